From an optimization exercise on the open Yosys and OpenROAD flow, aimed at small area; shortcuts taken in it are not production practice.
RTL that was checked went through simulation tests only; none was proved equivalent to the original.
The runs stand in the order in which they began. Some may have run side by side, so a run need not build on the results above it, and the first need not be the original design.
Not every run is shown, and edits may drop behaviour that the tests do not exercise.
No functional check of the RTL was part of runs 3 to 5.
No activity file was given, so power comes from the tool's default toggle rates. The clock port is modelled as an ideal driver; clocking choices that lean on that would not hold on a real chip.

## design/flow/design.v

```verilog
module dMemBase(addr, clk, enable, dataIn, readwrite, reset, dataOut);
input [31:0] addr;
input clk, enable, readwrite, reset;
input [31:0] dataIn;
output reg [31:0] dataOut;
wire [1023:0] storage;
wire [6:0] a0 = addr[6:0];
wire [6:0] a1 = addr[6:0] + 7'd1;
wire [6:0] a2 = addr[6:0] + 7'd2;
wire [6:0] a3 = addr[6:0] + 7'd3;
wire rd = enable && !readwrite;
wire wr = enable && readwrite;
genvar g;
generate
	for (g = 0; g < 128; g = g + 1) begin : loc
		reg [7:0] q;
		always @(posedge clk) begin
			if (reset) q <= 8'd0;
			else if (wr && a0 == g) q <= dataIn[7:0];
			else if (wr && a1 == g) q <= dataIn[15:8];
			else if (wr && a2 == g) q <= dataIn[23:16];
			else if (wr && a3 == g) q <= dataIn[31:24];
		end
		assign storage[8*g +: 8] = q;
	end
endgenerate
always @(posedge clk) begin
	if (!reset && rd) begin
		dataOut <= {storage[8*a3 +: 8], storage[8*a2 +: 8], storage[8*a1 +: 8], storage[8*a0 +: 8]};
	end
end 
endmodule
```

## design/flow/constraint.sdc

```tcl
create_clock -name core_clock -period 10.0 [get_ports {clk}]
set_input_delay 2.0000 -clock core_clock [delete_from_list [all_inputs] [get_ports {clk}]]
set_output_delay 2.0000 -clock core_clock [all_outputs]
set_load 0.01 [all_outputs]
```

## design/flow/run.sh

```bash
#!/bin/bash
# synth_recipe.tcl (not shown) runs the flow's synth.tcl, then flattens the netlist and writes it again
# the make line also repeats each setting of config.mk as NAME=value (left out here)
make -C /OpenROAD-flow-scripts/flow DESIGN_CONFIG=/design/flow/config.mk WORK_HOME=/design/flow/orfs CLKGATE_MAP_FILE= SYNTH_SCRIPT=/design/flow/synth_recipe.tcl finish
```

## design/flow/config.mk

```make
export PLATFORM = sky130hd
export DESIGN_NAME = dMemBase
export DESIGN_NICKNAME = dMemBase
export VERILOG_FILES = /design/flow/design.v
export SDC_FILE = /design/flow/constraint.sdc
export NUM_CORES = 8
export LEC_CHECK = 0
export CAP_MARGIN = 40
export CORE_MARGIN = 2
export CORE_UTILIZATION = 40
export SLEW_MARGIN = 40
```

==> implementation parameters, run 1 <==
Parameter                              Value

Outcome
  Status  timing/DRC/antenna clean

Finish
  Core Util, Final    0.449
  Area growth from synthesis to layout    11.8%
  Fraction of layout instances using a drive strength above 1    0.209
  Final design area excluding fillers    115,000 sq um
  Most common cell after layout, fill and taps aside    sky130_fd_sc_hd__nor2_1
  Filler cells    24,652
  Area used by multi-input combinational logic    between 70,000 and 80,000 sq um
  Final nets    11,373
  Post-layout instance count excluding filler cells    14,919
  Commonest cells after routing, fill and taps aside    1,226 x sky130_fd_sc_hd__nor2_1, 1,088 x sky130_fd_sc_hd__nand2_1, 1,024 x sky130_fd_sc_hd__dfxtp_1, 1,015 x sky130_fd_sc_hd__mux4_2, 760 x sky130_fd_sc_hd__a211oi_1
  Sequential cell area    21,500 sq um

Placement
  Placed wire-length estimate    547,000 microns
  Last weighted congestion value of the routability-driven placer    1.17
  Port Buf Inserts    between 70 and 80
  Total cell area at the placement stage    109,000 sq um
  Placement-stage worst setup slack    between 2000 and 2500 ps
  DP Cell Count    14,512

STA
  Total setup violations reported at the end of the flow    0
  Final Worst Setup Slack    2750 ps
  Setup repair after global routing missed its margin    no
  Slew Limit Fails    0
  Highest achievable clock rate    0.138 GHz
  Worst Hold Margin    ~510 ps
  Worst Clk Skew    33.5 ps
  Worst relative slew slack    0.251
  Final worst-path cycle share    0.725
  Minimum period implied by the final worst setup slack    ~7200 ps
  Slew @ Worst Pin    approximately 1100 ps
  Setup total negative slack    0 ps
  Number of endpoints with negative hold slack in the final report    0

Die
  Count of standard-cell rows    186
  CORE AREA    256,000 sq um
  DIE HEIGHT    512 microns
  Effective utilization at floorplan    0.402
  Total die area    262,000 sq um
  Ports    100
  Horiz. Die Dim    between 500 and 600 microns

Detailed routing
  Routed vias/inst    8.61
  Routed via count    128,489
  Met1 Routed Length    262,000 microns
  Detail Route Antenna Nets    0
  Met2 wirelength from detailed routing    289,000 microns
  Highest metal layer with signal wires    met5
  Final WL    between 700,000 and 800,000 microns
  Number of DRC violations after detailed routing    0
  Number of violations reported at the end of detailed-routing iteration 0    29,517
  Post-detailed-route wirelength per cell    53.3 microns
  Total met3 wirelength after detailed routing    about 150,000 microns
  Total iterations of the first detailed-routing run    14

Critical path
  Maximum fanout count along the critical path    92
  Biggest cell delay along the critical path    around 940 ps
  Slowest-stage cell, CP    sky130_fd_sc_hd__o211ai_1
  CP arrival    7950 ps
  Required time of the critical path    10,700 ps
  Nature of the critical path startpoint    input pin
  Crit-path cells    buf_16 -> clkinv_2 -> ha_1 -> nand3b_1 -> o21a_1 -> nor2_2 -> buf_4 -> nand2_1 -> o211ai_1 -> and2_0 -> a2111oi_0
  Critical Path End Type    flip-flop
  Startpoint-to-endpoint class of the critical path    input pin to flip-flop

Global routing
  Wire length of the first global-routing pass    1,040,000 microns
  Total global-route track usage    0.581
  Vias in the first global route    about 110k
  Remaining global-route overflow    0
  Maximum number of pins on one net before global-route repair    154
  Initial antenna violation count    128

Yosys
  Number of synthesized register bits    1,056
  Post-Synthesis Cell Area    approximately 100,000 sq um
  Cells after synthesis    12,006
  Post-synthesis async set-or-reset flop share    0
  Ys flop type    sky130_fd_sc_hd__dfxtp_1
  Register area share after synthesis    0.208
  Net Count, Synth    between 10,000 and 15,000
  Number of library cell types mapped by synthesis    slightly below 100
  Number of synthesized flops with an enable pin    32
  Avg Inst Size Synth    around 8.6 sq um
  YS warnings    1

Clocking
  Buffers inserted by post-CTS timing repair    0
  Cts repair resizes    0
  Number of buffers on the longest clock path    3
  Number of buffers created by CTS    145
  Clock transition at the registers of the reported paths    approximately 60 ps
  CTS H-Tree Depth    4
  Number of hold-repair buffers added at the cts stage    0
  Clock Latency Late Sink    just under 900 ps
  TritonCTS clock tree    done
  Buffer cell driving the clock tree root    sky130_fd_sc_hd__clkbuf_16
  Sinks on Clock Net    ~1,100

Worst hold path
  Worst min-delay path category    flip-flop to flip-flop

Job
  Max Cap Viol    0

Power
  Total power divided by cell area    117 nW/um^2
  Leakage    around 34 nW
  Power after layout    13.5 mW
  Max VDD drop    0.199 mV
==> state kept, by name, indices dropped and copies added (netlist names) <==
register	flops
dataOut	32
loc.q	1024
==> layer usage <==
metal,up-vias,global-route usage
li1,46564,-
met1,62771,0.667
met2,14820,0.740
met3,4215,0.359
met4,119,0.484
met5,-,0.0842
==> cell type report <==
cell class,count,area share
diodes,121,0.00263
clock buffers,198,0.0364
clock inverters,67,0.00708
inverters,53,0.00181
multi-input cells,9390,0.677
flip-flops and latches,1056,0.186
well taps,3384,0.0367
repair buffers,650,0.0519
==> kinds of logic after synthesis <==
family,synth area share
AOI/OAI and AO/OA,0.277
and+or+nand+nor,0.154
adders and majority gates,0.00109
buffers and inverters,0.0615
DFF,0.208
muxes,0.297
xor gates and xnor gates,0.00172
==> worst max-delay path: cells and delay by family <==
kind | cells | cell delay, ps
AO/OA/AOI/OAI | 3 | 1610
buffers and inverters | 3 | 1810
AND/OR/NAND/NOR | 4 | 1870
adder cells (fa/ha/maj) | 1 | 540
==> cells in the mapped netlist (21+ instances only) <==
cell	n	area share
sky130_fd_sc_hd__nor2_1	1273	0.046
sky130_fd_sc_hd__nand2_1	1105	0.040
sky130_fd_sc_hd__clkbuf_1	1066	0.039
sky130_fd_sc_hd__dfxtp_1	1024	0.20
sky130_fd_sc_hd__mux4_2	1015	0.22
sky130_fd_sc_hd__a211oi_1	783	0.057
sky130_fd_sc_hd__mux2i_1	721	0.070
sky130_fd_sc_hd__o211ai_1	696	0.051
sky130_fd_sc_hd__nor3_1	596	0.029
sky130_fd_sc_hd__o21ai_0	526	0.026
sky130_fd_sc_hd__a21oi_1	486	0.024
sky130_fd_sc_hd__buf_2	306	0.015
sky130_fd_sc_hd__nand3_1	305	0.015
sky130_fd_sc_hd__a22oi_1	229	0.017
sky130_fd_sc_hd__a31oi_1	212	0.013
sky130_fd_sc_hd__a311oi_1	161	0.014
sky130_fd_sc_hd__a221oi_1	138	0.012
sky130_fd_sc_hd__buf_1	109	0.0040
sky130_fd_sc_hd__nand4_1	105	0.0064
sky130_fd_sc_hd__o22ai_1	85	0.0052
sky130_fd_sc_hd__a2111oi_0	83	0.0071
sky130_fd_sc_hd__a211o_1	83	0.0071
sky130_fd_sc_hd__and2_1	77	0.0047
sky130_fd_sc_hd__a221o_1	70	0.0068
sky130_fd_sc_hd__o2111ai_1	69	0.0059
sky130_fd_sc_hd__o311ai_0	56	0.0048
sky130_fd_sc_hd__and3_1	52	0.0032
sky130_fd_sc_hd__inv_1	46	0.0017
sky130_fd_sc_hd__mux2_2	44	0.0048
sky130_fd_sc_hd__edfxtp_1	32	0.0093
sky130_fd_sc_hd__a221oi_2	30	0.0044
sky130_fd_sc_hd__or3_1	30	0.0018
sky130_fd_sc_hd__nor4_1	25	0.0015
sky130_fd_sc_hd__a32o_1	24	0.0023
sky130_fd_sc_hd__a32oi_1	22	0.0019
sky130_fd_sc_hd__buf_4	21	0.0015
==> where the power goes <==
| group | switching [mW] | internal [mW] | leakage (nW) | total, mW |
|---|---|---|---|---|
| Sequential | 0.0692 | 4.27 | 8.55 | 4.34 |
| Clock | 2.48 | 3.30 | 2.44 | 5.78 |
| Combinational | 2.56 | 0.778 | 22.6 | 3.34 |
| Total | 5.11 | 8.35 | 33.6 | 13.5 |
==> path summary, 6_finish.rpt <==
path	start	end	slack, ps	depth (start not counted)
min	loc[123].q[0]	loc[123].q[0]	510	2
min reg2reg	loc[123].q[0]	loc[123].q[0]	510	2
max	addr[0]	loc[12].q[4]	2750	11
max reg2reg	loc[18].q[6]	dataOut[6]	6310	7
==> inputs of run 2 (changes only) <==
==> design/flow/design.v (replaced) <==
module dMemBase(addr, clk, enable, dataIn, readwrite, reset, dataOut);
input [31:0] addr;
input clk, enable, readwrite, reset;
input [31:0] dataIn;
output reg [31:0] dataOut;
wire [4:0] R = addr[6:2];
wire [1:0] k = addr[1:0];
wire rd = enable && !readwrite;
wire wr = enable && readwrite;
wire [31:0] dec;
genvar g, c;
generate
	for (g = 0; g < 32; g = g + 1) begin : rdec
		assign dec[g] = (R == g);
	end
endgenerate
wire [3:0] hi;
assign hi[0] = (k == 2'd0);
assign hi[1] = (k <= 2'd1);
assign hi[2] = (k <= 2'd2);
assign hi[3] = 1'b1;
wire [127:0] hit;
wire [127:0] we;
wire [31:0] decw = ({32{wr}} & dec) | {32{reset}};
wire [3:0] hiw = hi | {4{reset}};
wire [3:0] low = ~hi | {4{reset}};
generate
	for (g = 0; g < 32; g = g + 1) begin : hrow
		for (c = 0; c < 4; c = c + 1) begin : hcol
			assign hit[4*g+c] = (dec[g] & hi[c]) | (dec[(g+31)%32] & ~hi[c]);
			assign we[4*g+c]  = (decw[g] & hiw[c]) | (decw[(g+31)%32] & low[c]);
		end
	end
endgenerate
wire [7:0] lane [0:3];
assign lane[0] = dataIn[7:0];
assign lane[1] = dataIn[15:8];
assign lane[2] = dataIn[23:16];
assign lane[3] = dataIn[31:24];
wire [7:0] wd [0:3];
generate
	for (c = 0; c < 4; c = c + 1) begin : wcol
		assign wd[c] = reset ? 8'd0 : lane[(c - k) & 2'd3];
	end
endgenerate
wire [1023:0] storage;
generate
	for (g = 0; g < 128; g = g + 1) begin : loc
		reg [7:0] q;
		always @(posedge clk) begin
			if (we[g]) q <= wd[g % 4];
		end
		assign storage[8*g +: 8] = q;
	end
endgenerate
reg [7:0] col [0:3];
integer r, cc;
always @(*) begin
	for (cc = 0; cc < 4; cc = cc + 1) begin
		col[cc] = 8'd0;
		for (r = 0; r < 32; r = r + 1)
			col[cc] = col[cc] | (storage[8*(4*r+cc) +: 8] & {8{hit[4*r+cc]}});
	end
end
wire [31:0] rdata = {col[(k+2'd3)&2'd3], col[(k+2'd2)&2'd3], col[(k+2'd1)&2'd3], col[k]};
always @(posedge clk) begin
	if (!reset && rd) dataOut <= rdata;
end
endmodule
--- a/design/flow/config.mk
+++ b/design/flow/config.mk
@@ -5,6 +5,7 @@
 export SDC_FILE = /design/flow/constraint.sdc
 export NUM_CORES = 8
 export LEC_CHECK = 0
+export ABC_AREA = 1
 export CAP_MARGIN = 40
 export CORE_MARGIN = 2
 export CORE_UTILIZATION = 40
==> implementation parameters, run 2 <==
Parameter                              Value

Clocking
  Number of hold-repair buffers added at the cts stage    0
  TritonCTS clock tree    done
  Cts repair resizes    0
  Number of buffers on the longest clock path    3
  Clock Latency Late Sink    700 ps
  Sinks on Clock Net    1,056
  Buffer cell driving the clock tree root    sky130_fd_sc_hd__clkbuf_16
  Clock transition at the registers of the reported paths    60 ps
  Buffers inserted by post-CTS timing repair    0
  CTS H-Tree Depth    3
  Number of buffers created by CTS    108

Finish
  Registers with the highest flip-flop counts    loc.q: 1024 flops, dataOut: 32 flops
  Most common cell after layout, fill and taps aside    sky130_fd_sc_hd__nand2_1
  Fraction of layout instances using a drive strength above 1    0.0807
  Register with the most flip-flops    loc.q
  Flip-flop count of the largest register, all copies and words added    1,024
  Commonest cells after routing, fill and taps aside    1,201 x sky130_fd_sc_hd__nand2_1, 1,056 x sky130_fd_sc_hd__edfxtp_1, 788 x sky130_fd_sc_hd__nand3_1, 334 x sky130_fd_sc_hd__nor2_1, 148 x sky130_fd_sc_hd__inv_1
  Final nets    approximately 4,200
  Area growth from synthesis to layout    15.7%

STA
  Worst relative slew slack    0.392
  Total setup violations reported at the end of the flow    0
  Setup total negative slack    0 ps
  Setup repair after global routing missed its margin    no
  Worst Clk Skew    24.4 ps
  Final worst-path cycle share    0.603
  Number of endpoints with negative hold slack in the final report    0
  Minimum period implied by the final worst setup slack    6030 ps
  Slew @ Worst Pin    909 ps
  Highest achievable clock rate    0.166 GHz
  Slew Limit Fails    0

Yosys
  Register area share after synthesis    0.719
  Number of synthesized flops with an enable pin    between 1,000 and 1,500
  YS warnings    2
  Number of synthesized register bits    1,056
  Number of library cell types mapped by synthesis    24
  Dominant cell type by area after synthesis    sky130_fd_sc_hd__edfxtp_1
  Synth cell count leaders    1,204 x sky130_fd_sc_hd__nand2_1, 1,056 x sky130_fd_sc_hd__edfxtp_1, 799 x sky130_fd_sc_hd__nand3_1
  Cells after synthesis    3,907
  Net Count, Synth    3,975
  Biggest area contributors in the synthesized netlist    sky130_fd_sc_hd__edfxtp_1 72%, sky130_fd_sc_hd__nand2_1 10%, sky130_fd_sc_hd__nand3_1 9.1%
  Ys flop type    sky130_fd_sc_hd__edfxtp_1
  Post-synthesis async set-or-reset flop share    0
  Post-Synthesis Cell Area    44,100 sq um
  Yosys top cell area share    0.719
  Avg Inst Size Synth    11.3 sq um
  Cell with the most instances after synthesis    sky130_fd_sc_hd__nand2_1

Worst hold path
  Worst min-delay path category    flip-flop to flip-flop

Critical path
  Critical Path End Type    flip-flop
  CP arrival    6420 ps
  Maximum fanout count along the critical path    17
  Required time of the critical path    10,390 ps
  Nature of the critical path startpoint    input pin
  Startpoint-to-endpoint class of the critical path    input pin to flip-flop

Detailed routing
  Post-detailed-route wirelength per cell    27.2 microns
  Routed via count    32,730
  Number of DRC violations after detailed routing    0
  Number of violations reported at the end of detailed-routing iteration 0    5,570
  Final WL    between 150,000 and 200,000 microns
  Routed vias/inst    5.78
  Detail Route Antenna Nets    0
  Total iterations of the first detailed-routing run    6

Die
  Effective utilization at floorplan    0.404
  DIE HEIGHT    around 340 microns
  CORE AREA    roughly 110,000 sq um
  Horiz. Die Dim    336 microns
  Total die area    113,000 sq um
  Count of standard-cell rows    121
  Ports    100

Power
  Max VDD drop    between 0.1 and 0.15 mV
  Total power divided by cell area    208 nW/um^2
  Leakage    20.3 nW
  Power after layout    10.6 mW

Global routing
  Vias in the first global route    30,043
  Maximum number of pins on one net before global-route repair    55
  Initial antenna violation count    5
  Total global-route track usage    0.269
  Wire length of the first global-routing pass    215,000 microns
  Remaining global-route overflow    0

Placement
  Placed wire-length estimate    103,000 microns
  Last weighted congestion value of the routability-driven placer    approximately 0.95
  Port Buf Inserts    74

Job
  Max Cap Viol    0

Outcome
  Status  timing/DRC/antenna clean
## run 2: cell types whose count changed in the layout (fill, tap and decap cells not counted), moves of 694 or more
cell                       change
sky130_fd_sc_hd__mux2i_1     -711
sky130_fd_sc_hd__a211oi_1    -760
sky130_fd_sc_hd__edfxtp_1   +1024
sky130_fd_sc_hd__nor2_1      -892
sky130_fd_sc_hd__o211ai_1    -694
sky130_fd_sc_hd__dfxtp_1    -1024
sky130_fd_sc_hd__mux4_2     -1015
## run 2: power by group
group          switching (mW)  internal (mW)
sequential              0.126           5.49
combinational           0.908          0.263
clock                    1.68           2.17
total                    2.71           7.92
## run 2: stage by stage
step	instance area, sq um	instances	util	setup WS (ps)	hold slack, ps
after floorplan	44100	3907	-	4710	760
after global placement	47300	5457	0.433	3520	954
after detailed placement	47600	5465	0.436	3370	970
after CTS	50900	5662	0.467	4080	987
after global routing	51000	5664	0.468	4210	1070
final	51000	5666	0.468	3970	999
## run 2: cell type report
cell class                      count  area (sq um)
Fill cell                        9918         58100
Sequential cell                  1056         31700
Multi-Input combinational cell   2616         12100
Clock buffer                      129          2850
Tap cell                         1476          1850
Timing Repair Buffer              157          1420
Inverter                          162           608
Clock inverter                     68           467
Antenna cell                        2          5.00
## run 2: worst max-delay path: stages
cell,delay [ps]
sky130_fd_sc_hd__clkdlybuf4s50_1,950
sky130_fd_sc_hd__inv_2,300
sky130_fd_sc_hd__nand3_1,620
sky130_fd_sc_hd__clkinv_1,700
sky130_fd_sc_hd__a21oi_2,740
sky130_fd_sc_hd__inv_1,520
sky130_fd_sc_hd__o22ai_1,330
sky130_fd_sc_hd__inv_1,250
## run 2: worst paths after layout
kind	start	endpoint	slack (ps)	cells past startpoint
worst max-delay path	addr[6]	loc[41].q[7]	3970	8
worst min register to register	loc[97].q[0]	dataOut[24]	1000	8
worst min-delay path	loc[97].q[0]	dataOut[24]	1000	8
worst max register to register	loc[20].q[2]	dataOut[18]	7720	8
## run 2: kinds of logic (layout without fill, tap and decap cells)
family,Yosys count,in the layout,synth area share
other,0,2,0
AOI/OAI and AO/OA,189,189,0.0273
and+or+nand+nor,2427,2427,0.233
buffers and inverters,235,516,0.0208
DFF,1056,1056,0.719
## run 2: routing by layer
| layer | wire [microns] | global-route usage | vias up |
|---|---|---|---|
| met2 | 64900 | 0.390 | 2157 |
| met1 | 59400 | 0.370 | 15808 |
| met4 | 8400 | 0.122 | 6 |
| met5 | 35 | 0 | - |
| met3 | 21500 | 0.0851 | 351 |
| li1 | - | - | 14408 |
==> inputs of run 3 (changes only) <==
==> design/flow/design.v (replaced) <==
module dm_aoi222(input a1, a2, b1, b2, c1, c2, output y);
	assign y = ~((a1 & a2) | (b1 & b2) | (c1 & c2));
endmodule
module dm_aoi22(input a1, a2, b1, b2, output y);
	assign y = ~((a1 & a2) | (b1 & b2));
endmodule
module dm_nand4(input a, b, c, d, output y);
	assign y = ~(a & b & c & d);
endmodule
module dm_nand3(input a, b, c, output y);
	assign y = ~(a & b & c);
endmodule
module dm_nand2(input a, b, output y);
	assign y = ~(a & b);
endmodule
module dm_or3(input a, b, c, output y);
	assign y = a | b | c;
endmodule
module dm_nor2(input a, b, output y);
	assign y = ~(a | b);
endmodule
module dm_ctrl(
	input [6:0] addr,
	input enable, readwrite, reset,
	output [63:0] rn,     
	output [63:0] wn,     
	output [15:0] rs,     
	output hold,          
	output [15:0] rw      
);
	wire [1:0] k = addr[1:0];
	wire [4:0] R = addr[6:2];
	wire rd_ok = enable & ~readwrite & ~reset;
	wire wr = enable & readwrite;
	assign hold = ~rd_ok;
	genvar c, i;
	generate
		for (c = 0; c < 4; c = c + 1) begin : col
			wire [4:0] row = R + {4'd0, (c < k)};
			for (i = 0; i < 4; i = i + 1) begin : p2
				wire p = (row[1:0] == i);
				assign rn[16*c + i] = ~p;
				assign wn[16*c + i] = ~((p & wr) | reset);
			end
			for (i = 0; i < 8; i = i + 1) begin : p3
				wire p = (row[4:2] == i);
				assign rn[16*c + 4 + i] = ~p;
				assign wn[16*c + 4 + i] = ~(p | reset);
			end
			for (i = 0; i < 4; i = i + 1) begin : rot
				assign rs[4*i + c] = rd_ok & (((k + i) & 2'd3) == c);
				assign rw[4*c + i] = ~reset & (((c - k) & 2'd3) == i);
			end
		end
	endgenerate
endmodule
module dMemBase(addr, clk, enable, dataIn, readwrite, reset, dataOut);
input [31:0] addr;
input clk, enable, readwrite, reset;
input [31:0] dataIn;
output reg [31:0] dataOut;
wire [63:0] rn, wn;
wire [15:0] rs, rw;
wire hold;
dm_ctrl u_ctrl(.addr(addr[6:0]), .enable(enable), .readwrite(readwrite), .reset(reset),
	.rn(rn), .wn(wn), .rs(rs), .hold(hold), .rw(rw));
wire [1023:0] storage;
wire [127:0] sel, we;
wire [31:0] wd;
wire [31:0] colb;
wire [31:0] dnext;
genvar r, c, b, t;
generate
	for (r = 0; r < 32; r = r + 1) begin : rsel
		for (c = 0; c < 4; c = c + 1) begin : cs
			dm_nor2 u_s(.a(rn[16*c + (r % 4)]), .b(rn[16*c + 4 + (r / 4)]), .y(sel[4*r + c]));
			dm_nor2 u_w(.a(wn[16*c + (r % 4)]), .b(wn[16*c + 4 + (r / 4)]), .y(we[4*r + c]));
		end
	end
	for (c = 0; c < 4; c = c + 1) begin : wdc
		for (b = 0; b < 8; b = b + 1) begin : wdb
			wire x, z;
			dm_aoi222 u_a(.a1(rw[4*c+0]), .a2(dataIn[b]), .b1(rw[4*c+1]), .b2(dataIn[8+b]),
				.c1(rw[4*c+2]), .c2(dataIn[16+b]), .y(x));
			dm_nand2 u_n(.a(rw[4*c+3]), .b(dataIn[24+b]), .y(z));
			dm_nand2 u_o(.a(x), .b(z), .y(wd[8*c+b]));
		end
	end
	for (r = 0; r < 128; r = r + 1) begin : loc
		reg [7:0] q;
		always @(posedge clk) begin
			if (we[r]) q <= wd[8*(r % 4) +: 8];
		end
		assign storage[8*r +: 8] = q;
	end
	for (c = 0; c < 4; c = c + 1) begin : rdc
		for (b = 0; b < 8; b = b + 1) begin : rdb
			wire [10:0] x;
			wire [2:0] y;
			for (t = 0; t < 10; t = t + 1) begin : g3
				dm_aoi222 u_a(
					.a1(sel[4*(3*t+0)+c]), .a2(storage[8*(4*(3*t+0)+c)+b]),
					.b1(sel[4*(3*t+1)+c]), .b2(storage[8*(4*(3*t+1)+c)+b]),
					.c1(sel[4*(3*t+2)+c]), .c2(storage[8*(4*(3*t+2)+c)+b]), .y(x[t]));
			end
			dm_aoi22 u_l(.a1(sel[4*30+c]), .a2(storage[8*(4*30+c)+b]),
				.b1(sel[4*31+c]), .b2(storage[8*(4*31+c)+b]), .y(x[10]));
			dm_nand4 u_y0(.a(x[0]), .b(x[1]), .c(x[2]), .d(x[3]), .y(y[0]));
			dm_nand4 u_y1(.a(x[4]), .b(x[5]), .c(x[6]), .d(x[7]), .y(y[1]));
			dm_nand3 u_y2(.a(x[8]), .b(x[9]), .c(x[10]), .y(y[2]));
			dm_or3 u_c(.a(y[0]), .b(y[1]), .c(y[2]), .y(colb[8*c+b]));
		end
	end
	for (t = 0; t < 4; t = t + 1) begin : lane
		for (b = 0; b < 8; b = b + 1) begin : lb
			wire x, z;
			dm_aoi222 u_a(.a1(rs[4*t+0]), .a2(colb[b]), .b1(rs[4*t+1]), .b2(colb[8+b]),
				.c1(rs[4*t+2]), .c2(colb[16+b]), .y(x));
			dm_aoi22 u_b(.a1(rs[4*t+3]), .a2(colb[24+b]), .b1(hold), .b2(dataOut[8*t+b]), .y(z));
			dm_nand2 u_o(.a(x), .b(z), .y(dnext[8*t+b]));
		end
	end
endgenerate
always @(posedge clk) dataOut <= dnext;
endmodule
==> design/flow/flow/run.sh (new file) <==
#!/bin/bash
# Own layout flow: the standard flow, with
#  - synthesis mapped by abc with an area-oriented script (flow/area.abc),
#  - CTS with small clock buffers and no dummy loads.
set -euo pipefail
W=$(pwd)
export OWN_WORK=$W
export OWN_ABC_SCRIPT=$W/flow/area.abc
CTS="-sink_clustering_enable -repair_clock_nets -dont_use_dummy_load -buf_list {sky130_fd_sc_hd__clkbuf_4 sky130_fd_sc_hd__clkbuf_8}"
bash standard.sh SYNTH_SCRIPT=$W/flow/synth.tcl "CTS_ARGS=$CTS" finish > $W/standard.log 2>&1
==> design/flow/flow/area.abc (new file) <==
strash
dch
amap
topo
stime -c
==> design/flow/flow/synth.tcl (new file) <==
# The standard synthesis (synth_recipe.tcl), with the abc mapping step
# run with an area-oriented script (amap) in place of ORFS's.
proc abc {args} {
  set i [lsearch -exact $args -script]
  if { $i >= 0 } { lset args [expr { $i + 1 }] $::env(OWN_ABC_SCRIPT) }
  yosys abc {*}$args
}
source $::env(OWN_WORK)/synth_recipe.tcl
==> design/flow/standard.sh (new file) <==
#!/bin/bash
# synth_recipe.tcl (not shown) runs the flow's synth.tcl, then flattens the netlist and writes it again
# the make line also repeats each setting of config.mk as NAME=value (left out here)
make -C /OpenROAD-flow-scripts/flow DESIGN_CONFIG=/design/flow/config.mk WORK_HOME=/design/flow/orfs CLKGATE_MAP_FILE= SYNTH_SCRIPT=/design/flow/synth_recipe.tcl "${@:-finish}"
--- a/design/flow/config.mk
+++ b/design/flow/config.mk
@@ -10,3 +10,4 @@
 export CORE_MARGIN = 2
 export CORE_UTILIZATION = 40
 export SLEW_MARGIN = 40
+export SYNTH_HIERARCHICAL = 1
removed: design/flow/run.sh
==> implementation parameters, run 3 <==
Parameter                              Value

Power
  Max VDD drop    0.0862 mV
  Leakage    roughly 13 nW
  Power after layout    9.36 mW
  Total power divided by cell area    214 nW/um^2

Detailed routing
  Routed via count    approximately 24,000
  Post-detailed-route wirelength per cell    26.9 microns
  Number of DRC violations after detailed routing    0
  Total iterations of the first detailed-routing run    10
  Final WL    100,000 microns
  Routed vias/inst    6.35
  Number of violations reported at the end of detailed-routing iteration 0    about 4,700
  Detail Route Antenna Nets    0

Global routing
  Wire length of the first global-routing pass    146,000 microns
  M2 GR Usage    0.291
  Layer carrying the most global-route usage    met1
  Remaining global-route overflow    0
  Met1 track demand over resource    0.295
  Initial antenna violation count    7
  Maximum number of pins on one net before global-route repair    50
  Met3 track utilization from global routing    0.0524
  Vias in the first global route    approximately 23,000
  Total global-route track usage    0.199

Die
  Count of standard-cell rows    ~110
  CORE AREA    96,600 sq um
  Effective utilization at floorplan    0.402
  Total die area    between 90,000 and 100,000 sq um
  Ports    100
  Horiz. Die Dim    316 microns
  DIE HEIGHT    around 320 microns

Finish
  Final design area excluding fillers    between 40,000 and 50,000 sq um
  Most common cell after layout, fill and taps aside    sky130_fd_sc_hd__edfxtp_1
  Area growth from synthesis to layout    12.5%
  Registers with the highest flip-flop counts    loc.q: 1024 flops, dataOut: 32 flops
  Final nets    2,535
  Core Util, Final    0.453
  Commonest cells after routing, fill and taps aside    1,024 x sky130_fd_sc_hd__edfxtp_1, 384 x sky130_fd_sc_hd__a222oi_1, 311 x sky130_fd_sc_hd__nor2_1, 165 x sky130_fd_sc_hd__clkbuf_8, 106 x sky130_fd_sc_hd__nand2_1
  Flip-flop count of the largest register, all copies and words added    1,024
  Register with the most flip-flops    loc.q
  Fraction of layout instances using a drive strength above 1    0.0988

Critical path
  Count of cell instances traversed by the critical path    13
  Maximum fanout count along the critical path    9
  Slowest-stage cell, CP    sky130_fd_sc_hd__clkdlybuf4s50_1
  Critical Path Most Common Cell    sky130_fd_sc_hd__nor2_1
  Critical Path End Type    flip-flop
  Crit-path cells    clkdlybuf4s50_1 -> clkinv_1 -> nor2_1 -> ha_1 -> nor2_1 -> a21oi_1 -> or2_0 -> nor2_1 -> a222oi_1 -> nand4_1 -> or3_1 -> a222oi_1 -> nand2_1
  Kind of cell with the highest combined delay on the critical path    simple AND/OR/NAND/NOR gates
  Required time of the critical path    10,670 ps
  Count of buffering cells on the critical path with inverters included    2
  Startpoint-to-endpoint class of the critical path    input pin to flip-flop
  Count of cells along the worst register-to-register path    5
  CP arrival    7060 ps
  Nature of the critical path startpoint    input pin
  Biggest cell delay along the critical path    ~800 ps

STA
  Setup total negative slack    0 ps
  Slew @ Worst Pin    861 ps
  Worst Clk Skew    68.3 ps
  Minimum period implied by the final worst setup slack    6380 ps
  Setup repair after global routing missed its margin    no
  Final worst-path cycle share    0.638
  Number of endpoints with negative hold slack in the final report    0
  Final Worst Setup Slack    3620 ps
  Worst relative slew slack    0.424
  Highest achievable clock rate    0.157 GHz
  Total setup violations reported at the end of the flow    0
  Slew Limit Fails    0

Clocking
  Sinks on Clock Net    around 1,100
  Number of hold-repair buffers added at the cts stage    0
  CTS H-Tree Depth    4
  Buffers inserted by post-CTS timing repair    0
  Clock Latency Late Sink    810 ps
  Number of buffers on the longest clock path    3
  TritonCTS clock tree    done
  Clock transition at the registers of the reported paths    60 ps
  Buffer cell driving the clock tree root    sky130_fd_sc_hd__clkbuf_8
  Number of buffers created by CTS    165
  Cts repair resizes    0

Placement
  Placed wire-length estimate    roughly 65,000 microns
  Total cell area at the placement stage    41,400 sq um
  Port Buf Inserts    74
  Last weighted congestion value of the routability-driven placer    between 0.8 and 0.9
  Placement-stage worst setup slack    2900 ps

Yosys
  Avg Inst Size Synth    ~18 sq um
  Net Count, Synth    ~2,300
  YS warnings    71
  Post-Synthesis Cell Area    between 30,000 and 40,000 sq um
  Cells after synthesis    2,210

Worst hold path
  Worst min-delay path category    flip-flop to flip-flop
  Depth of the worst hold-timing path    2

Job
  Max Cap Viol    0

Outcome
  Status  timing/DRC/antenna clean
-- run 3: path summary, 6_finish.rpt --
kind | endpoint | start | slack [ps]
worst min-delay path | dataOut[15] | dataOut[15] | 480
worst max register to register | dataOut[9] | loc[13].q[1] | 7650
worst max-delay path | dataOut[0] | addr[1] | 3620
worst min register to register | dataOut[15] | dataOut[15] | 480
-- run 3: power breakdown --
group / switching (mW) / internal [mW] / leakage [nW] / total, mW
Combinational: 0.639 / 0.242 / 2.91 / 0.882
Sequential: 0.161 / 5.45 / 9.33 / 5.61
Clock: 1.42 / 1.45 / 1.19 / 2.87
Total: 2.23 / 7.14 / 13.4 / 9.36
-- run 3: worst register-to-register path, stage by stage, from the launching register on --
cell and delay [ps]:
sky130_fd_sc_hd__edfxtp_1 380, sky130_fd_sc_hd__a222oi_1 480, sky130_fd_sc_hd__nand4_1 360, sky130_fd_sc_hd__or3_1 580
sky130_fd_sc_hd__a222oi_1 380, sky130_fd_sc_hd__nand2_1 100
-- run 3: through the flow --
stage | hold WS, ps | instances
2_1_floorplan | 507 | 2210
3_3_place_gp | 472 | 3567
3_5_place_dp | 472 | 3569
4_1_cts | 485 | 3734
5_1_grt | 492 | 3736
6_report | 484 | 3737
-- run 3: final cells by class --
class                           count  area, sq um
Fill cell                        8212        52800
Sequential cell                  1056        31400
Multi-Input combinational cell   1079         7280
Clock buffer                      165         2270
Tap cell                         1276         1600
Timing Repair Buffer              108          986
Inverter                           51          191
Antenna cell                        2         5.00
-- run 3: layer usage --
layer	wire length [microns]	part of all wire
met5	32	0.00032
met4	1730	0.017
met1	41300	0.41
met3	12600	0.13
met2	44700	0.45
==> inputs of run 4 (changes only) <==
--- a/design/flow/design.v
+++ b/design/flow/design.v
@@ -29,27 +29,29 @@
 	output [15:0] rw      
 );
 	wire [1:0] k = addr[1:0];
-	wire [4:0] R = addr[6:2];
+	wire [1:0] rl = addr[3:2];
+	wire [2:0] rh = addr[6:4];
 	wire rd_ok = enable & ~readwrite & ~reset;
 	wire wr = enable & readwrite;
 	assign hold = ~rd_ok;
 	genvar c, i;
 	generate
 		for (c = 0; c < 4; c = c + 1) begin : col
-			wire [4:0] row = R + {4'd0, (c < k)};
+			wire inc = (k > c);
+			wire cy = inc & (rl == 2'd3);
 			for (i = 0; i < 4; i = i + 1) begin : p2
-				wire p = (row[1:0] == i);
+				wire p = inc ? (rl == ((i + 3) % 4)) : (rl == i);
 				assign rn[16*c + i] = ~p;
 				assign wn[16*c + i] = ~((p & wr) | reset);
 			end
 			for (i = 0; i < 8; i = i + 1) begin : p3
-				wire p = (row[4:2] == i);
+				wire p = cy ? (rh == ((i + 7) % 8)) : (rh == i);
 				assign rn[16*c + 4 + i] = ~p;
 				assign wn[16*c + 4 + i] = ~(p | reset);
 			end
 			for (i = 0; i < 4; i = i + 1) begin : rot
-				assign rs[4*i + c] = rd_ok & (((k + i) & 2'd3) == c);
-				assign rw[4*c + i] = ~reset & (((c - k) & 2'd3) == i);
+				assign rs[4*i + c] = rd_ok & (k == ((c - i + 4) % 4));
+				assign rw[4*c + i] = ~reset & (k == ((c - i + 4) % 4));
 			end
 		end
 	endgenerate
==> design/flow/flow/run.sh (replaced) <==
#!/bin/bash
# Own layout flow: the standard flow (standard.sh), with
#  - synthesis mapped by abc with an area-oriented script (flow/area.abc),
#  - port buffers of the smallest buffer cell,
#  - CTS with small clock buffers, larger sink clusters and no dummy loads.
# Each tool's output goes to the ORFS logs under orfs/logs/; make's to standard.log.
set -euo pipefail
W=$(pwd)
export OWN_WORK=$W
export OWN_ABC_SCRIPT=$W/flow/area.abc
source $W/flow/knobs.sh
bash standard.sh SYNTH_SCRIPT=$W/flow/synth.tcl \
  "CTS_ARGS=$CTS" "BUFFER_PORTS_ARGS=$BPA" finish > $W/standard.log 2>&1
==> design/flow/flow/knobs.sh (new file) <==
CTS="-sink_clustering_enable -repair_clock_nets -dont_use_dummy_load -buf_list {sky130_fd_sc_hd__clkbuf_4 sky130_fd_sc_hd__clkbuf_8} -sink_clustering_size 20 -sink_clustering_max_diameter 80"
BPA="-buffer_cell sky130_fd_sc_hd__buf_1"
--- a/design/flow/config.mk
+++ b/design/flow/config.mk
@@ -6,8 +6,8 @@
 export NUM_CORES = 8
 export LEC_CHECK = 0
 export ABC_AREA = 1
-export CAP_MARGIN = 40
+export CAP_MARGIN = 20
 export CORE_MARGIN = 2
-export CORE_UTILIZATION = 40
-export SLEW_MARGIN = 40
+export CORE_UTILIZATION = 65
+export SLEW_MARGIN = 20
 export SYNTH_HIERARCHICAL = 1
==> implementation parameters, run 4 <==
Parameter                              Value

Yosys
  Post-Synthesis Cell Area    38,700 sq um
  Cells after synthesis    between 2,000 and 2,500
  Net Count, Synth    2,223
  Avg Inst Size Synth    18.0 sq um
  YS warnings    71

Finish
  Area growth from synthesis to layout    5.96%
  Post-layout instance count excluding filler cells    3,083
  Register with the most flip-flops    loc.q
  Core Util, Final    0.696
  Final nets    2,379
  Fraction of layout instances using a drive strength above 1    0.0572
  Registers with the highest flip-flop counts    loc.q: 1024 flops, dataOut: 32 flops
  Most common cell after layout, fill and taps aside    sky130_fd_sc_hd__edfxtp_1
  Final design area excluding fillers    about 40,000 sq um
  Commonest cells after routing, fill and taps aside    1,024 x sky130_fd_sc_hd__edfxtp_1, 384 x sky130_fd_sc_hd__a222oi_1, 297 x sky130_fd_sc_hd__nor2_1, 82 x sky130_fd_sc_hd__nand2_1, 73 x sky130_fd_sc_hd__buf_1
  Flip-flop count of the largest register, all copies and words added    1,024

Global routing
  Layer carrying the most global-route usage    met2
  Initial antenna violation count    2
  Remaining global-route overflow    0
  Vias in the first global route    21,627
  Wire length of the first global-routing pass    between 100,000 and 150,000 microns
  Maximum number of pins on one net before global-route repair    38
  Met1 track demand over resource    0.447
  Met3 track utilization from global routing    0.0451
  Total global-route track usage    0.310
  M2 GR Usage    0.509

Power
  Part of the total power dissipated in sequential elements    0.685
  Combinational group share of total power    0.106
  Max VDD drop    0.184 mV
  Total power divided by cell area    200 nW/um^2
  Reported net switching power    2.00 mW
  Net switching fraction of the power    0.245
  Leakage    between 10 and 15 nW
  Internal power    6.18 mW
  Power after layout    8.18 mW
  Portion of total power attributed to the clock network    0.209

Detailed routing
  Detail Route Antenna Nets    0
  Routed vias/inst    7.53
  Final WL    96,000 microns
  Routed via count    23,228
  Post-detailed-route wirelength per cell    31.1 microns
  Number of DRC violations after detailed routing    0
  Number of violations reported at the end of detailed-routing iteration 0    4,368
  Total iterations of the first detailed-routing run    13

STA
  Setup repair after global routing missed its margin    no
  Highest achievable clock rate    0.150 GHz
  Final worst-path cycle share    0.667
  Minimum period implied by the final worst setup slack    6670 ps
  Setup total negative slack    0 ps
  Worst relative slew slack    0.179
  Worst Hold Margin    480 ps
  Total setup violations reported at the end of the flow    0
  Slew Limit Fails    0
  Number of endpoints with negative hold slack in the final report    0
  Final Worst Setup Slack    3330 ps
  Worst Clk Skew    49.5 ps
  Slew @ Worst Pin    1220 ps

Die
  DIE HEIGHT    248 microns
  Ports    100
  Total die area    ~60,000 sq um
  Horiz. Die Dim    between 200 and 250 microns
  Effective utilization at floorplan    0.657
  Count of standard-cell rows    89
  CORE AREA    58,900 sq um

Placement
  Placement-stage worst setup slack    2730 ps
  Port Buf Inserts    between 70 and 80
  DP Cell Count    ~3,000
  Total cell area at the placement stage    between 40,000 and 50,000 sq um
  Last weighted congestion value of the routability-driven placer    0.864
  Placed wire-length estimate    62,200 microns

Critical path
  Internal reg-to-reg setup slack    7580 ps
  Startpoint-to-endpoint class of the critical path    input pin to flip-flop
  Nature of the critical path startpoint    input pin
  Maximum fanout count along the critical path    11
  Startpoint of the most critical register-to-register path    loc[72].q[6]
  Required time of the critical path    approximately 11,000 ps
  Critical Path End Type    flip-flop
  CP arrival    7250 ps
  Timing startpoint of the critical path    addr[2]

Clocking
  TritonCTS clock tree    done
  CTS H-Tree Depth    2
  Clock Latency Late Sink    730 ps
  Number of buffers created by CTS    58
  Number of hold-repair buffers added at the cts stage    0
  Sinks on Clock Net    between 1,000 and 1,500
  Cts repair resizes    0
  Number of buffers on the longest clock path    3
  Buffer cell driving the clock tree root    sky130_fd_sc_hd__clkbuf_8
  Clock transition at the registers of the reported paths    between 100 and 150 ps
  Buffers inserted by post-CTS timing repair    0

Job
  Max Cap Viol    0

Worst hold path
  Worst Hold Launch    dataOut[30]
  Worst min-delay path category    flip-flop to flip-flop

Outcome
  Status  timing/DRC/antenna clean
==> run 4: critical path: stages <==
cell	delay (ps)
sky130_fd_sc_hd__buf_1	270
sky130_fd_sc_hd__clkinv_1	160
sky130_fd_sc_hd__nor2_1	110
sky130_fd_sc_hd__buf_4	180
sky130_fd_sc_hd__clkinv_1	570
sky130_fd_sc_hd__nor2_1	720
sky130_fd_sc_hd__clkinv_1	360
sky130_fd_sc_hd__o22ai_1	600
sky130_fd_sc_hd__nor2_1	310
sky130_fd_sc_hd__a222oi_1	580
sky130_fd_sc_hd__nand4_1	340
sky130_fd_sc_hd__or3_1	570
sky130_fd_sc_hd__a222oi_1	360
sky130_fd_sc_hd__nand2_1	90
==> run 4: worst paths after layout <==
check | to | cells past startpoint
hold reg to reg | dataOut[30] | 2
setup / recovery | dataOut[10] | 14
hold / removal | dataOut[30] | 2
setup reg to reg | dataOut[30] | 5
==> run 4: final cells by class <==
class                           instances  area [sq um]
Tap cell                              773           967
Clock buffer                           58           798
Multi-Input combinational cell       1051          7140
Timing Repair Buffer                  120           626
Sequential cell                      1056         31400
Inverter                               24          90.1
Antenna cell                            1          2.50
Fill cell                            3772         17900
==> run 4: power groups by stage <==
| stage | Sequential (mW) | Combinational (mW) | Clock [mW] |
|---|---|---|---|
| after floorplan | 5.67 | 0.448 | 0 |
| after global placement | 5.68 | 0.828 | 0 |
| after detailed placement | 5.71 | 0.852 | 0 |
| after CTS | 5.61 | 0.853 | 1.74 |
| after global routing | 5.65 | 0.922 | 1.88 |
| final | 5.60 | 0.870 | 1.71 |
==> run 4: layer usage <==
layer / vias to the layer above / share of wire
li1: 9741 / -
met1: 11773 / 0.38
met2: 1552 / 0.49
met3: 160 / 0.11
met4: 2 / 0.025
met5: - / 0.00015
==> inputs of run 5 (changes only) <==
==> design/flow/flow/knobs.sh (replaced) <==
CTS="-sink_clustering_enable -repair_clock_nets -dont_use_dummy_load -buf_list {sky130_fd_sc_hd__clkbuf_16} -sink_clustering_size 32 -sink_clustering_max_diameter 100"
BPA="-buffer_cell sky130_fd_sc_hd__buf_1"
==> implementation parameters, run 5 <==
Parameter                              Value

Finish
  Fraction of layout instances using a drive strength above 1    0.0489
  Commonest cells after routing, fill and taps aside    1,024 x sky130_fd_sc_hd__edfxtp_1, 384 x sky130_fd_sc_hd__a222oi_1, 297 x sky130_fd_sc_hd__nor2_1, 82 x sky130_fd_sc_hd__nand2_1, 73 x sky130_fd_sc_hd__buf_1
  Sequential cell area    31,400 sq um
  Registers with the highest flip-flop counts    loc.q: 1024 flops, dataOut: 32 flops
  Final design area excluding fillers    roughly 40,000 sq um
  Most common cell after layout, fill and taps aside    sky130_fd_sc_hd__edfxtp_1
  Filler cells    3,746
  Area used by multi-input combinational logic    7140 sq um
  Flip-flop count of the largest register, all copies and words added    about 1,000
  Register with the most flip-flops    loc.q
  Area growth from synthesis to layout    6.37%
  Final nets    2,359

Global routing
  Vias in the first global route    ~21,000
  Maximum number of pins on one net before global-route repair    38
  Remaining global-route overflow    0
  Initial antenna violation count    1
  Wire length of the first global-routing pass    137,000 microns
  Total global-route track usage    0.308

Yosys
  Cells after synthesis    2,155
  YS warnings    71
  Post-Synthesis Cell Area    roughly 39,000 sq um
  Net Count, Synth    between 2,000 and 2,500
  Avg Inst Size Synth    around 18 sq um

Die
  CORE AREA    just under 60,000 sq um
  DIE HEIGHT    about 250 microns
  Total die area    ~62,000 sq um
  Count of standard-cell rows    89
  Effective utilization at floorplan    0.657
  Horiz. Die Dim    248 microns
  Ports    100

Critical path
  Slowest-stage cell, CP    sky130_fd_sc_hd__nor2_1
  Startpoint-to-endpoint class of the critical path    input pin to flip-flop
  Startpoint of the most critical register-to-register path    loc[72].q[6]
  Crit-path cells    buf_1 -> clkinv_1 -> nor2_1 -> buf_4 -> clkinv_1 -> nor2_1 -> clkinv_1 -> o22ai_1 -> nor2_1 -> a222oi_1 -> nand4_1 -> or3_1 -> a222oi_1 -> nand2_1
  Required time of the critical path    10,520 ps
  Timing startpoint of the critical path    addr[2]
  Maximum fanout count along the critical path    11
  Kind of cell with the highest combined delay on the critical path    simple AND/OR/NAND/NOR gates
  Critical Path End Type    flip-flop
  CP arrival    7310 ps
  Nature of the critical path startpoint    input pin
  Biggest cell delay along the critical path    720 ps
  Count of buffering cells on the critical path with inverters included    5

Placement
  Port Buf Inserts    74
  Last weighted congestion value of the routability-driven placer    0.864
  Placed wire-length estimate    62,200 microns
  Total cell area at the placement stage    40,100 sq um
  Placement-stage worst setup slack    approximately 2700 ps

STA
  Final worst-path cycle share    0.680
  Total setup violations reported at the end of the flow    0
  Worst Hold Margin    480 ps
  Setup total negative slack    0 ps
  Worst Clk Skew    between 30 and 40 ps
  Worst relative slew slack    0.214
  Setup repair after global routing missed its margin    no
  Slew Limit Fails    0
  Final Worst Setup Slack    3200 ps
  Number of endpoints with negative hold slack in the final report    0
  Minimum period implied by the final worst setup slack    between 6000 and 7000 ps
  Slew @ Worst Pin    1170 ps
  Highest achievable clock rate    0.147 GHz

Job
  Max Cap Viol    0

Detailed routing
  Number of DRC violations after detailed routing    0
  Final WL    roughly 96,000 microns
  Total iterations of the first detailed-routing run    10
  Routed vias/inst    7.48
  Number of violations reported at the end of detailed-routing iteration 0    roughly 4,400
  Post-detailed-route wirelength per cell    ~31 microns
  Detail Route Antenna Nets    0
  Routed via count    between 20,000 and 25,000

Outcome
  Status  timing/DRC/antenna clean

Clocking
  Number of hold-repair buffers added at the cts stage    0
  Sinks on Clock Net    1,056
  TritonCTS clock tree    done
  Clock Latency Late Sink    about 620 ps
  Number of buffers created by CTS    38
  Buffer cell driving the clock tree root    sky130_fd_sc_hd__clkbuf_16
  Cts repair resizes    0
  CTS H-Tree Depth    2
  Clock transition at the registers of the reported paths    110 ps
  Number of buffers on the longest clock path    3
  Buffers inserted by post-CTS timing repair    0

Power
  Total power divided by cell area    ~200 nW/um^2
  Max VDD drop    about 0.16 mV
  Leakage    12.5 nW
  Power after layout    8.35 mW

Worst hold path
  Worst Hold Launch    dataOut[30]
  Worst min-delay path category    flip-flop to flip-flop
[run 5: area by class of cell]
class,count,share of cell area
Tap cell,773,0.0235
Antenna cell,2,0.000122
Clock buffer,38,0.0231
Sequential cell,1056,0.762
Inverter,24,0.00219
Timing Repair Buffer,120,0.0152
Multi-Input combinational cell,1051,0.173
[run 5: where the power goes]
part,leakage (nW),total [mW],switching (mW),internal [mW]
Sequential,9.41,5.60,0.148,5.46
Clock,0.468,1.88,1.18,0.693
Combinational,2.62,0.867,0.663,0.204
Total,12.5,8.35,2.00,6.35
[run 5: final timing paths]
| kind | to | slack (ps) | depth (start not counted) |
|---|---|---|---|
| worst max register to register | dataOut[30] | 7570 | 5 |
| worst min register to register | dataOut[30] | 480 | 2 |
| worst max-delay path | dataOut[12] | 3200 | 14 |
| worst min-delay path | dataOut[30] | 480 | 2 |
[run 5: routing by layer]
metal | vias to the layer above | GRT usage | part of all wire
li1 | 9729 | - | -
met2 | 1516 | 0.504 | 0.49
met3 | 147 | 0.0493 | 0.11
met1 | 11528 | 0.444 | 0.38
met5 | - | 0 | 0
met4 | 0 | 0.0761 | 0.025
[run 5: worst reg2reg max path: stages (launching register included)]
cell	delay, ps
sky130_fd_sc_hd__edfxtp_1	380
sky130_fd_sc_hd__a222oi_1	550
sky130_fd_sc_hd__nand4_1	300
sky130_fd_sc_hd__or3_1	620
sky130_fd_sc_hd__a222oi_1	430
sky130_fd_sc_hd__nand2_1	90
[run 5: metrics by stage]
| step | util | std cells |
|---|---|---|
| after floorplan | - | 2155 |
| after global placement | 0.681 | 3021 |
| after detailed placement | 0.681 | 3021 |
| after CTS | 0.697 | 3059 |
| after global routing | 0.699 | 3062 |
| final | 0.699 | 3064 |
==> inputs of run 6 (changes only) <==
--- a/design/flow/design.v
+++ b/design/flow/design.v
@@ -22,11 +22,12 @@
 module dm_ctrl(
 	input [6:0] addr,
 	input enable, readwrite, reset,
-	output [63:0] rn,     
-	output [63:0] wn,     
-	output [15:0] rs,     
+	output [15:0] rn2,    
+	output [15:0] wn2,    
+	output [31:0] n3,     
+	output [3:0] rs,      
 	output hold,          
-	output [15:0] rw      
+	output [3:0] rw       
 );
 	wire [1:0] k = addr[1:0];
 	wire [1:0] rl = addr[3:2];
@@ -41,18 +42,15 @@
 			wire cy = inc & (rl == 2'd3);
 			for (i = 0; i < 4; i = i + 1) begin : p2
 				wire p = inc ? (rl == ((i + 3) % 4)) : (rl == i);
-				assign rn[16*c + i] = ~p;
-				assign wn[16*c + i] = ~((p & wr) | reset);
+				assign rn2[4*c + i] = ~p;
+				assign wn2[4*c + i] = ~((p & wr) | reset);
 			end
 			for (i = 0; i < 8; i = i + 1) begin : p3
 				wire p = cy ? (rh == ((i + 7) % 8)) : (rh == i);
-				assign rn[16*c + 4 + i] = ~p;
-				assign wn[16*c + 4 + i] = ~(p | reset);
+				assign n3[8*c + i] = ~(p | reset);
 			end
-			for (i = 0; i < 4; i = i + 1) begin : rot
-				assign rs[4*i + c] = rd_ok & (k == ((c - i + 4) % 4));
-				assign rw[4*c + i] = ~reset & (k == ((c - i + 4) % 4));
-			end
+			assign rs[c] = rd_ok & (k == c);
+			assign rw[c] = ~reset & (k == c);
 		end
 	endgenerate
 endmodule
@@ -61,11 +59,12 @@
 input clk, enable, readwrite, reset;
 input [31:0] dataIn;
 output reg [31:0] dataOut;
-wire [63:0] rn, wn;
-wire [15:0] rs, rw;
+wire [15:0] rn2, wn2;
+wire [31:0] n3;
+wire [3:0] rs, rw;
 wire hold;
 dm_ctrl u_ctrl(.addr(addr[6:0]), .enable(enable), .readwrite(readwrite), .reset(reset),
-	.rn(rn), .wn(wn), .rs(rs), .hold(hold), .rw(rw));
+	.rn2(rn2), .wn2(wn2), .n3(n3), .rs(rs), .hold(hold), .rw(rw));
 wire [1023:0] storage;
 wire [127:0] sel, we;
 wire [31:0] wd;
@@ -75,16 +74,16 @@
 generate
 	for (r = 0; r < 32; r = r + 1) begin : rsel
 		for (c = 0; c < 4; c = c + 1) begin : cs
-			dm_nor2 u_s(.a(rn[16*c + (r % 4)]), .b(rn[16*c + 4 + (r / 4)]), .y(sel[4*r + c]));
-			dm_nor2 u_w(.a(wn[16*c + (r % 4)]), .b(wn[16*c + 4 + (r / 4)]), .y(we[4*r + c]));
+			dm_nor2 u_s(.a(rn2[4*c + (r % 4)]), .b(n3[8*c + (r / 4)]), .y(sel[4*r + c]));
+			dm_nor2 u_w(.a(wn2[4*c + (r % 4)]), .b(n3[8*c + (r / 4)]), .y(we[4*r + c]));
 		end
 	end
 	for (c = 0; c < 4; c = c + 1) begin : wdc
 		for (b = 0; b < 8; b = b + 1) begin : wdb
 			wire x, z;
-			dm_aoi222 u_a(.a1(rw[4*c+0]), .a2(dataIn[b]), .b1(rw[4*c+1]), .b2(dataIn[8+b]),
-				.c1(rw[4*c+2]), .c2(dataIn[16+b]), .y(x));
-			dm_nand2 u_n(.a(rw[4*c+3]), .b(dataIn[24+b]), .y(z));
+			dm_aoi222 u_a(.a1(rw[(c+4)%4]), .a2(dataIn[b]), .b1(rw[(c+3)%4]), .b2(dataIn[8+b]),
+				.c1(rw[(c+2)%4]), .c2(dataIn[16+b]), .y(x));
+			dm_nand2 u_n(.a(rw[(c+1)%4]), .b(dataIn[24+b]), .y(z));
 			dm_nand2 u_o(.a(x), .b(z), .y(wd[8*c+b]));
 		end
 	end
@@ -116,9 +115,9 @@
 	for (t = 0; t < 4; t = t + 1) begin : lane
 		for (b = 0; b < 8; b = b + 1) begin : lb
 			wire x, z;
-			dm_aoi222 u_a(.a1(rs[4*t+0]), .a2(colb[b]), .b1(rs[4*t+1]), .b2(colb[8+b]),
-				.c1(rs[4*t+2]), .c2(colb[16+b]), .y(x));
-			dm_aoi22 u_b(.a1(rs[4*t+3]), .a2(colb[24+b]), .b1(hold), .b2(dataOut[8*t+b]), .y(z));
+			dm_aoi222 u_a(.a1(rs[(4-t)%4]), .a2(colb[b]), .b1(rs[(5-t)%4]), .b2(colb[8+b]),
+				.c1(rs[(6-t)%4]), .c2(colb[16+b]), .y(x));
+			dm_aoi22 u_b(.a1(rs[(7-t)%4]), .a2(colb[24+b]), .b1(hold), .b2(dataOut[8*t+b]), .y(z));
 			dm_nand2 u_o(.a(x), .b(z), .y(dnext[8*t+b]));
 		end
 	end
==> design/flow/flow/knobs.sh (replaced) <==
CTS="-sink_clustering_enable -repair_clock_nets -dont_use_dummy_load -buf_list {sky130_fd_sc_hd__clkbuf_4 sky130_fd_sc_hd__clkbuf_8} -sink_clustering_size 18 -sink_clustering_max_diameter 70"
BPA="-buffer_cell sky130_fd_sc_hd__buf_1"
==> implementation parameters, run 6 <==
Parameter                              Value

Outcome
  Status  timing/DRC/antenna clean

Finish
  Fraction of layout instances using a drive strength above 1    0.0690
  Final nets    2,360
  Commonest cells after routing, fill and taps aside    1,024 x sky130_fd_sc_hd__edfxtp_1, 384 x sky130_fd_sc_hd__a222oi_1, 297 x sky130_fd_sc_hd__nor2_1, 74 x sky130_fd_sc_hd__nand2_1, 73 x sky130_fd_sc_hd__buf_1
  Area growth from synthesis to layout    7.02%
  Registers with the highest flip-flop counts    loc.q: 1024 flops, dataOut: 32 flops
  Register with the most flip-flops    loc.q
  Flip-flop count of the largest register, all copies and words added    1,024
  Filler cells    3,784
  Most common cell after layout, fill and taps aside    sky130_fd_sc_hd__edfxtp_1
  Post-layout instance count excluding filler cells    3,071

Power
  Portion of total power attributed to the clock network    0.221
  Combinational group share of total power    0.107
  Max VDD drop    0.145 mV
  Net switching fraction of the power    0.243
  Total power divided by cell area    201 nW/um^2
  Internal power    around 6.3 mW
  Power after layout    8.27 mW
  Reported net switching power    2.01 mW
  Leakage    12.4 nW
  Part of the total power dissipated in sequential elements    0.672

Clocking
  Number of buffers created by CTS    68
  TritonCTS clock tree    done
  Number of hold-repair buffers added at the cts stage    0
  Sinks on Clock Net    around 1,100
  Number of buffers on the longest clock path    3
  Buffers inserted by post-CTS timing repair    0
  CTS H-Tree Depth    3
  Clock transition at the registers of the reported paths    100 ps
  Clock Latency Late Sink    680 ps
  Cts repair resizes    0
  Buffer cell driving the clock tree root    sky130_fd_sc_hd__clkbuf_8

Die
  Ports    100
  Count of standard-cell rows    89
  CORE AREA    58,700 sq um
  Effective utilization at floorplan    0.654
  DIE HEIGHT    247 microns
  Total die area    61,000 sq um
  Horiz. Die Dim    ~250 microns

Critical path
  Count of cells along the worst register-to-register path    5
  Required time of the critical path    about 11,000 ps
  Maximum fanout count along the critical path    11
  Slowest-stage cell, CP    sky130_fd_sc_hd__a221oi_1
  Startpoint-to-endpoint class of the critical path    input pin to flip-flop
  Nature of the critical path startpoint    input pin
  Critical Path End Type    flip-flop
  Biggest cell delay along the critical path    ~980 ps
  CP arrival    around 8000 ps
  Internal reg-to-reg setup slack    7660 ps
  Crit-path cells    buf_1 -> clkinv_1 -> nor2_1 -> clkinv_1 -> nor2_1 -> clkinv_1 -> a221oi_1 -> nor2_1 -> a222oi_1 -> nand4_1 -> or3_1 -> a222oi_1 -> nand2_1

STA
  Setup repair after global routing missed its margin    no
  Total setup violations reported at the end of the flow    0
  Highest achievable clock rate    0.135 GHz
  Setup total negative slack    0 ps
  Number of endpoints with negative hold slack in the final report    0
  Worst Clk Skew    39.5 ps
  Slew @ Worst Pin    1220 ps
  Worst relative slew slack    0.182
  Slew Limit Fails    0
  Minimum period implied by the final worst setup slack    7400 ps
  Final worst-path cycle share    0.740

Detailed routing
  Post-detailed-route wirelength per cell    between 30 and 40 microns
  Number of violations reported at the end of detailed-routing iteration 0    4,563
  Detail Route Antenna Nets    0
  Routed via count    22,923
  Routed vias/inst    between 7 and 8
  Total iterations of the first detailed-routing run    13
  Final WL    96,500 microns
  Number of DRC violations after detailed routing    0

Worst hold path
  Depth of the worst hold-timing path    2
  Worst min-delay path category    flip-flop to flip-flop

Yosys
  Number of synthesized flops with an enable pin    1,024
  Register area share after synthesis    0.817
  Yosys top cell area share    0.801
  Ys flop type    sky130_fd_sc_hd__edfxtp_1
  Avg Inst Size Synth    approximately 18 sq um
  Number of synthesized register bits    1,056
  Net Count, Synth    2,167
  Dominant cell type by area after synthesis    sky130_fd_sc_hd__edfxtp_1
  Post-synthesis async set-or-reset flop share    0
  Cells after synthesis    around 2,100
  Synth cell count leaders    1,024 x sky130_fd_sc_hd__edfxtp_1, 384 x sky130_fd_sc_hd__a222oi_1, 301 x sky130_fd_sc_hd__nor2_1
  Cell with the most instances after synthesis    sky130_fd_sc_hd__edfxtp_1
  Biggest area contributors in the synthesized netlist    sky130_fd_sc_hd__edfxtp_1 80%, sky130_fd_sc_hd__a222oi_1 10%, sky130_fd_sc_hd__nor2_1 2.9%
  Number of library cell types mapped by synthesis    16
  Post-Synthesis Cell Area    38,400 sq um
  YS warnings    7

Job
  Max Cap Viol    0

Global routing
  Initial antenna violation count    17
  Vias in the first global route    21,662
  Remaining global-route overflow    0
  Maximum number of pins on one net before global-route repair    54
  Total global-route track usage    0.320
  Wire length of the first global-routing pass    140,000 microns

Placement
  Last weighted congestion value of the routability-driven placer    0.873
  DP Cell Count    2,988
  Port Buf Inserts    74
  Placed wire-length estimate    61,800 microns
-- run 6: cells by family after synthesis --
logic type / after synthesis / synth area share
compound gates: 488 / 0.121
flops: 1056 / 0.817
buf+inv: 16 / 0.00156
simple gates: 539 / 0.0605
-- run 6: path summary, 6_finish.rpt --
check               start           to
max               addr[2]   dataOut[2]
min           dataOut[21]  dataOut[21]
max reg2reg  loc[24].q[2]   dataOut[2]
min reg2reg   dataOut[21]  dataOut[21]
-- run 6: area by class of cell --
class                   count  area [sq um]  area share
flip-flops and latches   1056         31400       0.764
clock buffers              68           936      0.0228
well taps                 773           967      0.0235
diodes                      8          20.0    0.000487
repair buffers            123           642      0.0156
multi-input cells        1027          7090       0.172
inverters                  16          60.1     0.00146
-- run 6: per-module statistics from Yosys (local to each module, per instance) --
module     cells  flops+latches  cell area, sq um
dm_nor2        1              0              3.75
dm_aoi22       1              0              7.51
dm_aoi222      1              0              10.0
dm_nand2       1              0              3.75
dm_nand4       1              0              6.26
dm_ctrl      115              0               608
dMemBase    1056           1056             31400
dm_nand3       1              0              5.00
dm_or3         1              0              6.26
-- run 6: routing by layer --
metal,global-route usage,share of wire,vias to the layer above
li1,-,-,9723
met1,0.469,0.38,11578
met2,0.484,0.47,1408
met3,0.0618,0.12,198
met4,0.121,0.036,16
met5,0,0.0011,-
-- run 6: power by group through the flow --
stage,combinational (mW),clock (mW),sequential (mW)
after global routing,0.942,2.01,5.60
after floorplan,0.479,0,5.62
after CTS,0.867,1.85,5.56
final,0.883,1.83,5.56
after global placement,0.843,0,5.64
after detailed placement,0.867,0,5.66
-- run 6: worst max-delay path: cells and delay by family --
kind                   cells  cell delay [ps]
and+or+nand+nor            6             2550
buffers and inverters      4             1400
AOI/OAI and AO/OA          3             2020
-- run 6: per-stage QoR --
stage / utilization / instance area (sq um) / setup slack (ps) / hold slack, ps
global route: 0.700 / 41100 / 2350 / 513
global placement: 0.682 / 40000 / 2100 / 449
detailed placement: 0.683 / 40100 / 2060 / 452
CTS: 0.698 / 41000 / 2800 / 477
floorplan: - / 38400 / 4450 / 509
finish: 0.700 / 41100 / 2600 / 478
==> inputs of run 7 (changes only) <==
--- a/design/flow/design.v
+++ b/design/flow/design.v
@@ -13,8 +13,14 @@
 module dm_nand2(input a, b, output y);
 	assign y = ~(a & b);
 endmodule
-module dm_or3(input a, b, c, output y);
-	assign y = a | b | c;
+module dm_nor3(input a, b, c, output y);
+	assign y = ~(a | b | c);
+endmodule
+module dm_oai22(input a1, a2, b1, b2, output y);
+	assign y = ~((a1 | a2) & (b1 | b2));
+endmodule
+module dm_a211o(input a1, a2, b, c, output y);
+	assign y = (a1 & a2) | b | c;
 endmodule
 module dm_nor2(input a, b, output y);
 	assign y = ~(a | b);
@@ -25,7 +31,7 @@
 	output [15:0] rn2,    
 	output [15:0] wn2,    
 	output [31:0] n3,     
-	output [3:0] rs,      
+	output [3:0] rsn,     
 	output hold,          
 	output [3:0] rw       
 );
@@ -49,7 +55,7 @@
 				wire p = cy ? (rh == ((i + 7) % 8)) : (rh == i);
 				assign n3[8*c + i] = ~(p | reset);
 			end
-			assign rs[c] = rd_ok & (k == c);
+			assign rsn[c] = ~(rd_ok & (k == c));
 			assign rw[c] = ~reset & (k == c);
 		end
 	endgenerate
@@ -61,14 +67,14 @@
 output reg [31:0] dataOut;
 wire [15:0] rn2, wn2;
 wire [31:0] n3;
-wire [3:0] rs, rw;
+wire [3:0] rsn, rw;
 wire hold;
 dm_ctrl u_ctrl(.addr(addr[6:0]), .enable(enable), .readwrite(readwrite), .reset(reset),
-	.rn2(rn2), .wn2(wn2), .n3(n3), .rs(rs), .hold(hold), .rw(rw));
+	.rn2(rn2), .wn2(wn2), .n3(n3), .rsn(rsn), .hold(hold), .rw(rw));
 wire [1023:0] storage;
 wire [127:0] sel, we;
 wire [31:0] wd;
-wire [31:0] colb;
+wire [31:0] ncolb;
 wire [31:0] dnext;
 genvar r, c, b, t;
 generate
@@ -109,16 +115,15 @@
 			dm_nand4 u_y0(.a(x[0]), .b(x[1]), .c(x[2]), .d(x[3]), .y(y[0]));
 			dm_nand4 u_y1(.a(x[4]), .b(x[5]), .c(x[6]), .d(x[7]), .y(y[1]));
 			dm_nand3 u_y2(.a(x[8]), .b(x[9]), .c(x[10]), .y(y[2]));
-			dm_or3 u_c(.a(y[0]), .b(y[1]), .c(y[2]), .y(colb[8*c+b]));
+			dm_nor3 u_c(.a(y[0]), .b(y[1]), .c(y[2]), .y(ncolb[8*c+b]));
 		end
 	end
 	for (t = 0; t < 4; t = t + 1) begin : lane
 		for (b = 0; b < 8; b = b + 1) begin : lb
 			wire x, z;
-			dm_aoi222 u_a(.a1(rs[(4-t)%4]), .a2(colb[b]), .b1(rs[(5-t)%4]), .b2(colb[8+b]),
-				.c1(rs[(6-t)%4]), .c2(colb[16+b]), .y(x));
-			dm_aoi22 u_b(.a1(rs[(7-t)%4]), .a2(colb[24+b]), .b1(hold), .b2(dataOut[8*t+b]), .y(z));
-			dm_nand2 u_o(.a(x), .b(z), .y(dnext[8*t+b]));
+			dm_oai22 u_a(.a1(rsn[(4-t)%4]), .a2(ncolb[b]), .b1(rsn[(5-t)%4]), .b2(ncolb[8+b]), .y(x));
+			dm_oai22 u_b(.a1(rsn[(6-t)%4]), .a2(ncolb[16+b]), .b1(rsn[(7-t)%4]), .b2(ncolb[24+b]), .y(z));
+			dm_a211o u_o(.a1(hold), .a2(dataOut[8*t+b]), .b(x), .c(z), .y(dnext[8*t+b]));
 		end
 	end
 endgenerate
--- a/design/flow/config.mk
+++ b/design/flow/config.mk
@@ -6,8 +6,8 @@
 export NUM_CORES = 8
 export LEC_CHECK = 0
 export ABC_AREA = 1
-export CAP_MARGIN = 20
+export CAP_MARGIN = 10
 export CORE_MARGIN = 2
-export CORE_UTILIZATION = 65
-export SLEW_MARGIN = 20
+export CORE_UTILIZATION = 55
+export SLEW_MARGIN = 10
 export SYNTH_HIERARCHICAL = 1
==> implementation parameters, run 7 <==
Parameter                              Value

STA
  Slew @ Worst Pin    1310 ps
  Worst Hold Margin    480 ps
  Minimum period implied by the final worst setup slack    roughly 7200 ps
  Number of endpoints with negative hold slack in the final report    0
  Final worst-path cycle share    0.723
  Worst Clk Skew    41.3 ps
  Highest achievable clock rate    0.138 GHz
  Final Worst Setup Slack    between 2000 and 3000 ps
  Setup total negative slack    0 ps
  Worst relative slew slack    0.124
  Total setup violations reported at the end of the flow    0
  Setup repair after global routing missed its margin    no
  Slew Limit Fails    0

Die
  Effective utilization at floorplan    0.557
  DIE HEIGHT    about 270 microns
  Ports    100
  Horiz. Die Dim    about 270 microns
  CORE AREA    68,800 sq um
  Total die area    71,900 sq um
  Count of standard-cell rows    96

Global routing
  Total global-route track usage    0.270
  Vias in the first global route    21,708
  Maximum number of pins on one net before global-route repair    54
  Initial antenna violation count    9
  Remaining global-route overflow    0
  Wire length of the first global-routing pass    about 140,000 microns

Finish
  Area growth from synthesis to layout    7.54%
  Core Util, Final    0.599
  Flip-flop count of the largest register, all copies and words added    1,024
  Commonest cells after routing, fill and taps aside    1,024 x sky130_fd_sc_hd__edfxtp_1, 352 x sky130_fd_sc_hd__a222oi_1, 297 x sky130_fd_sc_hd__nor2_1, 73 x sky130_fd_sc_hd__o22ai_1, 73 x sky130_fd_sc_hd__buf_1
  Final nets    2,371
  Fraction of layout instances using a drive strength above 1    0.0617
  Registers with the highest flip-flop counts    loc.q: 1024 flops, dataOut: 32 flops
  Final design area excluding fillers    41,300 sq um
  Most common cell after layout, fill and taps aside    sky130_fd_sc_hd__edfxtp_1
  Register with the most flip-flops    loc.q
  Post-layout instance count excluding filler cells    3,237
  Filler cells    5,127

Clocking
  TritonCTS clock tree    done
  Cts repair resizes    0
  Buffers inserted by post-CTS timing repair    0
  Number of buffers on the longest clock path    3
  Sinks on Clock Net    1,056
  CTS H-Tree Depth    3
  Number of hold-repair buffers added at the cts stage    0
  Clock Latency Late Sink    680 ps
  Number of buffers created by CTS    68
  Clock transition at the registers of the reported paths    110 ps
  Buffer cell driving the clock tree root    sky130_fd_sc_hd__clkbuf_8

Yosys
  Net Count, Synth    2,168
  Avg Inst Size Synth    18.3 sq um
  Synth cell count leaders    1,024 x sky130_fd_sc_hd__edfxtp_1, 352 x sky130_fd_sc_hd__a222oi_1, 299 x sky130_fd_sc_hd__nor2_1
  Cells after synthesis    ~2,100
  YS warnings    7
  Post-synthesis async set-or-reset flop share    0
  Biggest area contributors in the synthesized netlist    sky130_fd_sc_hd__edfxtp_1 80%, sky130_fd_sc_hd__a222oi_1 9.2%, sky130_fd_sc_hd__nor2_1 2.9%
  Cell with the most instances after synthesis    sky130_fd_sc_hd__edfxtp_1
  Register area share after synthesis    0.818
  Number of synthesized register bits    1,056
  Dominant cell type by area after synthesis    sky130_fd_sc_hd__edfxtp_1
  Post-Synthesis Cell Area    38,400 sq um
  Yosys top cell area share    0.801
  Number of synthesized flops with an enable pin    1,024
  Ys flop type    sky130_fd_sc_hd__edfxtp_1
  Number of library cell types mapped by synthesis    16

Critical path
  Startpoint-to-endpoint class of the critical path    input pin to flip-flop
  CP arrival    7780 ps
  Startpoint of the most critical register-to-register path    loc[24].q[5]
  Kind of cell with the highest combined delay on the critical path    simple AND/OR/NAND/NOR gates
  Count of buffering cells on the critical path with inverters included    4
  Nature of the critical path startpoint    input pin
  Slowest-stage cell, CP    sky130_fd_sc_hd__a221oi_1
  Critical Path End Type    flip-flop
  Internal reg-to-reg setup slack    7300 ps
  Reg-to-reg endpoint    dataOut[5]
  Crit-path cells    buf_1 -> clkinv_1 -> nor2_1 -> clkinv_1 -> nor2_1 -> clkinv_1 -> a221oi_1 -> nor2_1 -> a222oi_1 -> nand4_1 -> nor3_1 -> o22ai_1 -> a211o_1
  Maximum fanout count along the critical path    10
  Required time of the critical path    10,560 ps
  Count of cells along the worst register-to-register path    5
  Biggest cell delay along the critical path    980 ps

Detailed routing
  Post-detailed-route wirelength per cell    30.2 microns
  Detail Route Antenna Nets    0
  Number of violations reported at the end of detailed-routing iteration 0    3,724
  Routed vias/inst    ~7
  Final WL    around 98,000 microns
  Number of DRC violations after detailed routing    0
  Routed via count    between 20,000 and 25,000
  Total iterations of the first detailed-routing run    9

Power
  Net switching fraction of the power    0.244
  Total power divided by cell area    201 nW/um^2
  Combinational group share of total power    0.107
  Internal power    6.27 mW
  Part of the total power dissipated in sequential elements    0.671
  Portion of total power attributed to the clock network    0.222
  Reported net switching power    2.02 mW
  Power after layout    just over 8 mW
  Max VDD drop    about 0.13 mV
  Leakage    roughly 12 nW

Placement
  Placed wire-length estimate    ~64,000 microns
  DP Cell Count    approximately 3,200
  Port Buf Inserts    74
  Last weighted congestion value of the routability-driven placer    0.824
  Placement-stage worst setup slack    2240 ps
  Total cell area at the placement stage    40,300 sq um

Worst hold path
  Endpoint of the worst hold-timing path    dataOut[3]
  Worst Hold Launch    dataOut[3]
  Worst min-delay path category    flip-flop to flip-flop
  Depth of the worst hold-timing path    1

Job
  Max Cap Viol    0

Outcome
  Status  timing/DRC/antenna clean
[run 7: changes by cell type in the layout (fill, tap and decap cells not counted), moves of 22 or more]
cell and change:
sky130_fd_sc_hd__a211o_1 +32, sky130_fd_sc_hd__nand2_2 -22, sky130_fd_sc_hd__a22oi_1 -32, sky130_fd_sc_hd__or3_1 -32
sky130_fd_sc_hd__a222oi_1 -32, sky130_fd_sc_hd__nor3_1 +30, sky130_fd_sc_hd__o22ai_1 +64
[run 7: per-layer routing]
| layer | up-vias | share of wire | global-route usage |
|---|---|---|---|
| met3 | 141 | 0.086 | 0.0422 |
| met2 | 1089 | 0.47 | 0.429 |
| met1 | 11720 | 0.41 | 0.390 |
| li1 | 9745 | - | - |
| met4 | 6 | 0.028 | 0.0852 |
| met5 | - | 0.00033 | 0 |
[run 7: worst max path at each step]
stage                  from           to  slack (ps)  depth (start not counted)
floorplan           addr[2]   dataOut[0]        4500                         12
global placement    addr[1]  dataOut[21]        2460                         13
detailed placement  addr[1]  dataOut[21]        2240                         13
CTS                 addr[1]  dataOut[21]        2980                         13
global route        addr[1]  dataOut[13]        2530                         13
finish              addr[1]  dataOut[29]        2770                         13
[run 7: cell type report]
class                           count  area [sq um]  share of cell area
Antenna cell                        5          12.5            0.000303
Clock buffer                       68           936              0.0227
Inverter                           17          63.8             0.00155
Multi-Input combinational cell   1027          6980               0.169
Sequential cell                  1056         31400               0.761
Tap cell                          931          1160              0.0282
Timing Repair Buffer              133           717              0.0174
[run 7: modules after synthesis (local to each module, per instance), a selection]
module / copies in the design / cell area, sq um
dm_aoi222: 352 / 10.0
dm_ctrl: 1 / 613
dMemBase: 1 / 31400
dm_aoi22: 32 / 7.51
dm_oai22: 64 / 6.26
dm_nand3: 32 / 5.00
[run 7: power by group through the flow]
stage	sequential, mW	clock (mW)	combinational [mW]
3_5_place_dp	5.66	0	0.882
6_report	5.56	1.84	0.885
4_1_cts	5.56	1.89	0.882
5_1_grt	5.60	2.04	0.947
2_1_floorplan	5.62	0	0.484
3_3_place_gp	5.64	0	0.860
[run 7: cells by family after synthesis]
logic type,after synthesis,share of synthesized area
AOI/OAI and AO/OA,520,0.124
buffers and inverters,17,0.00166
DFF,1056,0.818
and+or+nand+nor,507,0.0564
[run 7: worst register-to-register path, delay by kind of cell, from the launching register on]
kind	cells	cell delay, ps
AOI/OAI and AO/OA	3	1120
and+or+nand+nor	2	1080
DFF	1	380
==> inputs of run 8 (changes only) <==
--- a/design/flow/config.mk
+++ b/design/flow/config.mk
@@ -8,6 +8,7 @@
 export ABC_AREA = 1
 export CAP_MARGIN = 10
 export CORE_MARGIN = 2
-export CORE_UTILIZATION = 55
+export CORE_UTILIZATION = 50
+export PLACE_DENSITY = 0.75
 export SLEW_MARGIN = 10
 export SYNTH_HIERARCHICAL = 1
==> implementation parameters, run 8 <==
Parameter                              Value

Outcome
  Status  timing/DRC/antenna clean

Placement
  Total cell area at the placement stage    about 40,000 sq um
  Placed wire-length estimate    63,700 microns
  Port Buf Inserts    74
  Last weighted congestion value of the routability-driven placer    0.879
  DP Cell Count    3,247

Critical path
  Timing startpoint of the critical path    addr[2]
  Slowest-stage cell, CP    sky130_fd_sc_hd__a221oi_1
  Count of buffering cells on the critical path with inverters included    5
  Startpoint of the most critical register-to-register path    loc[1].q[4]
  Biggest cell delay along the critical path    980 ps
  Internal reg-to-reg setup slack    7170 ps
  Reg-to-reg endpoint    dataOut[28]
  Nature of the critical path startpoint    input pin
  Required time of the critical path    10,610 ps
  Startpoint-to-endpoint class of the critical path    input pin to flip-flop
  Critical Path End Type    flip-flop
  End of the critical path    dataOut[28]
  Crit-path cells    buf_1 -> clkinv_1 -> nor2_1 -> buf_4 -> clkinv_1 -> nor2_1 -> clkinv_1 -> a221oi_1 -> nor2_1 -> a222oi_1 -> nand4_1 -> nor3_1 -> o22ai_1 -> a211o_1
  CP arrival    8490 ps
  Maximum fanout count along the critical path    11
  Kind of cell with the highest combined delay on the critical path    simple AND/OR/NAND/NOR gates
  Count of cells along the worst register-to-register path    5
  Count of cell instances traversed by the critical path    14

Die
  Effective utilization at floorplan    0.505
  CORE AREA    75,900 sq um
  DIE HEIGHT    281 microns
  Ports    100
  Total die area    79,000 sq um
  Count of standard-cell rows    a little over 100
  Horiz. Die Dim    between 200 and 300 microns

Detailed routing
  Post-detailed-route wirelength per cell    28.8 microns
  Routed vias/inst    6.98
  Total met3 wirelength after detailed routing    between 10,000 and 15,000 microns
  Number of violations reported at the end of detailed-routing iteration 0    4,793
  Detail Route Antenna Nets    0
  Number of DRC violations after detailed routing    0
  Routed via count    23,214
  Final WL    about 96,000 microns
  Total iterations of the first detailed-routing run    10
  Highest metal layer with signal wires    met5
  Met1 Routed Length    34,900 microns
  Met2 wirelength from detailed routing    44,800 microns

Clocking
  TritonCTS clock tree    done
  Clock Latency Late Sink    720 ps
  Buffer cell driving the clock tree root    sky130_fd_sc_hd__clkbuf_8
  Cts repair resizes    0
  Buffers inserted by post-CTS timing repair    0
  CTS H-Tree Depth    3
  Clock transition at the registers of the reported paths    100 ps
  Sinks on Clock Net    1,056
  Number of buffers on the longest clock path    3
  Number of buffers created by CTS    just under 70
  Number of hold-repair buffers added at the cts stage    0

Yosys
  Net Count, Synth    2,168
  Avg Inst Size Synth    18.3 sq um
  YS warnings    7
  Cell with the most instances after synthesis    sky130_fd_sc_hd__edfxtp_1
  Ys flop type    sky130_fd_sc_hd__edfxtp_1
  Register area share after synthesis    0.818
  Dominant cell type by area after synthesis    sky130_fd_sc_hd__edfxtp_1
  Synth cell count leaders    1,024 x sky130_fd_sc_hd__edfxtp_1, 352 x sky130_fd_sc_hd__a222oi_1, 299 x sky130_fd_sc_hd__nor2_1
  Post-Synthesis Cell Area    38,400 sq um
  Number of library cell types mapped by synthesis    16
  Cells after synthesis    about 2,100
  Biggest area contributors in the synthesized netlist    sky130_fd_sc_hd__edfxtp_1 80%, sky130_fd_sc_hd__a222oi_1 9.2%, sky130_fd_sc_hd__nor2_1 2.9%
  Number of synthesized flops with an enable pin    roughly 1,000
  Post-synthesis async set-or-reset flop share    0
  Number of synthesized register bits    1,056
  Yosys top cell area share    0.801

Finish
  Area growth from synthesis to layout    7.71%
  Registers with the highest flip-flop counts    loc.q: 1024 flops, dataOut: 32 flops
  Post-layout instance count excluding filler cells    3,325
  Final design area excluding fillers    ~41,000 sq um
  Most common cell after layout, fill and taps aside    sky130_fd_sc_hd__edfxtp_1
  Fraction of layout instances using a drive strength above 1    0.0564
  Final nets    between 2,000 and 2,500
  Commonest cells after routing, fill and taps aside    1,024 x sky130_fd_sc_hd__edfxtp_1, 352 x sky130_fd_sc_hd__a222oi_1, 297 x sky130_fd_sc_hd__nor2_1, 73 x sky130_fd_sc_hd__o22ai_1, 73 x sky130_fd_sc_hd__buf_1
  Register with the most flip-flops    loc.q
  Flip-flop count of the largest register, all copies and words added    1,024

Worst hold path
  Worst min-delay path category    flip-flop to flip-flop

STA
  Total setup violations reported at the end of the flow    0
  Minimum period implied by the final worst setup slack    7880 ps
  Number of endpoints with negative hold slack in the final report    0
  Setup repair after global routing missed its margin    no
  Highest achievable clock rate    0.127 GHz
  Final worst-path cycle share    0.788
  Slew Limit Fails    0
  Slew @ Worst Pin    1360 ps
  Worst relative slew slack    0.0902
  Setup total negative slack    0 ps
  Worst Clk Skew    between 100 and 150 ps

Power
  Part of the total power dissipated in sequential elements    0.671
  Total power divided by cell area    around 200 nW/um^2
  Net switching fraction of the power    0.242
  Leakage    12.4 nW
  Internal power    6.27 mW
  Portion of total power attributed to the clock network    0.221
  Reported net switching power    between 2 and 2.5 mW
  Max VDD drop    0.180 mV
  Combinational group share of total power    0.108

Global routing
  Wire length of the first global-routing pass    about 140,000 microns
  Remaining global-route overflow    0
  Total global-route track usage    0.239
  Initial antenna violation count    6
  Vias in the first global route    22,165
  Maximum number of pins on one net before global-route repair    41

Job
  Max Cap Viol    0
[run 8: cell type report]
class | count | area, sq um
timing repair buffer | 120 | 647
antenna | 6 | 15.0
fill | 5782 | 34600
sequential | 1056 | 31400
tap | 1030 | 1290
clock buffer | 69 | 950
multi-input combinational | 1027 | 6970
inverter | 17 | 63.8
[run 8: metrics by stage]
step | hold WS, ps | worst slack [ps] | util | total power, mW
3_5_place_dp | 449 | 1740 | 0.531 | 6.53
6_report | 469 | 2120 | 0.544 | 8.28
4_1_cts | 473 | 2510 | 0.543 | 8.29
5_1_grt | 486 | 2110 | 0.544 | 8.54
3_3_place_gp | 447 | 1980 | 0.531 | 6.46
2_1_floorplan | 508 | 4500 | - | 6.10
[run 8: metal layers]
| layer | vias up | track usage |
|---|---|---|
| li1 | 9711 | - |
| met1 | 11701 | 0.330 |
| met2 | 1589 | 0.372 |
| met3 | 203 | 0.0490 |
| met4 | 10 | 0.0993 |
| met5 | - | 0 |
[run 8: cell families (layout without fill, tap and decap cells)]
logic type,count (synthesis),after routing,share of synthesized area
other,0,6,0
AO/OA/AOI/OAI,520,520,0.124
buffers and inverters,17,206,0.00166
flip-flops,1056,1056,0.818
AND/OR/NAND/NOR,507,507,0.0564
[run 8: per-module statistics from Yosys (local to each module, per instance)]
module / area, sq um / cells inside / times used / flops+latches
dm_oai22: 6.26 / 1 / 64 / 0
dm_nor2: 3.75 / 1 / 256 / 0
dm_nor3: 5.00 / 1 / 32 / 0
dm_a211o: 8.76 / 1 / 32 / 0
dm_aoi22: 7.51 / 1 / 32 / 0
dm_nand2: 3.75 / 1 / 64 / 0
dMemBase: 31400 / 1056 / 1 / 1056
dm_nand4: 6.26 / 1 / 64 / 0
dm_ctrl: 613 / 116 / 1 / 0
dm_aoi222: 10.0 / 1 / 352 / 0
dm_nand3: 5.00 / 1 / 32 / 0
[run 8: how the worst min path moves through the flow]
stage / cells past startpoint / slack [ps] / endpoint / from
after floorplan: 1 / 510 / dataOut[0] / dataOut[0]
after global placement: 1 / 450 / dataOut[23] / dataOut[23]
after detailed placement: 1 / 450 / dataOut[7] / dataOut[7]
after CTS: 1 / 470 / dataOut[7] / dataOut[7]
after global routing: 1 / 490 / dataOut[31] / dataOut[31]
final: 1 / 470 / dataOut[7] / dataOut[7]
[run 8: worst register-to-register path: cells and delay by family (launching register included)]
kind               cells  cell delay (ps)
AOI/OAI and AO/OA      3             1180
DFF                    1              380
and+or+nand+nor        2             1240
[run 8: power by group through the flow]
stage	registers (mW)	logic, mW	clock network [mW]
after floorplan	5.62	0.484	0
after global placement	5.62	0.835	0
after detailed placement	5.66	0.872	0
after CTS	5.56	0.872	1.86
after global routing	5.59	0.941	2.01
final	5.56	0.894	1.83
==> inputs of run 9 (changes only) <==
--- a/design/flow/config.mk
+++ b/design/flow/config.mk
@@ -9,6 +9,6 @@
 export CAP_MARGIN = 10
 export CORE_MARGIN = 2
 export CORE_UTILIZATION = 50
-export PLACE_DENSITY = 0.75
+export PLACE_DENSITY = 0.85
 export SLEW_MARGIN = 10
 export SYNTH_HIERARCHICAL = 1
==> implementation parameters, run 9 <==
Parameter                              Value

Outcome
  Status  timing/DRC/antenna clean

Yosys
  Yosys top cell area share    0.801
  Number of synthesized flops with an enable pin    ~1,000
  Register area share after synthesis    0.818
  Avg Inst Size Synth    approximately 18 sq um
  Post-Synthesis Cell Area    38,400 sq um
  Cell with the most instances after synthesis    sky130_fd_sc_hd__edfxtp_1
  Dominant cell type by area after synthesis    sky130_fd_sc_hd__edfxtp_1
  Number of library cell types mapped by synthesis    16
  Number of synthesized register bits    1,056
  YS warnings    7
  Net Count, Synth    2,168
  Synth cell count leaders    1,024 x sky130_fd_sc_hd__edfxtp_1, 352 x sky130_fd_sc_hd__a222oi_1, 299 x sky130_fd_sc_hd__nor2_1
  Ys flop type    sky130_fd_sc_hd__edfxtp_1
  Biggest area contributors in the synthesized netlist    sky130_fd_sc_hd__edfxtp_1 80%, sky130_fd_sc_hd__a222oi_1 9.2%, sky130_fd_sc_hd__nor2_1 2.9%
  Cells after synthesis    roughly 2,100
  Post-synthesis async set-or-reset flop share    0

Die
  Count of standard-cell rows    101
  DIE HEIGHT    281 microns
  Horiz. Die Dim    281 microns
  CORE AREA    75,900 sq um
  Ports    100
  Effective utilization at floorplan    0.505
  Total die area    just under 80,000 sq um

Clocking
  Sinks on Clock Net    roughly 1,100
  Number of buffers created by CTS    70
  Clock Latency Late Sink    approximately 700 ps
  Number of buffers on the longest clock path    3
  Buffer cell driving the clock tree root    sky130_fd_sc_hd__clkbuf_8
  Clock transition at the registers of the reported paths    100 ps
  CTS H-Tree Depth    3
  Cts repair resizes    0
  Number of hold-repair buffers added at the cts stage    0
  TritonCTS clock tree    done
  Buffers inserted by post-CTS timing repair    0

Global routing
  Total global-route track usage    0.238
  Maximum number of pins on one net before global-route repair    54
  Initial antenna violation count    7
  Wire length of the first global-routing pass    140,000 microns
  Vias in the first global route    between 20,000 and 25,000
  Remaining global-route overflow    0

STA
  Minimum period implied by the final worst setup slack    8360 ps
  Setup repair after global routing missed its margin    no
  Highest achievable clock rate    about 0.12 GHz
  Slew @ Worst Pin    about 1300 ps
  Worst Clk Skew    ~75 ps
  Worst relative slew slack    0.111
  Final worst-path cycle share    0.836
  Number of endpoints with negative hold slack in the final report    0
  Slew Limit Fails    0
  Total setup violations reported at the end of the flow    0
  Setup total negative slack    0 ps

Finish
  Final nets    ~2,400
  Fraction of layout instances using a drive strength above 1    0.0531
  Most common cell after layout, fill and taps aside    sky130_fd_sc_hd__edfxtp_1
  Area growth from synthesis to layout    7.50%
  Registers with the highest flip-flop counts    loc.q: 1024 flops, dataOut: 32 flops
  Flip-flop count of the largest register, all copies and words added    1,024
  Register with the most flip-flops    loc.q
  Commonest cells after routing, fill and taps aside    1,024 x sky130_fd_sc_hd__edfxtp_1, 352 x sky130_fd_sc_hd__a222oi_1, 297 x sky130_fd_sc_hd__nor2_1, 73 x sky130_fd_sc_hd__o22ai_1, 73 x sky130_fd_sc_hd__buf_1
  Filler cells    about 5,500

Detailed routing
  Number of violations reported at the end of detailed-routing iteration 0    between 5,000 and 6,000
  Number of DRC violations after detailed routing    0
  Detail Route Antenna Nets    0
  Routed via count    23,848
  Routed vias/inst    7.20
  Total iterations of the first detailed-routing run    14
  Final WL    95,800 microns
  Post-detailed-route wirelength per cell    28.9 microns

Critical path
  Count of buffering cells on the critical path with inverters included    4
  Timing startpoint of the critical path    addr[2]
  Critical Path End Type    flip-flop
  Startpoint-to-endpoint class of the critical path    input pin to flip-flop
  Slowest-stage cell, CP    sky130_fd_sc_hd__a221oi_1
  Crit-path cells    buf_1 -> clkinv_1 -> nor2_1 -> clkinv_1 -> nor2_1 -> clkinv_1 -> a221oi_1 -> nor2_1 -> a222oi_1 -> nand4_1 -> nor3_1 -> o22ai_1 -> a211o_1
  CP arrival    between 8000 and 9000 ps
  Startpoint of the most critical register-to-register path    loc[85].q[4]
  Maximum fanout count along the critical path    11
  Biggest cell delay along the critical path    around 1100 ps
  Nature of the critical path startpoint    input pin
  Required time of the critical path    between 10,000 and 15,000 ps
  Kind of cell with the highest combined delay on the critical path    simple AND/OR/NAND/NOR gates

Worst hold path
  Worst min-delay path category    flip-flop to flip-flop
  Worst Hold Launch    dataOut[17]

Power
  Portion of total power attributed to the clock network    0.221
  Net switching fraction of the power    0.244
  Power after layout    8.31 mW
  Part of the total power dissipated in sequential elements    0.672
  Combinational group share of total power    0.107
  Internal power    approximately 6.3 mW
  Reported net switching power    2.03 mW
  Total power divided by cell area    slightly above 200 nW/um^2
  Leakage    12.4 nW
  Max VDD drop    0.0990 mV

Placement
  Placed wire-length estimate    63,000 microns
  Last weighted congestion value of the routability-driven placer    0.894
  Port Buf Inserts    74

Job
  Max Cap Viol    0
==> run 9: changes by cell type in the layout (fill, tap and decap cells not counted), moves of 4 or more <==
cell,change
sky130_fd_sc_hd__buf_4,-8
sky130_fd_sc_hd__diode_2,-5
sky130_fd_sc_hd__nand3_1,+4
sky130_fd_sc_hd__nand3_2,-4
==> run 9: worst paths after layout <==
path,end,slack (ps),cells after the start
setup / recovery,dataOut[19],1640,13
hold / removal,dataOut[17],480,1
setup reg to reg,dataOut[4],7170,5
hold reg to reg,dataOut[17],480,1
==> run 9: modules after synthesis, one instance, submodules excluded, a selection <==
module	cells inside	flops+latches	times used	area [sq um]
dm_a211o	1	0	32	8.76
dm_aoi222	1	0	352	10.0
dm_ctrl	116	0	1	613
dm_oai22	1	0	64	6.26
dMemBase	1056	1056	1	31400
dm_nand3	1	0	32	5.00
dm_aoi22	1	0	32	7.51
dm_nand2	1	0	64	3.75
==> run 9: power by group through the flow <==
stage / combinational [mW] / clock, mW / sequential (mW)
final: 0.887 / 1.84 / 5.58
after global routing: 0.927 / 1.99 / 5.62
after CTS: 0.853 / 1.85 / 5.58
after detailed placement: 0.851 / 0 / 5.68
after global placement: 0.804 / 0 / 5.63
after floorplan: 0.484 / 0 / 5.62
==> run 9: through the flow <==
| step | std cells | utilization | cell area, sq um | hold WS (ps) | worst slack, ps |
|---|---|---|---|---|---|
| after detailed placement | 3239 | 0.530 | 40200 | 452 | 1480 |
| after floorplan | 2100 | - | 38400 | 508 | 4500 |
| final | 3311 | 0.543 | 41200 | 479 | 1640 |
| after global placement | 3239 | 0.530 | 40200 | 448 | 1860 |
| after CTS | 3309 | 0.543 | 41200 | 476 | 2150 |
| after global routing | 3310 | 0.543 | 41200 | 487 | 1560 |
==> run 9: area by class of cell <==
class	instances	area [sq um]	area share
Antenna cell	1	2.50	0.0000607
Clock buffer	70	963	0.0234
Inverter	17	63.8	0.00155
Multi-Input combinational cell	1027	6970	0.169
Sequential cell	1056	31400	0.761
Tap cell	1030	1290	0.0312
Timing Repair Buffer	110	567	0.0137
==> run 9: kinds of logic after synthesis <==
group                  count (synthesis)  share of synthesized area
flip-flops                          1056                      0.818
AO/OA/AOI/OAI                        520                      0.124
AND/OR/NAND/NOR                      507                     0.0564
buffers and inverters                 17                    0.00166
==> run 9: metal layers <==
layer / wire length [microns] / global-route usage / up-vias
met5: 56 / 0 / -
li1: - / - / 9695
met2: 44300 / 0.372 / 2245
met3: 15500 / 0.0752 / 297
met1: 32000 / 0.315 / 11601
met4: 3970 / 0.0899 / 10
==> run 9: worst register-to-register path, stage by stage (launching register included) <==
cell and delay (ps):
sky130_fd_sc_hd__edfxtp_1 380, sky130_fd_sc_hd__a222oi_1 450, sky130_fd_sc_hd__nand4_1 290, sky130_fd_sc_hd__nor3_1 1060, sky130_fd_sc_hd__o22ai_1 240, sky130_fd_sc_hd__a211o_1 320
==> inputs of run 10 (changes only) <==
--- a/design/flow/config.mk
+++ b/design/flow/config.mk
@@ -9,6 +9,6 @@
 export CAP_MARGIN = 10
 export CORE_MARGIN = 2
 export CORE_UTILIZATION = 50
-export PLACE_DENSITY = 0.85
+export PLACE_DENSITY = 0.95
 export SLEW_MARGIN = 10
 export SYNTH_HIERARCHICAL = 1
==> implementation parameters, run 10 <==
Parameter                              Value

Power
  Leakage    12.4 nW
  Max VDD drop    0.117 mV
  Power after layout    between 8 and 9 mW
  Total power divided by cell area    between 200 and 250 nW/um^2

Clocking
  Number of buffers created by CTS    just under 70
  Clock transition at the registers of the reported paths    roughly 90 ps
  Number of hold-repair buffers added at the cts stage    0
  Buffers inserted by post-CTS timing repair    0
  Sinks on Clock Net    between 1,000 and 1,500
  TritonCTS clock tree    done
  CTS H-Tree Depth    3
  Number of buffers on the longest clock path    3
  Buffer cell driving the clock tree root    sky130_fd_sc_hd__clkbuf_8
  Cts repair resizes    0
  Clock Latency Late Sink    700 ps

Die
  Effective utilization at floorplan    0.505
  CORE AREA    75,900 sq um
  Horiz. Die Dim    approximately 280 microns
  DIE HEIGHT    281 microns
  Count of standard-cell rows    a little over 100
  Ports    100
  Total die area    around 79,000 sq um

Yosys
  Cells after synthesis    2,100
  Ys flop type    sky130_fd_sc_hd__edfxtp_1
  Cell with the most instances after synthesis    sky130_fd_sc_hd__edfxtp_1
  Synth cell count leaders    1,024 x sky130_fd_sc_hd__edfxtp_1, 352 x sky130_fd_sc_hd__a222oi_1, 299 x sky130_fd_sc_hd__nor2_1
  Register area share after synthesis    0.818
  Post-synthesis async set-or-reset flop share    0
  Biggest area contributors in the synthesized netlist    sky130_fd_sc_hd__edfxtp_1 80%, sky130_fd_sc_hd__a222oi_1 9.2%, sky130_fd_sc_hd__nor2_1 2.9%
  Net Count, Synth    between 2,000 and 2,500
  YS warnings    7
  Avg Inst Size Synth    18.3 sq um
  Number of library cell types mapped by synthesis    16
  Post-Synthesis Cell Area    38,400 sq um
  Dominant cell type by area after synthesis    sky130_fd_sc_hd__edfxtp_1
  Number of synthesized register bits    about 1,100
  Yosys top cell area share    0.801
  Number of synthesized flops with an enable pin    1,024

STA
  Worst relative slew slack    0.0526
  Final Worst Setup Slack    ~1800 ps
  Setup repair after global routing missed its margin    no
  Slew Limit Fails    0
  Final worst-path cycle share    0.825
  Minimum period implied by the final worst setup slack    8250 ps
  Number of endpoints with negative hold slack in the final report    0
  Setup total negative slack    0 ps
  Worst Clk Skew    52.1 ps
  Highest achievable clock rate    0.121 GHz
  Slew @ Worst Pin    around 1400 ps
  Total setup violations reported at the end of the flow    0

Critical path
  Count of buffering cells on the critical path with inverters included    4
  Required time of the critical path    10,590 ps
  Critical Path End Type    flip-flop
  Nature of the critical path startpoint    input pin
  CP arrival    between 8000 and 9000 ps
  Crit-path cells    buf_1 -> clkinv_1 -> nor2_1 -> clkinv_1 -> nor2_1 -> clkinv_1 -> a221oi_1 -> nor2_1 -> a222oi_1 -> nand4_1 -> nor3_1 -> o22ai_1 -> a211o_1
  Startpoint-to-endpoint class of the critical path    input pin to flip-flop
  Kind of cell with the highest combined delay on the critical path    simple AND/OR/NAND/NOR gates
  Maximum fanout count along the critical path    11
  Biggest cell delay along the critical path    ~1200 ps
  Slowest-stage cell, CP    sky130_fd_sc_hd__a221oi_1

Global routing
  Remaining global-route overflow    0
  Maximum number of pins on one net before global-route repair    54
  Wire length of the first global-routing pass    between 100,000 and 150,000 microns
  Initial antenna violation count    8
  Vias in the first global route    ~23,000
  Total global-route track usage    0.244

Finish
  Core Util, Final    0.543
  Final nets    2,343
  Fraction of layout instances using a drive strength above 1    0.0541
  Post-layout instance count excluding filler cells    3,307
  Registers with the highest flip-flop counts    loc.q: 1024 flops, dataOut: 32 flops
  Register with the most flip-flops    loc.q
  Flip-flop count of the largest register, all copies and words added    1,024
  Area growth from synthesis to layout    7.46%
  Most common cell after layout, fill and taps aside    sky130_fd_sc_hd__edfxtp_1
  Commonest cells after routing, fill and taps aside    1,024 x sky130_fd_sc_hd__edfxtp_1, 352 x sky130_fd_sc_hd__a222oi_1, 297 x sky130_fd_sc_hd__nor2_1, 73 x sky130_fd_sc_hd__buf_1, 72 x sky130_fd_sc_hd__o22ai_1

Detailed routing
  Final WL    roughly 98,000 microns
  Post-detailed-route wirelength per cell    29.7 microns
  Detail Route Antenna Nets    0
  Routed vias/inst    7.36
  Total iterations of the first detailed-routing run    12
  Routed via count    24,334
  Number of violations reported at the end of detailed-routing iteration 0    6,350
  Number of DRC violations after detailed routing    0

Placement
  Port Buf Inserts    74
  Placed wire-length estimate    roughly 64,000 microns
  DP Cell Count    about 3,200
  Last weighted congestion value of the routability-driven placer    0.931
  Placement-stage worst setup slack    1670 ps

Job
  Max Cap Viol    0

Worst hold path
  Worst min-delay path category    flip-flop to flip-flop

Outcome
  Status  timing/DRC/antenna clean
run 10: layer usage:
| metal | vias to the layer above | GRT usage | routed length [microns] |
|---|---|---|---|
| met5 | - | 0 | 90 |
| met4 | 14 | 0.110 | 5120 |
| met3 | 443 | 0.0801 | 16900 |
| met2 | 2529 | 0.384 | 45400 |
| met1 | 11659 | 0.309 | 30600 |
| li1 | 9689 | - | - |
run 10: cells by family after synthesis:
group,synth area share
AO/OA/AOI/OAI,0.124
buffers and inverters,0.00166
flip-flops,0.818
AND/OR/NAND/NOR,0.0564
run 10: per-stage QoR:
stage / hold WS [ps] / cell area, sq um
2_1_floorplan: 508 / 38400
3_3_place_gp: 453 / 40200
3_5_place_dp: 459 / 40200
4_1_cts: 484 / 41100
5_1_grt: 497 / 41200
6_report: 482 / 41200
run 10: path summary, 6_finish.rpt:
check	end	slack, ps	cells past startpoint	startpoint
min reg2reg	dataOut[22]	480	1	dataOut[22]
max reg2reg	dataOut[22]	7090	5	loc[96].q[6]
min	dataOut[22]	480	1	dataOut[22]
max	dataOut[22]	1750	13	addr[2]
run 10: cell type report:
type | instances | area [sq um]
Antenna cell | 4 | 10.0
Clock buffer | 68 | 936
Fill cell | 5366 | 34700
Inverter | 17 | 63.8
Multi-Input combinational cell | 1027 | 7010
Sequential cell | 1056 | 31400
Tap cell | 1030 | 1290
Timing Repair Buffer | 105 | 534
run 10: modules after synthesis, one instance, submodules excluded, excerpt:
| module | flops+latches | copies in the design | cells |
|---|---|---|---|
| dm_nand3 | 0 | 32 | 1 |
| dm_nand4 | 0 | 64 | 1 |
| dm_nor2 | 0 | 256 | 1 |
| dm_aoi22 | 0 | 32 | 1 |
| dm_nor3 | 0 | 32 | 1 |
| dm_oai22 | 0 | 64 | 1 |
run 10: report_power, final:
part	internal [mW]	total (mW)	switching, mW
Sequential	5.42	5.59	0.168
Combinational	0.228	0.903	0.675
Clock	0.615	1.81	1.20
==> inputs of run 11 (changes only) <==
--- a/design/flow/config.mk
+++ b/design/flow/config.mk
@@ -9,6 +9,7 @@
 export CAP_MARGIN = 10
 export CORE_MARGIN = 2
 export CORE_UTILIZATION = 50
-export PLACE_DENSITY = 0.95
+export GPL_TIMING_DRIVEN = 0
+export PLACE_DENSITY = 0.85
 export SLEW_MARGIN = 10
 export SYNTH_HIERARCHICAL = 1
==> implementation parameters, run 11 <==
Parameter                              Value

Power
  Internal power    6.27 mW
  Net switching fraction of the power    0.244
  Reported net switching power    2.03 mW
  Part of the total power dissipated in sequential elements    0.672
  Max VDD drop    0.103 mV
  Total power divided by cell area    approximately 200 nW/um^2
  Combinational group share of total power    0.107
  Leakage    12.3 nW
  Portion of total power attributed to the clock network    0.220

Critical path
  Startpoint of the most critical register-to-register path    loc[85].q[2]
  End of the critical path    dataOut[28]
  Required time of the critical path    10,580 ps
  Count of cell instances traversed by the critical path    13
  CP arrival    8940 ps
  Count of buffering cells on the critical path with inverters included    4
  Nature of the critical path startpoint    input pin
  Timing startpoint of the critical path    addr[2]
  Maximum fanout count along the critical path    11
  Kind of cell with the highest combined delay on the critical path    simple AND/OR/NAND/NOR gates
  Count of cells along the worst register-to-register path    5
  Critical Path End Type    flip-flop
  Crit-path cells    buf_1 -> clkinv_1 -> nor2_1 -> clkinv_1 -> nor2_1 -> clkinv_1 -> a221oi_1 -> nor2_1 -> a222oi_1 -> nand4_1 -> nor3_1 -> o22ai_1 -> a211o_1
  Slowest-stage cell, CP    sky130_fd_sc_hd__nor3_1
  Startpoint-to-endpoint class of the critical path    input pin to flip-flop
  Internal reg-to-reg setup slack    7070 ps
  Biggest cell delay along the critical path    roughly 1100 ps
  Reg-to-reg endpoint    dataOut[2]

Global routing
  Initial antenna violation count    9
  Wire length of the first global-routing pass    141,000 microns
  Total global-route track usage    0.241
  Maximum number of pins on one net before global-route repair    34
  Remaining global-route overflow    0
  Vias in the first global route    between 20,000 and 25,000

Finish
  Registers with the highest flip-flop counts    loc.q: 1024 flops, dataOut: 32 flops
  Final nets    2,330
  Fraction of layout instances using a drive strength above 1    0.0544
  Most common cell after layout, fill and taps aside    sky130_fd_sc_hd__edfxtp_1
  Area growth from synthesis to layout    7.36%
  Register with the most flip-flops    loc.q
  Flip-flop count of the largest register, all copies and words added    1,024
  Commonest cells after routing, fill and taps aside    1,024 x sky130_fd_sc_hd__edfxtp_1, 352 x sky130_fd_sc_hd__a222oi_1, 297 x sky130_fd_sc_hd__nor2_1, 73 x sky130_fd_sc_hd__o22ai_1, 73 x sky130_fd_sc_hd__buf_1

Clocking
  Buffer cell driving the clock tree root    sky130_fd_sc_hd__clkbuf_8
  Clock transition at the registers of the reported paths    around 100 ps
  TritonCTS clock tree    done
  Number of buffers on the longest clock path    3
  Number of hold-repair buffers added at the cts stage    0
  Buffers inserted by post-CTS timing repair    0
  CTS H-Tree Depth    3
  Number of buffers created by CTS    between 60 and 70
  Clock Latency Late Sink    720 ps
  Sinks on Clock Net    roughly 1,100
  Cts repair resizes    0

Detailed routing
  Number of violations reported at the end of detailed-routing iteration 0    ~5,300
  Routed via count    23,668
  Detail Route Antenna Nets    0
  Routed vias/inst    around 7.2
  Final WL    97,000 microns
  Post-detailed-route wirelength per cell    29.5 microns
  Total iterations of the first detailed-routing run    12
  Number of DRC violations after detailed routing    0

Yosys
  Avg Inst Size Synth    18.3 sq um
  Net Count, Synth    2,168
  Cell with the most instances after synthesis    sky130_fd_sc_hd__edfxtp_1
  Number of synthesized flops with an enable pin    roughly 1,000
  Yosys top cell area share    0.801
  Synth cell count leaders    1,024 x sky130_fd_sc_hd__edfxtp_1, 352 x sky130_fd_sc_hd__a222oi_1, 299 x sky130_fd_sc_hd__nor2_1
  Biggest area contributors in the synthesized netlist    sky130_fd_sc_hd__edfxtp_1 80%, sky130_fd_sc_hd__a222oi_1 9.2%, sky130_fd_sc_hd__nor2_1 2.9%
  Post-synthesis async set-or-reset flop share    0
  Post-Synthesis Cell Area    38,400 sq um
  Cells after synthesis    2,100
  Dominant cell type by area after synthesis    sky130_fd_sc_hd__edfxtp_1
  YS warnings    7
  Register area share after synthesis    0.818
  Number of synthesized register bits    1,056
  Number of library cell types mapped by synthesis    16
  Ys flop type    sky130_fd_sc_hd__edfxtp_1

STA
  Total setup violations reported at the end of the flow    0
  Highest achievable clock rate    0.120 GHz
  Slew @ Worst Pin    about 1300 ps
  Minimum period implied by the final worst setup slack    8350 ps
  Slew Limit Fails    0
  Worst Clk Skew    66.2 ps
  Worst Hold Margin    ~470 ps
  Number of endpoints with negative hold slack in the final report    0
  Setup total negative slack    0 ps
  Final worst-path cycle share    0.835
  Worst relative slew slack    0.114
  Setup repair after global routing missed its margin    no

Placement
  Placed wire-length estimate    approximately 63,000 microns
  Last weighted congestion value of the routability-driven placer    0.894
  Port Buf Inserts    74

Die
  CORE AREA    75,900 sq um
  Total die area    79,000 sq um
  Ports    100
  Effective utilization at floorplan    0.505
  Count of standard-cell rows    between 100 and 150
  Horiz. Die Dim    281 microns
  DIE HEIGHT    281 microns

Job
  Max Cap Viol    0

Worst hold path
  Worst min-delay path category    flip-flop to flip-flop

Outcome
  Status  timing/DRC/antenna clean
==> run 11: cell counts after synthesis <==
No cell type changed its count.
==> run 11: worst min-delay path by stage <==
| stage | depth (start not counted) | start | endpoint | slack, ps |
|---|---|---|---|---|
| final | 1 | dataOut[10] | dataOut[10] | 470 |
| after global routing | 1 | dataOut[10] | dataOut[10] | 490 |
| after CTS | 1 | dataOut[10] | dataOut[10] | 470 |
| after detailed placement | 1 | dataOut[10] | dataOut[10] | 450 |
| after global placement | 1 | dataOut[9] | dataOut[9] | 450 |
| after floorplan | 1 | dataOut[0] | dataOut[0] | 510 |
==> run 11: metrics by stage <==
stage / util / cells / power, mW / worst slack (ps) / cell area (sq um)
final: 0.542 / 3293 / 8.30 / 1650 / 41200
after global routing: 0.542 / 3290 / 8.53 / 1530 / 41200
after CTS: 0.541 / 3283 / 8.27 / 1920 / 41100
after detailed placement: 0.528 / 3214 / 6.53 / 1230 / 40100
after global placement: 0.526 / 3204 / 6.43 / 1390 / 39900
after floorplan: - / 2100 / 6.10 / 4500 / 38400
==> run 11: power groups by stage <==
stage                     Clock, mW  Sequential (mW)  Combinational, mW
after floorplan                   0             5.62              0.484
after global placement            0             5.64              0.794
after detailed placement          0             5.68              0.850
after CTS                      1.84             5.58              0.852
after global routing           1.98             5.62              0.929
final                          1.83             5.58              0.890
==> run 11: cell families (layout without fill, tap and decap cells) <==
kind of cell | after synthesis | after routing | share of synthesized area
and+or+nand+nor | 507 | 507 | 0.0564
other | 0 | 3 | 0
DFF | 1056 | 1056 | 0.818
buffers and inverters | 17 | 177 | 0.00166
AOI/OAI and AO/OA | 520 | 520 | 0.124
==> run 11: Yosys stat by module (local to each module, per instance) <==
module,area (sq um),cells,flops+latches,copies in the design
dm_oai22,6.26,1,0,64
dMemBase,31400,1056,1056,1
dm_nand2,3.75,1,0,64
dm_nor3,5.00,1,0,32
dm_aoi222,10.0,1,0,352
dm_nor2,3.75,1,0,256
dm_nand3,5.00,1,0,32
dm_nand4,6.26,1,0,64
dm_aoi22,7.51,1,0,32
dm_a211o,8.76,1,0,32
dm_ctrl,613,116,0,1
==> run 11: layout make-up <==
type,count,area [sq um]
tap,1030,1290
clock buffer,69,950
inverter,17,63.8
multi-input combinational,1027,7050
fill,5503,34800
timing repair buffer,91,442
antenna,3,7.51
sequential,1056,31400
==> run 11: metal layers <==
metal / global-route usage / wire [microns]
met4: 0.0906 / 4300
met2: 0.374 / 44700
met3: 0.0802 / 16300
met1: 0.317 / 31700
met5: 0 / 51
==> run 11: worst reg2reg max path: stages (launching register included) <==
cell	delay, ps
sky130_fd_sc_hd__edfxtp_1	390
sky130_fd_sc_hd__a222oi_1	520
sky130_fd_sc_hd__nand4_1	280
sky130_fd_sc_hd__nor3_1	1070
sky130_fd_sc_hd__o22ai_1	250
sky130_fd_sc_hd__a211o_1	330

## port drivers added, routing unchanged
Ports are ideal in the flow. The routed layouts listed here were re-timed in OpenROAD. Step 1 assumes that a clkbuf_16 drives the clock port and a buf_2 every other input. Step 2 times the ports against the registers' clock, not the clock port: input delays grow and output delays shrink by t, the midpoint of the rising clock arrivals with the driver on. Three values: no drivers, after step 1, after step 2; two values: the first two.
run	shift t [ns]	slack for setup (ns)	worst slew at a driven data input, ns
run 1	0.955	2.751 / 2.756 / 1.802	0.17
run 2	0.758	3.973 / 3.991 / 3.233	0.17
run 3	0.837	3.616 / 3.652 / 2.816	0.14
run 4	0.767	3.329 / 3.364 / 2.597	0.11
run 5	0.665	3.202 / 3.241 / 2.576	0.12
run 6	0.729	2.598 / 2.557 / 1.828	0.14
run 7	0.723	2.774 / 2.763 / 2.040	0.14
run 8	0.717	2.121 / 2.155 / 1.439	0.18
run 9	0.733	1.637 / 1.617 / 0.884	0.11
run 10	0.729	1.750 / 1.669 / 0.940	0.16
run 11	0.738	1.645 / 1.683 / 0.945	0.10
After both steps setup and hold are still met in every run listed. For run 1, which loses most, drivers alone change the setup slack by +0.005 ns; drivers and shift together by -0.949 ns.
